This design comes from an exercise in tuning for small area, a short achievable clock period and few clock cycles per item on the open sky130 flow, not from production work. The RTL was checked by simulation tests, not by an equivalence proof against the original design. Order is by start time. A run may have started before the one above it ended, and the first run may already hold edits. Some runs may be left out. An edit can pass the tests and still lose a function that they never use.

<file path="design/flow/design.v">
module gcd_ctrl
	(input start				,
	input reset_n				,
	input clk					,
	input registers_equal		,
	input register_a_smaller	,
	output swap_registers		,
	output subtract_registers	,
	output done_flag			);
	enum logic [1:0] {
		TEST = 2'h0,
		SWAP = 2'h1,
		SUBT = 2'h2,
		DONE = 2'h3
	} ps, ns;
	always_ff @(posedge clk, negedge reset_n) begin
		if (~reset_n)			ps <= DONE;
		else					ps <= ns;
	end
	always_comb
		case (ps)
			DONE:	if (start)						ns = TEST;
					else							ns = DONE;
			TEST:	if (registers_equal)			ns = DONE;
					else if (register_a_smaller)	ns = SWAP;
					else 							ns = SUBT;
			SWAP:									ns = SUBT;
			SUBT:									ns = TEST;
		endcase
	assign swap_registers		= (ns == SWAP);
	assign subtract_registers	= (ns == SUBT);
	assign done_flag			= (ns == DONE && ps == TEST);
endmodule
	module gcd(	input [31:0] a_in,           
			input [31:0] b_in,           
			input start,                 
			input reset_n,               
			input clk,                   
			output reg [31:0] result,   
			output reg done);           
	logic			registers_equal		;
	logic			register_a_smaller	;
	logic			swap_registers		;
	logic			subtract_registers	;
	logic			done_flag			;
	logic	[31:0]	register_b			;
	always_ff @(posedge clk, negedge reset_n) begin
		if (~reset_n)					register_b <= 0;
		else if (start)					register_b <= b_in;
		else if (swap_registers)		register_b <= result;
	end
	always_ff @(posedge clk, negedge reset_n) begin
		if (~reset_n)					result <= 0;
		else if (start)					result <= a_in;
		else if (swap_registers)		result <= register_b;
		else if (subtract_registers)	result <= result - register_b;
	end
	always_ff @(posedge clk, negedge reset_n) begin
		if (~reset_n)					done <= 0;
		else if (done_flag)				done <= 1;
		else							done <= 0;
	end
	assign registers_equal		= (result == register_b);
	assign register_a_smaller	= (result < register_b);
	gcd_ctrl gcd_ctrl_0(
		.start					,
		.reset_n				,
		.clk					,
		.registers_equal		,
		.register_a_smaller		,
		.swap_registers			,
		.subtract_registers		,
		.done_flag				);
endmodule
</file>
<file path="design/flow/run.sh">
#!/bin/bash
# synth_recipe.tcl (not shown) runs the flow's synth.tcl, then flattens the netlist and writes it again
# the make line also repeats each setting of config.mk as NAME=value (left out here)
make -C /OpenROAD-flow-scripts/flow DESIGN_CONFIG=/design/flow/config.mk WORK_HOME=/design/flow/orfs CLKGATE_MAP_FILE= SYNTH_SCRIPT=/design/flow/synth_recipe.tcl finish
</file>
<file path="design/flow/config.mk">
export PLATFORM = sky130hd
export DESIGN_NAME = gcd
export DESIGN_NICKNAME = gcd
export VERILOG_FILES = /design/flow/design.v
export SDC_FILE = /design/flow/constraint.sdc
export NUM_CORES = 4
export LEC_CHECK = 0
export CAP_MARGIN = 20
export CORE_MARGIN = 2
export CORE_UTILIZATION = 40
export SLEW_MARGIN = 20
</file>
<file path="design/flow/constraint.sdc">
create_clock -name core_clock -period 4.5 [get_ports {clk}]
set_input_delay 0.9000 -clock core_clock [delete_from_list [all_inputs] [get_ports {clk}]]
set_output_delay 0.9000 -clock core_clock [all_outputs]
set_load 0.01 [all_outputs]
</file>
==> results of run 1 <==
## cell usage in the layout (no fill, tap or decap), types with 4 or more instances in the layout
cell and count:
sky130_fd_sc_hd__nor3_1 10, sky130_fd_sc_hd__o31ai_2 8, sky130_fd_sc_hd__o221ai_1 7, sky130_fd_sc_hd__o21ai_0 34, sky130_fd_sc_hd__a211oi_2 11, sky130_fd_sc_hd__xnor2_1 14, sky130_fd_sc_hd__nand2b_1 7, sky130_fd_sc_hd__ha_1 32
sky130_fd_sc_hd__xor2_1 12, sky130_fd_sc_hd__nor3b_1 4, sky130_fd_sc_hd__a211oi_1 9, sky130_fd_sc_hd__inv_1 43, sky130_fd_sc_hd__o31ai_1 8, sky130_fd_sc_hd__nand2_1 95, sky130_fd_sc_hd__o21ai_1 22, sky130_fd_sc_hd__a21o_1 10
sky130_fd_sc_hd__nand4_1 5, sky130_fd_sc_hd__a21oi_1 113, sky130_fd_sc_hd__a22oi_1 7, sky130_fd_sc_hd__clkdlybuf4s50_1 97, sky130_fd_sc_hd__dfrtp_1 65, sky130_fd_sc_hd__a31oi_1 7, sky130_fd_sc_hd__nor2b_1 5, sky130_fd_sc_hd__buf_4 8
sky130_fd_sc_hd__nor2_1 39, sky130_fd_sc_hd__nand3_1 10, sky130_fd_sc_hd__clkbuf_16 9, sky130_fd_sc_hd__o21a_1 7, sky130_fd_sc_hd__o211ai_1 5
## per-layer routing
layer	wire (um)	vias to the layer above	GRT usage, %
met4	168	0	6.92
met3	639	11	3.69
met2	7040	110	35.8
met5	0	-	0
li1	-	2560	-
met1	7090	2388	29.3
## worst reg2reg max path, delay by kind of cell, from the launching register on
| family | cells | cell delay [ns] |
|---|---|---|
| compound gates | 4 | 0.81 |
| flops | 1 | 0.39 |
| buf+inv | 2 | 0.40 |
| fa+ha+maj | 2 | 0.65 |
| simple gates | 5 | 1.13 |
## through the flow
step	std cells	worst slack, ns	cell area (um^2)	hold slack (ns)
global placement	909	1.07	6380	0.534
floorplan	669	1.68	5280	0.513
finish	925	1.02	6650	0.541
detailed placement	909	1.01	6380	0.534
CTS	925	0.978	6650	0.542
global route	925	0.581	6650	0.570
## final timing paths
kind                                             from                          to  cells after the start  slack [ns]
setup / recovery                result[0]$_DFFE_PN0P_      result[30]$_DFFE_PN0P_                     13        1.02
hold / removal             register_b[21]$_DFFE_PN0P_      result[21]$_DFFE_PN0P_                      2        0.54
setup reg to reg                result[0]$_DFFE_PN0P_      result[30]$_DFFE_PN0P_                     13        1.02
hold reg to reg            register_b[21]$_DFFE_PN0P_      result[21]$_DFFE_PN0P_                      2        0.54
max in group asynchronous                     reset_n  gcd_ctrl_0.ps[1]$_DFF_PN1_                      2        2.89
min in group asynchronous                     reset_n       result[3]$_DFFE_PN0P_                      1        0.62
## area by class of cell
type	instances	area (um^2)
Clock buffer	14	264
Clock inverter	2	10.0
Fill cell	1224	6120
Inverter	43	161
Multi-Input combinational cell	521	3290
Sequential cell	67	1680
Tap cell	172	215
Timing Repair Buffer	106	1040
## flip-flops by register name, summed over array words and instances (netlist names)
name           flops
register_b        32
result            32
gcd_ctrl_0.ps      2
done               1
## cell families (layout without fill, tap and decap cells)
group	Yosys count	after routing	share of synthesized area, %
adder cells (fa/ha/maj)	33	33	7.96
AO/OA/AOI/OAI	271	271	33.0
AND/OR/NAND/NOR	190	190	16.4
flip-flops	67	67	31.8
XOR/XNOR	26	26	4.31
buffers and inverters	81	165	6.42
multiplexers	1	1	0.189
==> out/results.env, run 1 <==
FIRST_PASS_ITERS=5
RUN_STATUS='no timing/DRC/antenna violations'
TOP_POST_SYNTHESIS_CELLS_BY_COUNT='113 x sky130_fd_sc_hd__a21oi_1, 95 x sky130_fd_sc_hd__nand2_1, 65 x sky130_fd_sc_hd__dfrtp_1, 43 x sky130_fd_sc_hd__inv_1, 39 x sky130_fd_sc_hd__nor2_1'
POST-DP-HPWL_UM=10600
WORST-ENDPOINT-ARRIVAL_NS=3.71
CHIPHEIGHT_UM=119
CTS_HOLD_REPAIR.BUFFERS=0
LAYOUT.CORE_UTILIZATION_PCT=52.1
INITIAL_CORE_UTIL_PCT=41.4
DRT_FIRST_ITER_VIOLATIONS=247
SYNTHTOLAYOUTAREAGROWTH_PCT=26.0
FINAL.PERIOD_UTILIZATION_PCT=77.4
SYNTH_AREA_UM2=5280
ROUTABILITYCONGESTION=0.923
YS_ASYNC_SR_FRACTION_PCT=100
PATH_COMMON_CELL='sky130_fd_sc_hd__nand2_1'
HTREE_LEVELS=3
CTSROOTBUFFERMASTER='sky130_fd_sc_hd__clkbuf_16'
NUM-NETS-FINAL=848
CLOCKBUFFERDEPTH=2
YOSYS_MOST_USED_DFF='sky130_fd_sc_hd__dfrtp_1'
YOSYS.CELL_COUNT.TOP_TYPE='sky130_fd_sc_hd__a21oi_1'
CP.BUFFERS_INVERTERS=2
SETUP_VIOLATIONS=0
RSZ_0062_RAISED_AFTER_GLOBAL_ROUTING='false'
FIN_WORST_SKEW_NS=0.00829
DIE_W_UM=119
DRTANTENNAVIOLNETS=0
IOPINCOUNT=100
POST-ROUTE-DRC-COUNT=0
HOLDCRITPATHCLASS='flop to flop'
FIRST_GLOBAL_VIAS=5023
ANTENNADIODECOUNT=0
CRIT_FAMILY='simple AND/OR/NAND/NOR gates'
MAXCAPVIOLCOUNT=0
CTS-RESIZED-GATES=0
SYN_NETS=769
FLOORPLAN.DIE_AREA_UM2=14100
YS_SEQ_ELEMENTS=67
SYNTH.TOP_CELL.AREA_SHARE_PCT=30.8
CRIT_FANOUT=52
WORSTSETUPENDPOINTTYPE='flop'
CLOCK_INSERTION_DELAY_WORST_SKEW_NS=0.35
HOLD_VIOL=0
GLOBALROUTETOTALUTIL_PCT=21.8
GRT_FIRST_PASS_WIRELENGTH_UM=25200
CRITPATHKIND='flop to flop'
SYNTH-SEQ-AREA-SHARE_PCT=31.8
SYNTHCELLS=669
DRT-WIRELENGTH-PER-CELL_UM=16.1
PERIOD_MINUS_SLACK_NS=3.48
FLOORPLAN.ROWS=41
WORSTPATHREQUIRED_NS=4.73
YOSYS_WARNINGS=2
CTS_NUM_SINKS=67
GRT_START_MAX_NET_PINS=60
GR-TOTAL-OVERFLOW=0
AVGSYNTHCELLAREA_UM2=7.90
VIAS_PER_CELL=5.48
DRT-TOTAL-WL_UM=14900
POST-CTS-SETUP-BUFFER-COUNT=0
IO_BUFFERS=99
LAYOUT-DRIVE-GT1-SHARE_PCT=7.17
SETUP_TOTAL_NEGATIVE_SLACK_NS=0
WORST-SLEW-PIN-TRANSITION_NS=0.981
CORE_AREA_UM2=12800
RELATIVE_MAX_TRANSITION_MARGIN_PCT=34.6
ANTENNA_FOUND_INITIAL=0
CRITICAL-PATH-MAX-STAGE-DELAY_NS=0.42
SYNTH.LARGEST_AREA_CELL='sky130_fd_sc_hd__dfrtp_1'
WORSTPATHCELLLIST='inv_1, ha_1, fa_1, nor2b_1, o21bai_1, a211oi_2, nor3_2, nor2_2, o21ai_4, buf_4, nand2_1, nand2_1, o221a_1'
SLEW_VIOL_FINAL=0
CTS_INSERTED_BUFFERS=9
CRITICAL-PATH-SLOWEST-CELL='sky130_fd_sc_hd__fa_1'
SYNTH.LIB_CELLS_USED.DISTINCT=57
YOSYS-TOP-CELLS-AREA='sky130_fd_sc_hd__dfrtp_1 31%, sky130_fd_sc_hd__a21oi_1 11%, sky130_fd_sc_hd__ha_1 7.6%'
MAX_FREQ_MHz=287
CLK_PIN_SLEW_WORST_PATHS_NS=0.06
DR_TOTAL_VIAS=5069
TRITONCTS='built'
NUMBER_OF_ENABLE_FLIP_FLOP_CELLS_AFTER_SYNTHESIS=0
STARTPOINT_TYPE='flop'
Testbench counts, summed over its fixed seeds: cycles 1,879,978, items 8,000.
Power of run 1 is not shown: the default activity estimate is doubtful for this run.
==> run 2, diff against run 1 <==
==> design/flow/design.v (replaced) <==
module gcd #(parameter int CAP = 4)
	(	input [31:0] a_in,           
		input [31:0] b_in,           
		input start,                 
		input reset_n,               
		input clk,                   
		output logic [31:0] result,  
		output logic done);          
	logic	[31:0]	reg_a, reg_b;
	logic			busy;
	logic			zero_a, zero_b;      
	logic			b_even;              
	logic			finish;              
	logic	[4:0]	k;                   
	logic	[31:0]	op_a, op_b, x, gen, prop, carry, diff, mask, shifted, next_a;
	logic			sign, equal, more_twos, k_zero, shl, step;
	logic	[CAP:1]	sel;
	logic	[4:0]	k_in;
	assign op_a		= zero_a ? 32'd0 : reg_a;
	assign op_b		= zero_b ? 32'd0 : reg_b;
	assign x		= op_a ^ op_b;
	assign gen		= op_a & ~op_b;
	assign prop		= ~x;
	logic	[31:0]	pg0, pg1, pg2, pg3, pg4, pg5;    
	logic	[31:0]	pp0, pp1, pp2, pp3, pp4, pp5;    
	assign pg0 = gen;
	assign pp0 = prop;
	prefix_level #(0) u_l0 (pg0, pp0, pg1, pp1);
	prefix_level #(1) u_l1 (pg1, pp1, pg2, pp2);
	prefix_level #(2) u_l2 (pg2, pp2, pg3, pp3);
	prefix_level #(3) u_l3 (pg3, pp3, pg4, pp4);
	prefix_level #(4) u_l4 (pg4, pp4, pg5, pp5);
	assign carry	= {pg5[30:0] | pp5[30:0], 1'b1};
	assign diff		= prop ^ carry;
	assign sign		= ~(pg5[31] | pp5[31]);      
	logic	[CAP:1]	none;                
	assign none[1] = 1'b1;
	for (genvar j = 1; j <= CAP; j++) begin : g_sel
		if (j < CAP) begin : g_mid
			assign sel[j]		= none[j] & x[j];
			assign none[j+1]	= none[j] & ~x[j];
		end else begin : g_last
			assign sel[j]		= none[j];
		end
	end
	assign more_twos = (x[CAP:0] == '0);
	for (genvar i = 0; i < 32; i++) begin : g_shift
		logic [CAP:1] terms, fit;
		for (genvar j = 1; j <= CAP; j++) begin : g_term
			if (i + j <= 31) begin : g_in
				assign terms[j]	= sel[j] & diff[i + j];
				assign fit[j]	= sel[j];
			end else begin : g_out
				assign terms[j]	= 1'b0;
				assign fit[j]	= 1'b0;
			end
		end
		assign shifted[i] = |terms;
		if (i == 0) begin : g_lsb
			assign mask[i] = more_twos & ~pp5[CAP - 1];
		end else if (i + CAP <= 31) begin : g_low
			assign mask[i] = more_twos ? ~pp5[i + CAP - 1] : 1'b1;
		end else begin : g_top
			assign mask[i] = |fit;
		end
	end
	assign next_a	= shifted ^ (mask & {32{sign}});
	assign equal	= ~zero_a & ~zero_b & (x == '0);
	assign k_zero	= (k == 5'd0);
	assign done		= busy & k_zero & (finish | equal);
	assign shl		= busy & ~k_zero & (finish | equal);
	assign step		= busy & ~finish & ~equal;
	always_comb begin
		k_in = 5'd0;
		for (int i = 31; i >= 0; i--)
			if (a_in[i] | b_in[i]) k_in = 5'(i);
	end
	always_ff @(posedge clk, negedge reset_n) begin
		if (~reset_n)		busy <= 1'b0;
		else				busy <= start | (busy & ~done);
	end
	always_ff @(posedge clk) begin
		if (start) begin
			reg_a	<= a_in;
			zero_b	<= ~a_in[0];
			zero_a	<= a_in[0] & ~b_in[0];
			b_even	<= ~b_in[0];
		end else begin
			reg_a	<= next_a;
			zero_b	<= more_twos;
			zero_a	<= b_even & zero_b & ~more_twos;
			b_even	<= b_even & zero_b;
		end
	end
	always_ff @(posedge clk) begin
		if (start) begin
			reg_b	<= b_in;
			finish	<= 1'b0;
			k		<= k_in;
		end else if (shl) begin
			reg_b	<= reg_b << 1;
			finish	<= 1'b1;
			k		<= k - 5'd1;
		end else if (step & sign) begin
			reg_b	<= reg_a;
		end
	end
	assign result	= reg_b;
endmodule
module prefix_level #(parameter int L = 0)
	(	input [31:0] g_in, p_in,
		output logic [31:0] g_out, p_out);
	for (genvar i = 0; i < 32; i++) begin : g_bit
		localparam int J = ((i >> L) << L) - 1;
		localparam bit NODE = ((i >> L) % 2 == 1);
		if (NODE) begin : g_node
			assign g_out[i] = g_in[i] | p_in[i] & g_in[J];
			assign p_out[i] = p_in[i] & p_in[J];
		end else begin : g_pass
			assign g_out[i] = g_in[i];
			assign p_out[i] = p_in[i];
		end
	end
endmodule
--- a/design/flow/config.mk
+++ b/design/flow/config.mk
@@ -5,7 +5,9 @@
 export SDC_FILE = /design/flow/constraint.sdc
 export NUM_CORES = 4
 export LEC_CHECK = 0
+export ABC_AREA = 1
 export CAP_MARGIN = 20
 export CORE_MARGIN = 2
 export CORE_UTILIZATION = 40
+export SETUP_SLACK_MARGIN = 0.6
 export SLEW_MARGIN = 20
==> run 2 against run 1 <==
Compared with the run above:
- global-route usage grew 1.7 points
- final area grew 27%
- maximum frequency shrank 7.4%
- register-to-register slack lost 0.16 ns
- clock-buffer cell count shrank 3
- sequential cell count grew 7
- critical path depth grew 3
- synthesized cell count grew 59%
- first-iteration DRC count grew 110%
- hold slack lost 0.028 ns
- utilization shrank 0.70 points
- critical endpoint is now done
==> out/results.env, run 2 <==
RUN_STATUS='no timing/DRC/antenna violations'
CTSROOTBUFFERMASTER='sky130_fd_sc_hd__clkbuf_16'
CHIPHEIGHT_UM=133
HTREE_LEVELS=3
FIN_WORST_SKEW_NS=0.00461
FLOORPLAN.DIE_AREA_UM2=17700
GR-TOTAL-OVERFLOW=0
LAYOUT.CELLS.MOST_COMMON_LIST='279 x sky130_fd_sc_hd__nand2_1, 146 x sky130_fd_sc_hd__nor2_1, 120 x sky130_fd_sc_hd__inv_1, 97 x sky130_fd_sc_hd__clkdlybuf4s50_1, 91 x sky130_fd_sc_hd__o21ai_0'
RSZ_0062_RAISED_AFTER_GLOBAL_ROUTING='true'
VIAS_PER_CELL=5.17
WORST-ENDPOINT-ARRIVAL_NS=2.86
CLK_PIN_SLEW_WORST_PATHS_NS=0.06
SYNTH.LIB_CELLS_USED.DISTINCT=55
CTS_HOLD_REPAIR.BUFFERS=0
FLOORPLAN.ROWS=47
SETUP_TOTAL_NEGATIVE_SLACK_NS=0
DRT_FIRST_ITER_VIOLATIONS=522
ANTENNADIODECOUNT=0
SLEW_VIOL_FINAL=0
REGS_BY_FF_COUNT='reg_a (32), reg_b (32), k (5)'
SYNTH-SEQ-AREA-SHARE_PCT=27.9
SYNTH_AREA_UM2=6660
PERIOD_MINUS_SLACK_NS=3.76
YS_SEQ_ELEMENTS=74
CRIT_FANOUT=7
CRIT_FAMILY='simple AND/OR/NAND/NOR gates'
POST-DP-HPWL_UM=15300
CP.BUFFERS_INVERTERS=4
CRITPATHKIND='flop to output pin'
CLOCK_INSERTION_DELAY_WORST_SKEW_NS=0.35
CTS_INSERTED_BUFFERS=9
TOP_POST_SYNTHESIS_CELLS_BY_COUNT='282 x sky130_fd_sc_hd__nand2_1, 152 x sky130_fd_sc_hd__nor2_1, 121 x sky130_fd_sc_hd__inv_1, 92 x sky130_fd_sc_hd__o21ai_0, 49 x sky130_fd_sc_hd__nand3_1'
GRT_START_MAX_NET_PINS=104
POST-ROUTE-DRC-COUNT=0
SYNTHCELLS=1062
IOPINCOUNT=100
SYN_NETS=1163
LAYOUT.CORE_UTILIZATION_PCT=51.4
FIRST_GLOBAL_VIAS=6610
SYNTH.TOP_CELL.AREA_SHARE_PCT=16.7
GRT_FIRST_PASS_WIRELENGTH_UM=33400
YOSYS.CELL_COUNT.TOP_TYPE='sky130_fd_sc_hd__nand2_1'
WORST-SLEW-PIN-TRANSITION_NS=0.947
FINAL.PERIOD_UTILIZATION_PCT=83.5
CORE_AREA_UM2=16400
MOSTFREQUENTLAYOUTCELL='sky130_fd_sc_hd__nand2_1'
CTS_NUM_SINKS=74
ROUTABILITYCONGESTION=0.939
WORSTSETUPENDPOINTTYPE='output pin'
MAX_FREQ_MHz=266
YOSYS_MOST_USED_DFF='sky130_fd_sc_hd__edfxtp_1'
CRITICAL-PATH-SLOWEST-CELL='sky130_fd_sc_hd__or3_1'
DR_TOTAL_VIAS=7114
YOSYS-TOP-CELLS-AREA='sky130_fd_sc_hd__edfxtp_1 17%, sky130_fd_sc_hd__nand2_1 16%, sky130_fd_sc_hd__dfxtp_1 11%'
DRT-TOTAL-WL_UM=20700
IO_BUFFERS=99
AVGSYNTHCELLAREA_UM2=6.27
FIRST_PASS_ITERS=5
MAXCAPVIOLCOUNT=0
CRITICAL-PATH-MAX-STAGE-DELAY_NS=0.36
TRITONCTS='built'
RELATIVE_MAX_TRANSITION_MARGIN_PCT=36.8
HOLDCRITPATHCLASS='flop to flop'
N_FILL_CELL=1677
DIE_W_UM=133
SETUP_VIOLATIONS=0
NUM-NETS-FINAL=1252
SYNTH.LARGEST_AREA_CELL='sky130_fd_sc_hd__edfxtp_1'
GLOBALROUTETOTALUTIL_PCT=23.5
NUMBER_OF_ENABLE_FLIP_FLOP_CELLS_AFTER_SYNTHESIS=37
YS_ASYNC_SR_FRACTION_PCT=1.35
WORSTPATHCELLLIST='inv_2, buf_4, nand2_1, ha_1, nand2_2, nor2_4, nand2_1, inv_2, nand2_4, nor2_2, nand2_1, or3_1, nand2_2, nand2_1, nor2_1, clkbuf_2'
DRTANTENNAVIOLNETS=0
PLACEDINSTANCEAREA_UM2=7910
ANTENNA_FOUND_INITIAL=0
SYNTHTOLAYOUTAREAGROWTH_PCT=26.6
STARTPOINT_TYPE='flop'
FINAL_CELL_AREA_UM2=8430
DRT-WIRELENGTH-PER-CELL_UM=15.0
LAYOUT-DRIVE-GT1-SHARE_PCT=8.22
PATH_COMMON_CELL='sky130_fd_sc_hd__nand2_1'
FINALHOLDWORSTSLACK_NS=0.514
CLOCKBUFFERDEPTH=2
YOSYS_WARNINGS=1
INITIAL_CORE_UTIL_PCT=40.6
WORSTPATHREQUIRED_NS=3.60
HOLD_VIOL=0
==> run 2: cell types whose count changed in the layout (fill, tap and decap cells not counted), sizes merged, moves of 36 or more <==
cell / change
a21oi: -72
dfrtp: -64
dfxtp: +36
edfxtp: +37
inv: +83
nand2: +193
nand3: +39
nor2: +116
o21ai: +60
==> run 2: worst reg2reg max path, stage by stage (launching register included) <==
cell and delay [ns]:
sky130_fd_sc_hd__dfxtp_1 0.33, sky130_fd_sc_hd__inv_2 0.11, sky130_fd_sc_hd__buf_4 0.18, sky130_fd_sc_hd__nand2_1 0.07, sky130_fd_sc_hd__ha_1 0.35, sky130_fd_sc_hd__buf_8 0.19, sky130_fd_sc_hd__a21oi_2 0.19, sky130_fd_sc_hd__o21ai_2 0.08
sky130_fd_sc_hd__nand2_1 0.06, sky130_fd_sc_hd__nand2_1 0.12, sky130_fd_sc_hd__o21ai_2 0.20, sky130_fd_sc_hd__nand2_1 0.08, sky130_fd_sc_hd__nand2_1 0.10, sky130_fd_sc_hd__nand2_1 0.06, sky130_fd_sc_hd__nand2_1 0.09, sky130_fd_sc_hd__nand2_1 0.07
sky130_fd_sc_hd__nand2_2 0.09, sky130_fd_sc_hd__nand2_1 0.09, sky130_fd_sc_hd__a21oi_2 0.17, sky130_fd_sc_hd__xor2_2 0.25, sky130_fd_sc_hd__o22ai_1 0.12, sky130_fd_sc_hd__nor2_2 0.19, sky130_fd_sc_hd__a21oi_1 0.08, sky130_fd_sc_hd__o21ai_1 0.17
sky130_fd_sc_hd__o21a_1 0.14
==> run 2: through the flow <==
step	worst slack, ns	cells
5_1_grt	0.556	1376
6_report	0.742	1376
3_3_place_gp	0.462	1356
3_5_place_dp	0.429	1356
4_1_cts	0.602	1374
2_1_floorplan	0.607	1062
==> run 2: layer usage <==
metal / vias to the layer above / part of all wire [%] / global-route usage [%]
met1: 3241 / 48 / 31.8
li1: 3698 / - / -
met5: - / 0 / 0
met4: 0 / 1.4 / 7.17
met3: 15 / 3.8 / 2.49
met2: 160 / 47 / 39.5
==> run 2: layout make-up <==
cell class	instances	area (um^2)	area share, %
multi-input cells	818	4300	51.0
clock buffers	11	253	3.00
well taps	220	275	3.26
inverters	128	480	5.70
repair buffers	120	1190	14.1
flip-flops and latches	74	1860	22.0
clock inverters	5	76.3	0.905
==> run 2: logic make-up after synthesis <==
kind of cell             share of synthesized area [%]
AND/OR/NAND/NOR                                   33.3
AO/OA/AOI/OAI                                     20.3
buffers and inverters                             9.84
flip-flops                                        27.9
adder cells (fa/ha/maj)                           6.39
XOR/XNOR                                          2.37
==> run 2: final timing paths <==
| check | startpoint | endpoint | slack [ns] | cells after the start |
|---|---|---|---|---|
| max | zero_b$_DFF_P_ | done | 0.74 | 16 |
| min | finish$_SDFFE_PP0P_ | finish$_SDFFE_PP0P_ | 0.51 | 4 |
| max in group asynchronous | reset_n | busy$_DFF_PN0_ | 3.72 | 1 |
| min reg2reg | finish$_SDFFE_PP0P_ | finish$_SDFFE_PP0P_ | 0.51 | 4 |
| max reg2reg | zero_b$_DFF_P_ | reg_a[9]$_DFF_P_ | 0.86 | 24 |
| min in group asynchronous | reset_n | busy$_DFF_PN0_ | 0.69 | 1 |
==> run 2: repair_timing <==
action / 4_1_cts / 5_1_grt
pin swaps: 1 / 2
endpoints found under the setup margin: 1 / 18
gates resized for setup: 18 / 20
endpoints found under the hold margin: 0 / 0
gates cloned: 1 / 0
buffers inserted: 1 / 2
Testbench counts for the RTL of run 2, summed over its fixed seeds: cycles 158,140, items 8,000.
Power of run 2 is not shown: the default activity estimate is doubtful for this run.
==> run 3, diff against run 2 <==
==> design/flow/flow/run.sh (new file) <==
#!/bin/bash
# The standard layout, with the port buffers made of the smallest buffer
# (buf_1) instead of the default pick. Each step's full log is under
# orfs/logs/; make's own output goes to make.log here.
set -euo pipefail
export BUFFER_PORTS_ARGS="-buffer_cell sky130_fd_sc_hd__buf_1"
bash standard.sh finish > make.log 2>&1
==> design/flow/standard.sh (new file) <==
#!/bin/bash
# synth_recipe.tcl (not shown) runs the flow's synth.tcl, then flattens the netlist and writes it again
# the make line also repeats each setting of config.mk as NAME=value (left out here)
make -C /OpenROAD-flow-scripts/flow DESIGN_CONFIG=/design/flow/config.mk WORK_HOME=/design/flow/orfs CLKGATE_MAP_FILE= SYNTH_SCRIPT=/design/flow/synth_recipe.tcl "${@:-finish}"
removed: design/flow/run.sh
==> run 3 against run 2 <==
Compared with the run above:
- synthesized area unchanged
- final area decreased by 6.4%
- first-iteration DRC count decreased by 7.3%
- critical path depth decreased by 1
- via count increased by 0.32%
- utilization decreased by 3.3 points
- maximum frequency decreased by 0.16%
- synthesized cell count unchanged
- die area unchanged
- sequential share of layout area increased by 1.5 points
- worst setup slack got worse by 0.0061 ns
==> out/results.env, run 3 <==
CORE_AREA_UM2=16400
VIAS_PER_CELL=5.18
RUN_STATUS='no timing/DRC/antenna violations'
HTREE_LEVELS=3
GR-TOTAL-OVERFLOW=0
CP.BUFFERS_INVERTERS=5
YOSYS_MOST_USED_DFF='sky130_fd_sc_hd__edfxtp_1'
YS_ASYNC_SR_FRACTION_PCT=1.35
PATH_COMMON_CELL='sky130_fd_sc_hd__nand2_1'
SLEW_VIOL_FINAL=0
SYNTHCELLS=1062
RELATIVE_MAX_TRANSITION_MARGIN_PCT=36.2
LAYOUT.CELLS.MOST_COMMON_LIST='277 x sky130_fd_sc_hd__nand2_1, 145 x sky130_fd_sc_hd__nor2_1, 120 x sky130_fd_sc_hd__inv_1, 97 x sky130_fd_sc_hd__buf_1, 91 x sky130_fd_sc_hd__o21ai_0'
LAYOUT-DRIVE-GT1-SHARE_PCT=8.81
MAXCAPVIOLCOUNT=0
YOSYS_WARNINGS=1
STARTPOINT_TYPE='flop'
AVGSYNTHCELLAREA_UM2=6.27
FINAL_CELL_AREA_UM2=7900
CTS_NUM_SINKS=74
RSZ_0062_RAISED_AFTER_GLOBAL_ROUTING='true'
NUM-NETS-FINAL=1254
GRT_FIRST_PASS_WIRELENGTH_UM=33700
GRT_START_MAX_NET_PINS=104
DIE_W_UM=133
WORST-ENDPOINT-ARRIVAL_NS=2.86
GLOBALROUTETOTALUTIL_PCT=23.7
FINAL.PERIOD_UTILIZATION_PCT=83.6
DRT-WIRELENGTH-PER-CELL_UM=15.0
ANTENNADIODECOUNT=0
MAX_FREQ_MHz=266
CHIPHEIGHT_UM=133
IO_BUFFERS=99
SYNTH_AREA_UM2=6660
SEQCELLAREA_UM2=1860
NUMBER_OF_ENABLE_FLIP_FLOP_CELLS_AFTER_SYNTHESIS=37
SETUP_TOTAL_NEGATIVE_SLACK_NS=0
SETUP_VIOLATIONS=0
SYNTH-SEQ-AREA-SHARE_PCT=27.9
PLACEDINSTANCEAREA_UM2=7280
INITIAL_CORE_UTIL_PCT=40.6
WORSTPATHREQUIRED_NS=3.60
HOLDCRITPATHCLASS='primary input to async pin'
SYNTH.LIB_CELLS_USED.DISTINCT=55
CRIT_FANOUT=15
SYNTH.TOP_CELL.AREA_SHARE_PCT=16.7
HOLD_VIOL=0
PERIOD_MINUS_SLACK_NS=3.76
CRITICAL-PATH-MAX-STAGE-DELAY_NS=0.35
CLOCKBUFFERDEPTH=2
AREA_OF_COMBINATIONAL_CELLS_WITH_MULTIPLE_INPUTS_UM2=4350
WORST-SLEW-PIN-TRANSITION_NS=0.957
WL_MET1_UM=9830
YOSYS-TOP-CELLS-AREA='sky130_fd_sc_hd__edfxtp_1 17%, sky130_fd_sc_hd__nand2_1 16%, sky130_fd_sc_hd__dfxtp_1 11%'
IOPINCOUNT=100
SYN_NETS=1163
DR_WL_MET3_UM=861
TOP_LAYER_USED='met4'
CLK_PIN_SLEW_WORST_PATHS_NS=0.06
SYNTH.LARGEST_AREA_CELL='sky130_fd_sc_hd__edfxtp_1'
LAYOUT.CORE_UTILIZATION_PCT=48.1
FIRST_GLOBAL_VIAS=6818
TOP_POST_SYNTHESIS_CELLS_BY_COUNT='282 x sky130_fd_sc_hd__nand2_1, 152 x sky130_fd_sc_hd__nor2_1, 121 x sky130_fd_sc_hd__inv_1, 92 x sky130_fd_sc_hd__o21ai_0, 49 x sky130_fd_sc_hd__nand3_1'
CTSROOTBUFFERMASTER='sky130_fd_sc_hd__clkbuf_16'
YS_SEQ_ELEMENTS=74
CRITICAL-PATH-SLOWEST-CELL='sky130_fd_sc_hd__dfxtp_2'
ANTENNA_FOUND_INITIAL=0
CTS_INSERTED_BUFFERS=9
CRIT_FAMILY='simple AND/OR/NAND/NOR gates'
WORSTPATHCELLLIST='clkinvlp_4, buf_12, buf_12, nand2_1, ha_1, inv_1, nor3_4, nand2_4, nor2_4, nand2_1, or3_1, nand2_2, nand2_1, nor2_2, buf_2'
ROUTABILITYCONGESTION=0.921
SYNTHTOLAYOUTAREAGROWTH_PCT=18.5
FLOORPLAN.DIE_AREA_UM2=17700
DRT-TOTAL-WL_UM=20700
FLOORPLAN.ROWS=47
TRITONCTS='built'
WORSTSETUPENDPOINTTYPE='output pin'
POST-DP-HPWL_UM=15300
FIRST_PASS_ITERS=5
POST-ROUTE-DRC-COUNT=0
REGS_BY_FF_COUNT='reg_a (32), reg_b (32), k (5)'
MOSTFREQUENTLAYOUTCELL='sky130_fd_sc_hd__nand2_1'
DRTANTENNAVIOLNETS=0
MET2_WIRELENGTH_UM=9720
DRT_FIRST_ITER_VIOLATIONS=484
DR_TOTAL_VIAS=7137
CLOCK_INSERTION_DELAY_WORST_SKEW_NS=0.35
FIN_WORST_SKEW_NS=0.00657
CRITPATHKIND='flop to output pin'
N_FILL_CELL=1765
YOSYS.CELL_COUNT.TOP_TYPE='sky130_fd_sc_hd__nand2_1'
run 3: cell counts after synthesis:
Identical to the previous run, type by type.
run 3: cell families after synthesis:
family	Yosys count	synth area share (%)
flip-flops	74	27.9
adder cells (fa/ha/maj)	34	6.39
XOR/XNOR	18	2.37
buffers and inverters	170	9.84
AND/OR/NAND/NOR	536	33.3
AO/OA/AOI/OAI	230	20.3
run 3: final timing paths:
path	from	end	slack, ns	cells after the start
hold / removal	reset_n	busy$_DFF_PN0_	0.30	1
min in group core_clock	b_even$_DFF_P_	b_even$_DFF_P_	0.51	2
setup reg to reg	zero_b$_DFF_P_	reg_a[9]$_DFF_P_	0.92	24
setup / recovery	zero_b$_DFF_P_	done	0.74	15
hold reg to reg	b_even$_DFF_P_	b_even$_DFF_P_	0.51	2
max in group asynchronous	reset_n	busy$_DFF_PN0_	4.10	1
run 3: worst register-to-register path: stages (launching register included):
cell and delay, ns:
sky130_fd_sc_hd__dfxtp_2 0.38, sky130_fd_sc_hd__clkinvlp_4 0.11, sky130_fd_sc_hd__buf_12 0.15, sky130_fd_sc_hd__buf_12 0.15, sky130_fd_sc_hd__nand2_1 0.07, sky130_fd_sc_hd__ha_1 0.25
sky130_fd_sc_hd__inv_1 0.10, sky130_fd_sc_hd__o21ai_0 0.11, sky130_fd_sc_hd__a31oi_1 0.27, sky130_fd_sc_hd__nand2_2 0.14, sky130_fd_sc_hd__o21ai_2 0.19, sky130_fd_sc_hd__nand2_1 0.07
sky130_fd_sc_hd__nand2_1 0.10, sky130_fd_sc_hd__nand2_1 0.06, sky130_fd_sc_hd__nand2_1 0.09, sky130_fd_sc_hd__nand2_1 0.07, sky130_fd_sc_hd__nand2_2 0.09, sky130_fd_sc_hd__nand2_1 0.08
sky130_fd_sc_hd__a21oi_2 0.17, sky130_fd_sc_hd__xor2_2 0.21, sky130_fd_sc_hd__o22ai_1 0.11, sky130_fd_sc_hd__nor2_2 0.19, sky130_fd_sc_hd__buf_4 0.13, sky130_fd_sc_hd__o21ai_1 0.08
sky130_fd_sc_hd__o21a_1 0.11
run 3: what timing repair did:
action / 4_1_cts / 5_1_grt
pin swaps: 2 / 7
hold buffers: 0 / 0
buffers inserted: 1 / 6
gates cloned: 0 / 0
resized for setup: 26 / 13
endpoints found under the setup margin: 33 / 4
run 3: stage by stage:
stage | hold slack [ns] | setup slack, ns | cells
final | 0.300 | 0.736 | 1378
after global routing | 0.296 | 0.543 | 1378
after CTS | 0.293 | 0.615 | 1372
after detailed placement | 0.480 | 0.522 | 1355
after global placement | 0.496 | 0.555 | 1355
after floorplan | 0.453 | 0.607 | 1062
run 3: layout make-up:
type                            count  share of cell area [%]
Sequential cell                    74                    23.5
Clock inverter                      4                   0.919
Clock buffer                       12                    3.38
Timing Repair Buffer              122                    7.43
Multi-Input combinational cell    818                    55.1
Inverter                          128                    6.13
Tap cell                          220                    3.49
run 3: metal layers:
metal / global-route usage, % / vias up
met2: 39.8 / 172
met3: 2.84 / 19
met1: 32.0 / 3242
li1: - / 3704
met5: 0 / -
met4: 7.11 / 0
Power of run 3 is not shown: the default activity estimate is doubtful for this run.
==> run 4, diff against run 3 <==
--- a/design/flow/design.v
+++ b/design/flow/design.v
@@ -9,15 +9,16 @@
 	logic	[31:0]	reg_a, reg_b;
 	logic			busy;
 	logic			zero_a, zero_b;      
+	logic			plus_one;            
 	logic			b_even;              
 	logic			finish;              
 	logic	[4:0]	k;                   
-	logic	[31:0]	op_a, op_b, x, gen, prop, carry, diff, mask, shifted, next_a;
-	logic			sign, equal, more_twos, k_zero, shl, step;
+	logic	[31:0]	op_a, op_b, x, gen, prop, carry, diff, shifted, next_a;
+	logic			c_out, sign, equal, more_twos, k_zero, shl, step;
 	logic	[CAP:1]	sel;
 	logic	[4:0]	k_in;
 	assign op_a		= zero_a ? 32'd0 : reg_a;
-	assign op_b		= zero_b ? 32'd0 : reg_b;
+	assign op_b		= zero_b ? {32{plus_one}} : reg_b;
 	assign x		= op_a ^ op_b;
 	assign gen		= op_a & ~op_b;
 	assign prop		= ~x;
@@ -31,8 +32,9 @@
 	prefix_level #(3) u_l3 (pg3, pp3, pg4, pp4);
 	prefix_level #(4) u_l4 (pg4, pp4, pg5, pp5);
 	assign carry	= {pg5[30:0] | pp5[30:0], 1'b1};
+	assign c_out	= pg5[31] | pp5[31];
 	assign diff		= prop ^ carry;
-	assign sign		= ~(pg5[31] | pp5[31]);      
+	assign sign		= ~(c_out | zero_b);
 	logic	[CAP:1]	none;                
 	assign none[1] = 1'b1;
 	for (genvar j = 1; j <= CAP; j++) begin : g_sel
@@ -43,28 +45,19 @@
 			assign sel[j]		= none[j];
 		end
 	end
-	assign more_twos = (x[CAP:0] == '0);
+	assign more_twos = none[CAP] & ~x[CAP];
 	for (genvar i = 0; i < 32; i++) begin : g_shift
-		logic [CAP:1] terms, fit;
+		logic [CAP:1] terms;
 		for (genvar j = 1; j <= CAP; j++) begin : g_term
 			if (i + j <= 31) begin : g_in
 				assign terms[j]	= sel[j] & diff[i + j];
-				assign fit[j]	= sel[j];
 			end else begin : g_out
-				assign terms[j]	= 1'b0;
-				assign fit[j]	= 1'b0;
+				assign terms[j]	= sel[j] & sign;
 			end
 		end
 		assign shifted[i] = |terms;
-		if (i == 0) begin : g_lsb
-			assign mask[i] = more_twos & ~pp5[CAP - 1];
-		end else if (i + CAP <= 31) begin : g_low
-			assign mask[i] = more_twos ? ~pp5[i + CAP - 1] : 1'b1;
-		end else begin : g_top
-			assign mask[i] = |fit;
-		end
 	end
-	assign next_a	= shifted ^ (mask & {32{sign}});
+	assign next_a	= {shifted[31:1] ^ {31{sign}}, more_twos ? shifted[0] ^ sign : 1'b1};
 	assign equal	= ~zero_a & ~zero_b & (x == '0);
 	assign k_zero	= (k == 5'd0);
 	assign done		= busy & k_zero & (finish | equal);
@@ -81,15 +74,17 @@
 	end
 	always_ff @(posedge clk) begin
 		if (start) begin
-			reg_a	<= a_in;
-			zero_b	<= ~a_in[0];
-			zero_a	<= a_in[0] & ~b_in[0];
-			b_even	<= ~b_in[0];
+			reg_a		<= a_in;
+			zero_b		<= ~a_in[0];
+			zero_a		<= a_in[0] & ~b_in[0];
+			b_even		<= ~b_in[0];
+			plus_one	<= 1'b0;
 		end else begin
-			reg_a	<= next_a;
-			zero_b	<= more_twos;
-			zero_a	<= b_even & zero_b & ~more_twos;
-			b_even	<= b_even & zero_b;
+			reg_a		<= next_a;
+			zero_b		<= more_twos;
+			zero_a		<= b_even & zero_b & ~more_twos;
+			b_even		<= b_even & zero_b;
+			plus_one	<= sign & more_twos;
 		end
 	end
 	always_ff @(posedge clk) begin
==> design/flow/flow/run.sh (replaced) <==
#!/bin/bash
# The standard layout with two changes:
#  - synthesis maps the logic with an area-oriented ABC script (abc.script
#    here, in place of ORFS's abc_area.script; ABC_AREA is 1 in config.mk),
#    leaving the sizing for timing to the placement and repair steps;
#  - the port buffers are the smallest buffer (buf_1).
# Each step's full log is under orfs/logs/; make's output goes to make.log.
set -euo pipefail
here=$(pwd)
rm -rf "$here/scripts"
cp -r "$FLOW_HOME/scripts" "$here/scripts"
chmod -R u+w "$here/scripts"
cp "$here/flow/abc.script" "$here/scripts/abc_area.script"
export SCRIPTS_DIR="$here/scripts"
export BUFFER_PORTS_ARGS="-buffer_cell sky130_fd_sc_hd__buf_1"
bash standard.sh finish > make.log 2>&1
==> design/flow/flow/abc.script (new file) <==
strash
&get -n
&st
&dch
&nf -a
&put
topo
stime -c
--- a/design/flow/config.mk
+++ b/design/flow/config.mk
@@ -8,6 +8,6 @@
 export ABC_AREA = 1
 export CAP_MARGIN = 20
 export CORE_MARGIN = 2
-export CORE_UTILIZATION = 40
-export SETUP_SLACK_MARGIN = 0.6
+export CORE_UTILIZATION = 60
+export SETUP_SLACK_MARGIN = 0.3
 export SLEW_MARGIN = 20
==> run 4 against run 3 <==
Compared with the run above:
- sequential share of layout area is 4.3 points higher
- register-to-register slack worse by 0.40 ns
- clock skew is 0.0035 ns higher
- utilization is 25 points higher
- final area is 14% lower
==> out/results.env, run 4 <==
DRT-TOTAL-WL_UM=17200
ROUTABILITYCONGESTION=0.942
CRIT_FANOUT=15
SYNTH.LARGEST_AREA_CELL='sky130_fd_sc_hd__edfxtp_1'
SYN_NETS=815
YOSYS_MOST_USED_DFF='sky130_fd_sc_hd__edfxtp_1'
SEQCELLAREA_UM2=1880
FIN_WORST_SKEW_NS=0.0101
DRT_FIRST_ITER_VIOLATIONS=329
GRT_FIRST_PASS_WIRELENGTH_UM=27200
CORE_AREA_UM2=9280
CLOCKBUFFERDEPTH=2
HOLD_VIOL=0
WORST-SLEW-PIN-TRANSITION_NS=1.07
CTS_INSERTED_BUFFERS=9
AVGSYNTHCELLAREA_UM2=8.08
GRT_START_MAX_NET_PINS=74
AREA_OF_COMBINATIONAL_CELLS_WITH_MULTIPLE_INPUTS_UM2=3980
SYNTH_AREA_UM2=5770
RUN_STATUS='no timing/DRC/antenna violations'
GLOBALROUTETOTALUTIL_PCT=33.3
SYNTHTOLAYOUTAREAGROWTH_PCT=17.3
SYNTH.TOP_CELL.AREA_SHARE_PCT=19.3
RSZ_0062_RAISED_AFTER_GLOBAL_ROUTING='true'
SETUP_TOTAL_NEGATIVE_SLACK_NS=0
ANTENNADIODECOUNT=0
SETUP_VIOLATIONS=0
SYNTH.LIB_CELLS_USED.DISTINCT=43
FIRST_GLOBAL_VIAS=5665
HOLDCRITPATHCLASS='primary input to async pin'
WORST-ENDPOINT-ARRIVAL_NS=3.14
WORSTSETUPENDPOINTTYPE='output pin'
PERIOD_MINUS_SLACK_NS=4.04
DIE_W_UM=102
YOSYS-TOP-CELLS-AREA='sky130_fd_sc_hd__edfxtp_1 19%, sky130_fd_sc_hd__dfxtp_1 13%, sky130_fd_sc_hd__ha_1 7.4%'
POST-DP-HPWL_UM=12400
SYNTHCELLS=714
TOP_POST_SYNTHESIS_CELLS_BY_COUNT='94 x sky130_fd_sc_hd__nand2_1, 82 x sky130_fd_sc_hd__o21ai_0, 73 x sky130_fd_sc_hd__nor2_1, 69 x sky130_fd_sc_hd__a21oi_1, 42 x sky130_fd_sc_hd__o22ai_1'
N_FILL_CELL=796
NUM-NETS-FINAL=939
CHIPHEIGHT_UM=102
SYNTH-SEQ-AREA-SHARE_PCT=32.5
DR_TOTAL_VIAS=5970
DRTANTENNAVIOLNETS=0
CTS_NUM_SINKS=75
MAXCAPVIOLCOUNT=0
NUMBER_OF_ENABLE_FLIP_FLOP_CELLS_AFTER_SYNTHESIS=37
FLOORPLAN.DIE_AREA_UM2=10400
ANTENNA_FOUND_INITIAL=0
RELATIVE_MAX_TRANSITION_MARGIN_PCT=29.0
YOSYS.CELL_COUNT.TOP_TYPE='sky130_fd_sc_hd__nand2_1'
TRITONCTS='built'
DRT-WIRELENGTH-PER-CELL_UM=17.7
FLOORPLAN.ROWS=35
LAYOUT.CELLS.MOST_COMMON_LIST='98 x sky130_fd_sc_hd__buf_1, 94 x sky130_fd_sc_hd__nand2_1, 81 x sky130_fd_sc_hd__o21ai_0, 71 x sky130_fd_sc_hd__nor2_1, 66 x sky130_fd_sc_hd__a21oi_1'
MOSTFREQUENTLAYOUTCELL='sky130_fd_sc_hd__buf_1'
CTSROOTBUFFERMASTER='sky130_fd_sc_hd__clkbuf_8'
MAX_FREQ_MHz=247
VIAS_PER_CELL=6.14
CLOCK_INSERTION_DELAY_WORST_SKEW_NS=0.37
WORSTPATHREQUIRED_NS=3.60
STARTPOINT_TYPE='flop'
GR-TOTAL-OVERFLOW=0
CRITPATHKIND='flop to output pin'
SLEW_VIOL_FINAL=0
FINAL.PERIOD_UTILIZATION_PCT=89.9
YS_ASYNC_SR_FRACTION_PCT=1.33
REGS_BY_FF_COUNT='reg_a (32), reg_b (32), k (5)'
IOPINCOUNT=100
YS_SEQ_ELEMENTS=75
LAYOUT-DRIVE-GT1-SHARE_PCT=6.41
FIRST_PASS_ITERS=5
IO_BUFFERS=99
CLK_PIN_SLEW_WORST_PATHS_NS=0.09
YOSYS_WARNINGS=1
INITIAL_CORE_UTIL_PCT=62.1
HTREE_LEVELS=3
POST-ROUTE-DRC-COUNT=0
[run 4: cell types whose count changed after synthesis, moves of 17 or more]
cell                       before  now
sky130_fd_sc_hd__a21oi_1       38   69
sky130_fd_sc_hd__clkbuf_1      30    0
sky130_fd_sc_hd__inv_1        121    0
sky130_fd_sc_hd__mux2i_1        0   31
sky130_fd_sc_hd__nand2_1      282   94
sky130_fd_sc_hd__nand3_1       49   14
sky130_fd_sc_hd__nor2_1       152   73
sky130_fd_sc_hd__nor2b_1        0   37
sky130_fd_sc_hd__o21ai_1       23    0
sky130_fd_sc_hd__o22ai_1       25   42
sky130_fd_sc_hd__xnor2_1        5   23
sky130_fd_sc_hd__xor2_1        13   36
[run 4: cell type report]
class                      count  area share, %
clock buffer                   9           1.83
clock inverter                 7          0.999
inverter                      15          0.944
tap                          129           2.39
sequential                    75           27.9
timing repair buffer         111           7.12
multi-input combinational    626           58.9
[run 4: kinds of logic (layout without fill, tap and decap cells)]
group           count (synthesis)  in the layout  synth area share (%)
simple gates                  258            260                  20.4
compound gates                241            241                  24.2
flops                          75             75                  32.5
xor+xnor                       59             59                  8.96
fa+ha+maj                      34             34                  7.38
mux                            32             32                  5.58
buf+inv                        15            142                 0.976
[run 4: path summary, 6_finish.rpt]
path / from / endpoint / slack, ns / cells past startpoint
max in group asynchronous: reset_n / busy$_DFF_PN0_ / 4.13 / 1
worst max register to register: plus_one$_SDFF_PP0_ / reg_a[27]$_DFF_P_ / 0.52 / 19
worst min register to register: finish$_SDFFE_PP0P_ / finish$_SDFFE_PP0P_ / 0.52 / 2
worst max-delay path: plus_one$_SDFF_PP0_ / done / 0.46 / 11
worst min-delay path: reset_n / busy$_DFF_PN0_ / 0.27 / 1
min in group core_clock: finish$_SDFFE_PP0P_ / finish$_SDFFE_PP0P_ / 0.52 / 2
[run 4: what timing repair did]
item,CTS,global route
cloned,1,1
buffers inserted,0,3
resized for setup,4,21
pin swaps,1,10
hold buffers,0,0
endpoints found under the setup margin,1,12
[run 4: metal layers]
metal / GRT usage, % / wire, um
met5: 0 / 0
met4: 14.3 / 620
met3: 4.38 / 1150
met2: 55.8 / 8020
met1: 43.5 / 7420
[run 4: per-stage QoR]
step	util, %	setup slack, ns	instances	hold WS [ns]	cell area [um^2]
final	72.8	0.455	972	0.274	6760
after global routing	72.8	0.280	972	0.271	6760
after CTS	71.6	0.313	968	0.268	6650
after detailed placement	69.3	0.266	951	0.512	6430
after global placement	69.3	0.362	951	0.479	6430
after floorplan	-	0.340	714	0.464	5830
[run 4: worst max-delay path: stages (launching register included)]
cell	delay, ns
sky130_fd_sc_hd__dfxtp_1	0.43
sky130_fd_sc_hd__and2_4	0.24
sky130_fd_sc_hd__a21oi_2	0.06
sky130_fd_sc_hd__ha_4	0.37
sky130_fd_sc_hd__nand2_1	0.13
sky130_fd_sc_hd__nor4_2	0.27
sky130_fd_sc_hd__nand2_1	0.17
sky130_fd_sc_hd__or4_4	0.52
sky130_fd_sc_hd__nor3_4	0.17
sky130_fd_sc_hd__o21ai_1	0.14
sky130_fd_sc_hd__nor2_1	0.10
sky130_fd_sc_hd__buf_1	0.16
Testbench counts for the RTL of run 4, summed over its fixed seeds: cycles 158,140, items 8,000.
Power of run 4 is not shown: the default activity estimate is doubtful for this run.
==> run 5, diff against run 4 <==
--- a/design/flow/design.v
+++ b/design/flow/design.v
@@ -10,7 +10,6 @@
 	logic			busy;
 	logic			zero_a, zero_b;      
 	logic			plus_one;            
-	logic			b_even;              
 	logic			finish;              
 	logic	[4:0]	k;                   
 	logic	[31:0]	op_a, op_b, x, gen, prop, carry, diff, shifted, next_a;
@@ -77,13 +76,11 @@
 			reg_a		<= a_in;
 			zero_b		<= ~a_in[0];
 			zero_a		<= a_in[0] & ~b_in[0];
-			b_even		<= ~b_in[0];
 			plus_one	<= 1'b0;
 		end else begin
 			reg_a		<= next_a;
 			zero_b		<= more_twos;
-			zero_a		<= b_even & zero_b & ~more_twos;
-			b_even		<= b_even & zero_b;
+			zero_a		<= ~reg_b[0] & zero_b & ~more_twos;    
 			plus_one	<= sign & more_twos;
 		end
 	end
==> run 5 against run 4 <==
Compared with the run above:
- synthesized area fell by 1.3%
- critical path depth increased by 1
- clock-buffer cell count is the same
- maximum frequency is essentially flat
- final cell count is 0.21% higher
- global-route usage about the same
- worst setup slack got worse by 0.0011 ns
- sequential share of layout area fell by 0.38 points
- hold slack improved by 0.032 ns
- non-clock buffer count up 10
- critical endpoint unchanged
==> out/results.env, run 5 <==
WORSTSETUPENDPOINTTYPE='output pin'
DRTANTENNAVIOLNETS=0
STARTPOINT_TYPE='flop'
FIRST_PASS_ITERS=5
IOPINCOUNT=100
FIN_WORST_SKEW_NS=0.0138
FLOORPLAN.ROWS=35
GRT_FIRST_PASS_WIRELENGTH_UM=26800
CHIPHEIGHT_UM=101
YS_SEQ_ELEMENTS=74
DR_TOTAL_VIAS=5956
DRT-TOTAL-WL_UM=16900
DIE_W_UM=101
SLEW_VIOL_FINAL=0
TRITONCTS='built'
CLOCK_INSERTION_DELAY_WORST_SKEW_NS=0.36
MAX_FREQ_MHz=247
WORST-SLEW-PIN-TRANSITION_NS=0.732
DRT_FIRST_ITER_VIOLATIONS=560
CTS_NUM_SINKS=74
GRT_START_MAX_NET_PINS=81
FLOORPLAN.DIE_AREA_UM2=10300
HOLDCRITPATHCLASS='primary input to async pin'
POST-DP-HPWL_UM=12400
CTS_INSERTED_BUFFERS=9
SYNTH.LIB_CELLS_USED.DISTINCT=37
CLOCKBUFFERDEPTH=2
YS_ASYNC_SR_FRACTION_PCT=1.35
NUMBER_OF_ENABLE_FLIP_FLOP_CELLS_AFTER_SYNTHESIS=37
HTREE_LEVELS=3
LAYOUT.CELLS.MOST_COMMON_LIST='97 x sky130_fd_sc_hd__buf_1, 89 x sky130_fd_sc_hd__nand2_1, 80 x sky130_fd_sc_hd__nor2_1, 74 x sky130_fd_sc_hd__o21ai_0'
SYNTH.TOP_CELL.AREA_SHARE_PCT=19.5
SYNTH_AREA_UM2=5690
POST-ROUTE-DRC-COUNT=0
RELATIVE_MAX_TRANSITION_MARGIN_PCT=51.2
NUM-NETS-FINAL=941
CTSROOTBUFFERMASTER='sky130_fd_sc_hd__clkbuf_8'
LAYOUT-DRIVE-GT1-SHARE_PCT=6.98
REGS_BY_FF_COUNT='reg_a (32), reg_b (32), k (5)'
N_FILL_CELL=716
SETUP_VIOLATIONS=0
SYNTHTOLAYOUTAREAGROWTH_PCT=19.0
SYNTH.LARGEST_AREA_CELL='sky130_fd_sc_hd__edfxtp_1'
SYN_NETS=809
HOLD_VIOL=0
VIAS_PER_CELL=6.11
FINAL_CELL_AREA_UM2=6770
FINAL.PERIOD_UTILIZATION_PCT=89.9
YOSYS.CELL_COUNT.TOP_TYPE='sky130_fd_sc_hd__nand2_1'
YOSYS-TOP-CELLS-AREA='sky130_fd_sc_hd__edfxtp_1 20%, sky130_fd_sc_hd__dfxtp_1 13%, sky130_fd_sc_hd__ha_1 7.5%'
CRIT_FANOUT=16
SYNTHCELLS=708
RUN_STATUS='no timing/DRC/antenna violations'
INITIAL_CORE_UTIL_PCT=61.6
SETUP_TOTAL_NEGATIVE_SLACK_NS=0
PLACEDINSTANCEAREA_UM2=6470
CLK_PIN_SLEW_WORST_PATHS_NS=0.08
GLOBALROUTETOTALUTIL_PCT=33.3
YOSYS_WARNINGS=1
ROUTABILITYCONGESTION=0.988
CORE_AREA_UM2=9240
CRITPATHKIND='flop to output pin'
FIRST_GLOBAL_VIAS=5450
SYNTH-SEQ-AREA-SHARE_PCT=32.6
MOSTFREQUENTLAYOUTCELL='sky130_fd_sc_hd__buf_1'
PERIOD_MINUS_SLACK_NS=4.05
IO_BUFFERS=99
WORSTPATHREQUIRED_NS=3.60
MAXCAPVIOLCOUNT=0
DRT-WIRELENGTH-PER-CELL_UM=17.3
RSZ_0062_RAISED_AFTER_GLOBAL_ROUTING='false'
AVGSYNTHCELLAREA_UM2=8.04
ANTENNADIODECOUNT=0
TOP_POST_SYNTHESIS_CELLS_BY_COUNT='89 x sky130_fd_sc_hd__nand2_1, 81 x sky130_fd_sc_hd__nor2_1, 76 x sky130_fd_sc_hd__o21ai_0, 62 x sky130_fd_sc_hd__a21oi_1, 59 x sky130_fd_sc_hd__o22ai_1'
WORST-ENDPOINT-ARRIVAL_NS=3.15
GR-TOTAL-OVERFLOW=0
ANTENNA_FOUND_INITIAL=0
YOSYS_MOST_USED_DFF='sky130_fd_sc_hd__edfxtp_1'
[run 5: cell types whose count changed after synthesis, sizes merged, moves of 2 or more]
cell / previous run / this run
a221oi: 3 / 0
xor2: 36 / 43
nor2b: 37 / 35
o22ai: 42 / 59
nand3: 14 / 16
a21oi: 69 / 62
a211oi: 5 / 7
nand2: 94 / 89
nor2: 73 / 81
xnor2: 23 / 17
a21o: 4 / 2
o21ai: 82 / 76
o221ai: 2 / 0
[run 5: logic make-up after synthesis]
| logic type | Yosys count | share of synthesized area [%] |
|---|---|---|
| mux | 31 | 5.45 |
| fa+ha+maj | 34 | 7.47 |
| flops | 74 | 32.6 |
| xor+xnor | 60 | 9.23 |
| buf+inv | 14 | 0.923 |
| compound gates | 234 | 23.5 |
| simple gates | 261 | 20.8 |
[run 5: per-stage QoR]
step                      util, %  std cells  worst slack, ns  hold slack, ns
after CTS                    72.2        970            0.324           0.302
after floorplan                 -        708            0.307           0.458
final                        73.3        974            0.454           0.306
after global routing         73.3        974            0.275           0.304
after detailed placement     70.1        954            0.359           0.481
after global placement       70.1        954            0.476           0.475
[run 5: critical path, stage by stage, from the launching register on]
cell	delay, ns
sky130_fd_sc_hd__dfxtp_4	0.39
sky130_fd_sc_hd__and2_4	0.23
sky130_fd_sc_hd__buf_8	0.17
sky130_fd_sc_hd__a21oi_1	0.05
sky130_fd_sc_hd__ha_1	0.34
sky130_fd_sc_hd__nand4_1	0.19
sky130_fd_sc_hd__nor3_2	0.22
sky130_fd_sc_hd__nand2_1	0.12
sky130_fd_sc_hd__or4_4	0.52
sky130_fd_sc_hd__nor3_4	0.20
sky130_fd_sc_hd__o21ai_1	0.13
sky130_fd_sc_hd__nor2_1	0.10
sky130_fd_sc_hd__clkbuf_2	0.13
[run 5: final timing paths]
kind / start / end / slack (ns) / depth (start not counted)
min reg2reg: finish$_SDFFE_PP0P_ / finish$_SDFFE_PP0P_ / 0.51 / 2
max: zero_b$_DFF_P_ / done / 0.45 / 12
min in group core_clock: finish$_SDFFE_PP0P_ / finish$_SDFFE_PP0P_ / 0.51 / 2
max in group asynchronous: reset_n / busy$_DFF_PN0_ / 4.09 / 1
min: reset_n / busy$_DFF_PN0_ / 0.31 / 1
max reg2reg: zero_b$_DFF_P_ / reg_a[21]$_DFF_P_ / 0.56 / 19
[run 5: area by class of cell]
class / instances / area (um^2) / share of cell area (%)
multi-input cells: 620 / 3890 / 57.4
flip-flops and latches: 74 / 1860 / 27.5
inverters: 14 / 57.6 / 0.850
repair buffers: 121 / 611 / 9.01
clock inverters: 7 / 68.8 / 1.02
clock buffers: 9 / 124 / 1.83
well taps: 129 / 161 / 2.38
[run 5: per-layer routing]
metal  global-route usage (%)  wire length [um]  up-vias  part of all wire [%]
met5                        0                 0        -                     0
met4                     9.98               364        0                   2.2
met3                     5.04              1650       40                   9.8
met2                     52.3              7520      322                    45
met1                     47.6              7350     2708                    44
li1                         -                 -     2886                     -
[run 5: repair_timing]
item	4_1_cts	5_1_grt
endpoints found under the setup margin	1	14
pin swaps	0	6
setup buffers	0	4
resized for setup	2	18
hold buffers	0	0
Testbench counts for the RTL of run 5, summed over its fixed seeds: cycles 158,140, items 8,000.
Power of run 5 is left out: the tool's default activity adds up to more than one toggle a clock period on the data nets, which glitch-free logic cannot reach.
==> run 6, diff against run 5 <==
--- a/design/flow/design.v
+++ b/design/flow/design.v
@@ -10,6 +10,7 @@
 	logic			busy;
 	logic			zero_a, zero_b;      
 	logic			plus_one;            
+	logic			b_even;              
 	logic			finish;              
 	logic	[4:0]	k;                   
 	logic	[31:0]	op_a, op_b, x, gen, prop, carry, diff, shifted, next_a;
@@ -76,11 +77,13 @@
 			reg_a		<= a_in;
 			zero_b		<= ~a_in[0];
 			zero_a		<= a_in[0] & ~b_in[0];
+			b_even		<= ~b_in[0];
 			plus_one	<= 1'b0;
 		end else begin
 			reg_a		<= next_a;
 			zero_b		<= more_twos;
-			zero_a		<= ~reg_b[0] & zero_b & ~more_twos;    
+			zero_a		<= b_even & zero_b & ~more_twos;
+			b_even		<= b_even & zero_b;
 			plus_one	<= sign & more_twos;
 		end
 	end
--- a/design/flow/config.mk
+++ b/design/flow/config.mk
@@ -8,6 +8,6 @@
 export ABC_AREA = 1
 export CAP_MARGIN = 20
 export CORE_MARGIN = 2
-export CORE_UTILIZATION = 60
-export SETUP_SLACK_MARGIN = 0.3
+export CORE_UTILIZATION = 65
+export SETUP_SLACK_MARGIN = 0.35
 export SLEW_MARGIN = 20
==> run 6 against run 5 <==
Compared with the run above:
- still clean on timing, DRC and antenna
- worst setup slack improved by 0.011 ns
- non-clock buffer count fell by 1
- via count rose by 4.0%
- critical path type unchanged
==> out/results.env, run 6 <==
RUN_STATUS='no timing/DRC/antenna violations'
CHIPHEIGHT_UM=98.2
SYNTH.LARGEST_AREA_CELL='sky130_fd_sc_hd__edfxtp_1'
NUM-NETS-FINAL=949
PERIOD_MINUS_SLACK_NS=4.03
CTS_INSERTED_BUFFERS=9
DIE_W_UM=98.2
WORSTSETUPENDPOINTTYPE='output pin'
MAX_FREQ_MHz=248
GRT_START_MAX_NET_PINS=74
LAYOUT.CELLS.MOST_COMMON_LIST='97 x sky130_fd_sc_hd__buf_1, 94 x sky130_fd_sc_hd__nand2_1, 80 x sky130_fd_sc_hd__o21ai_0, 70 x sky130_fd_sc_hd__nor2_1, 65 x sky130_fd_sc_hd__a21oi_1'
CLK_PIN_SLEW_WORST_PATHS_NS=0.08
STARTPOINT_TYPE='flop'
SLEW_VIOL_FINAL=0
CLOCKBUFFERDEPTH=2
NUMBER_OF_ENABLE_FLIP_FLOP_CELLS_AFTER_SYNTHESIS=37
GR-TOTAL-OVERFLOW=0
SYN_NETS=815
CRITICAL-PATH-MAX-STAGE-DELAY_NS=0.62
FLOORPLAN.DIE_AREA_UM2=9640
DRT-WIRELENGTH-PER-CELL_UM=18.7
CRITPATHKIND='flop to output pin'
ANTENNA_FOUND_INITIAL=0
VIAS_PER_CELL=6.45
CORE_AREA_UM2=8680
POST-DP-HPWL_UM=12300
WORSTPATHCELLLIST='and2_4, buf_4, a21oi_1, ha_1, nand4_1, or4_4, nor3_4, o21ai_2, nor2_1, clkbuf_2'
WORST-ENDPOINT-ARRIVAL_NS=3.13
FIRST_PASS_ITERS=6
WORSTPATHREQUIRED_NS=3.60
GRT_FIRST_PASS_WIRELENGTH_UM=28000
SETUP_VIOLATIONS=0
GLOBALROUTETOTALUTIL_PCT=35.5
FINALHOLDWORSTSLACK_NS=0.290
MAXCAPVIOLCOUNT=0
HOLDCRITPATHCLASS='primary input to async pin'
DRT_FIRST_ITER_VIOLATIONS=494
YOSYS_WARNINGS=1
TOP_POST_SYNTHESIS_CELLS_BY_COUNT='94 x sky130_fd_sc_hd__nand2_1, 82 x sky130_fd_sc_hd__o21ai_0, 73 x sky130_fd_sc_hd__nor2_1, 69 x sky130_fd_sc_hd__a21oi_1, 42 x sky130_fd_sc_hd__o22ai_1'
LAYOUT.CORE_UTILIZATION_PCT=79.4
MOSTFREQUENTLAYOUTCELL='sky130_fd_sc_hd__buf_1'
ROUTABILITYCONGESTION=0.934
SETUP_TOTAL_NEGATIVE_SLACK_NS=0
FINAL_CELL_AREA_UM2=6890
DR_TOTAL_VIAS=6196
FIN_WORST_SKEW_NS=0.0169
SYNTHTOLAYOUTAREAGROWTH_PCT=19.5
CP.BUFFERS_INVERTERS=2
CTS_NUM_SINKS=75
CLOCK_INSERTION_DELAY_WORST_SKEW_NS=0.37
IO_BUFFERS=99
RELATIVE_MAX_TRANSITION_MARGIN_PCT=35.1
TRITONCTS='built'
N_FILL_CELL=626
IOPINCOUNT=100
DRTANTENNAVIOLNETS=0
YS_SEQ_ELEMENTS=75
SYNTHCELLS=714
SYNTH.TOP_CELL.AREA_SHARE_PCT=19.3
YOSYS.CELL_COUNT.TOP_TYPE='sky130_fd_sc_hd__nand2_1'
FIRST_GLOBAL_VIAS=5876
FINAL.PERIOD_UTILIZATION_PCT=89.7
CRIT_FANOUT=9
POST-ROUTE-DRC-COUNT=0
LAYOUT-DRIVE-GT1-SHARE_PCT=7.97
YOSYS_MOST_USED_DFF='sky130_fd_sc_hd__edfxtp_1'
PLACEDINSTANCEAREA_UM2=6400
YOSYS-TOP-CELLS-AREA='sky130_fd_sc_hd__edfxtp_1 19%, sky130_fd_sc_hd__dfxtp_1 13%, sky130_fd_sc_hd__ha_1 7.4%'
YS_ASYNC_SR_FRACTION_PCT=1.33
ANTENNADIODECOUNT=0
HTREE_LEVELS=3
CRIT_FAMILY='simple AND/OR/NAND/NOR gates'
SYNTH-SEQ-AREA-SHARE_PCT=32.5
SYNTH_AREA_UM2=5770
AVGSYNTHCELLAREA_UM2=8.08
SYNTH.LIB_CELLS_USED.DISTINCT=43
DRT-TOTAL-WL_UM=18000
INITIAL_CORE_UTIL_PCT=66.5
WORST-SLEW-PIN-TRANSITION_NS=0.973
FLOORPLAN.ROWS=34
CRITICAL-PATH-SLOWEST-CELL='sky130_fd_sc_hd__or4_4'
RSZ_0062_RAISED_AFTER_GLOBAL_ROUTING='true'
HOLD_VIOL=0
REGS_BY_FF_COUNT='reg_a (32), reg_b (32), k (5)'
CTSROOTBUFFERMASTER='sky130_fd_sc_hd__clkbuf_8'
run 6: stage by stage:
step | setup slack, ns | cells
2_1_floorplan | 0.369 | 714
3_3_place_gp | 0.405 | 929
3_5_place_dp | 0.318 | 929
4_1_cts | 0.379 | 948
5_1_grt | 0.322 | 961
6_report | 0.465 | 961
run 6: final cells by class:
type	count	area [um^2]	share of cell area, %
Multi-Input combinational cell	626	3980	57.7
Clock buffer	10	128	1.85
Tap cell	108	135	1.96
Clock inverter	6	138	2.00
Timing Repair Buffer	120	554	8.04
Sequential cell	75	1880	27.3
Inverter	15	68.8	0.999
Timing Repair inverter	1	8.76	0.127
run 6: what timing repair did:
item | CTS | global route
resized for setup | 5 | 20
pin swaps | 1 | 13
setup endpoints to repair | 4 | 43
hold buffers | 0 | 0
cloned | 2 | 1
endpoints found under the hold margin | 0 | 0
setup buffers | 1 | 12
run 6: per-layer routing:
layer	part of all wire [%]	routed length [um]	up-vias	global-route usage, %
met1	40	7200	2842	46.9
met5	0	0	-	0
met2	47	8500	393	59.0
li1	-	-	2906	-
met3	9.9	1770	55	6.30
met4	2.6	472	0	11.8
run 6: final timing paths:
| check | startpoint | end | slack (ns) | cells past startpoint |
|---|---|---|---|---|
| worst max-delay path | zero_b$_DFF_P_ | done | 0.47 | 10 |
| worst min-delay path | reset_n | busy$_DFF_PN0_ | 0.29 | 1 |
| worst max register to register | zero_b$_DFF_P_ | reg_a[20]$_DFF_P_ | 0.52 | 21 |
| worst min register to register | finish$_SDFFE_PP0P_ | finish$_SDFFE_PP0P_ | 0.55 | 2 |
| max in group asynchronous | reset_n | busy$_DFF_PN0_ | 4.11 | 1 |
| min in group core_clock | finish$_SDFFE_PP0P_ | finish$_SDFFE_PP0P_ | 0.55 | 2 |
run 6: logic make-up after synthesis:
logic type / Yosys count / synth area share, %
buffers and inverters: 15 / 0.976
multiplexers: 32 / 5.58
adder cells (fa/ha/maj): 34 / 7.38
XOR/XNOR: 59 / 8.96
flip-flops: 75 / 32.5
AO/OA/AOI/OAI: 241 / 24.2
AND/OR/NAND/NOR: 258 / 20.4
Testbench counts for the RTL of run 6, summed over its fixed seeds: cycles 158,140, items 8,000.
Power of run 6 is not shown: the default activity estimate is doubtful for this run.
==> run 7, diff against run 6 <==
--- a/design/flow/design.v
+++ b/design/flow/design.v
@@ -10,7 +10,6 @@
 	logic			busy;
 	logic			zero_a, zero_b;      
 	logic			plus_one;            
-	logic			b_even;              
 	logic			finish;              
 	logic	[4:0]	k;                   
 	logic	[31:0]	op_a, op_b, x, gen, prop, carry, diff, shifted, next_a;
@@ -77,13 +76,11 @@
 			reg_a		<= a_in;
 			zero_b		<= ~a_in[0];
 			zero_a		<= a_in[0] & ~b_in[0];
-			b_even		<= ~b_in[0];
 			plus_one	<= 1'b0;
 		end else begin
 			reg_a		<= next_a;
 			zero_b		<= more_twos;
-			zero_a		<= b_even & zero_b & ~more_twos;
-			b_even		<= b_even & zero_b;
+			zero_a		<= ~reg_b[0] & zero_b & ~more_twos;    
 			plus_one	<= sign & more_twos;
 		end
 	end
==> design/flow/flow/run.sh (replaced) <==
#!/bin/bash
# The standard layout with three changes:
#  - synthesis maps the logic with an area-oriented ABC script (abc.script
#    here, in place of ORFS's abc_area.script; ABC_AREA is 1 in config.mk),
#    leaving the sizing for timing to the placement and repair steps;
#  - the port buffers are the smallest buffer (buf_1);
#  - clock tree synthesis inserts no dummy loads.
# Each step's full log is under orfs/logs/; make's output goes to make.log.
set -euo pipefail
here=$(pwd)
rm -rf "$here/scripts"
cp -r "$FLOW_HOME/scripts" "$here/scripts"
chmod -R u+w "$here/scripts"
cp "$here/flow/abc.script" "$here/scripts/abc_area.script"
export SCRIPTS_DIR="$here/scripts"
export BUFFER_PORTS_ARGS="-buffer_cell sky130_fd_sc_hd__buf_1"
export CTS_ARGS="-sink_clustering_enable -repair_clock_nets -dont_use_dummy_load"
bash standard.sh finish > make.log 2>&1
--- a/design/flow/config.mk
+++ b/design/flow/config.mk
@@ -8,6 +8,6 @@
 export ABC_AREA = 1
 export CAP_MARGIN = 20
 export CORE_MARGIN = 2
-export CORE_UTILIZATION = 65
-export SETUP_SLACK_MARGIN = 0.35
+export CORE_UTILIZATION = 60
+export SETUP_SLACK_MARGIN = 0.3
 export SLEW_MARGIN = 20
==> run 7 against run 6 <==
Compared with the run above:
- still clean on timing, DRC and antenna
- worst setup slack got worse by 0.071 ns
- synthesized cell count fell by 0.84%
- maximum frequency is 1.7% lower
- clock-buffer cell count decreased by 1
- clock skew increased by 0.0095 ns
- routed wire length down 6.3%
- final area is 2.8% lower
- final cell count increased by 0.62%
- synthesized area down 1.3%
- register-to-register slack improved by 0.06 ns
- utilization down 6.9 points
- largest cell class unchanged
- highest routed layer unchanged
==> out/results.env, run 7 <==
RUN_STATUS='no timing/DRC/antenna violations'
YOSYS-TOP-CELLS-AREA='sky130_fd_sc_hd__edfxtp_1 20%, sky130_fd_sc_hd__dfxtp_1 13%, sky130_fd_sc_hd__ha_1 7.5%'
CLOCKBUFFERDEPTH=2
HOLD_VIOL=0
DR_TOTAL_VIAS=5887
HOLDCRITPATHCLASS='primary input to async pin'
FLOORPLAN.ROWS=35
WORSTSETUPENDPOINTTYPE='output pin'
DRTANTENNAVIOLNETS=0
ANTENNADIODECOUNT=0
ANTENNA_FOUND_INITIAL=0
CORE_AREA_UM2=9240
TRITONCTS='built'
NUMBER_OF_ENABLE_FLIP_FLOP_CELLS_AFTER_SYNTHESIS=37
ROUTABILITYCONGESTION=0.988
DRT-WIRELENGTH-PER-CELL_UM=17.4
WORST-SLEW-PIN-TRANSITION_NS=0.753
GRT_START_MAX_NET_PINS=81
CTSROOTBUFFERMASTER='sky130_fd_sc_hd__clkbuf_8'
SYNTHTOLAYOUTAREAGROWTH_PCT=17.7
FIN_WORST_SKEW_NS=0.0263
SYNTHCELLS=708
CTS_INSERTED_BUFFERS=9
CRITICAL-PATH-SLOWEST-CELL='sky130_fd_sc_hd__or4_4'
RSZ_0062_RAISED_AFTER_GLOBAL_ROUTING='false'
CHIPHEIGHT_UM=101
SYN_NETS=809
LAYOUT.CORE_UTILIZATION_PCT=72.5
CLK_PIN_SLEW_WORST_PATHS_NS=0.07
MAXCAPVIOLCOUNT=0
AVGSYNTHCELLAREA_UM2=8.04
SYNTH.TOP_CELL.AREA_SHARE_PCT=19.5
SYNTHSIMPLEGATEAREAFRAC_PCT=20.8
WORST-ENDPOINT-ARRIVAL_NS=3.21
CLOCK_INSERTION_DELAY_WORST_SKEW_NS=0.35
SETUP_TOTAL_NEGATIVE_SLACK_NS=0
CP-STARTPOINT='zero_b$_DFF_P_'
YS_ASYNC_SR_FRACTION_PCT=1.35
GLOBALROUTETOTALUTIL_PCT=33.0
POST-ROUTE-DRC-COUNT=0
SETUP_VIOLATIONS=0
DRT-TOTAL-WL_UM=16800
SLEW_VIOL_FINAL=0
YOSYS_MOST_USED_DFF='sky130_fd_sc_hd__edfxtp_1'
PERIOD_MINUS_SLACK_NS=4.11
VIAS_PER_CELL=6.09
FIRST_GLOBAL_VIAS=5379
RR_WORST_DEPTH=19
LAYOUT.CELLS.MOST_COMMON_LIST='97 x sky130_fd_sc_hd__buf_1, 89 x sky130_fd_sc_hd__nand2_1, 80 x sky130_fd_sc_hd__nor2_1, 74 x sky130_fd_sc_hd__o21ai_0'
POST-DP-HPWL_UM=12400
SYNTH-SEQ-AREA-SHARE_PCT=32.6
YS_SEQ_ELEMENTS=74
LAYOUT-DRIVE-GT1-SHARE_PCT=6.32
HTREE_LEVELS=3
CRIT_FANOUT=10
YOSYS_WARNINGS=1
RELATIVE_MAX_TRANSITION_MARGIN_PCT=49.8
GRT_FIRST_PASS_WIRELENGTH_UM=26500
INITIAL_CORE_UTIL_PCT=61.6
POST_SYNTHESIS_COMPOUND_GATE_AREA_FRACTION_PCT=23.5
POST_SYNTH_MUX_AREA_SHARE_PCT=5.45
MAIN_COMBINATIONAL_CELL_FAMILY_BY_AREA_AFTER_SYNTHESIS='compound AO/OA/AOI/OAI gates'
MAX_FREQ_MHz=244
CTS_NUM_SINKS=74
GR-TOTAL-OVERFLOW=0
TIMING.RR.START='zero_b$_DFF_P_'
STARTPOINT_TYPE='flop'
IOPINCOUNT=100
IO_BUFFERS=99
TOP_POST_SYNTHESIS_CELLS_BY_COUNT='89 x sky130_fd_sc_hd__nand2_1, 81 x sky130_fd_sc_hd__nor2_1, 76 x sky130_fd_sc_hd__o21ai_0, 62 x sky130_fd_sc_hd__a21oi_1, 59 x sky130_fd_sc_hd__o22ai_1'
FLOORPLAN.DIE_AREA_UM2=10300
NUM-NETS-FINAL=941
SYNTH_ADDER_AREA_SHARE_PCT=7.47
DIE_W_UM=101
CRITICAL-PATH-MAX-STAGE-DELAY_NS=0.58
REGS_BY_FF_COUNT='reg_a (32), reg_b (32), k (5)'
N_FILL_CELL=726
SYNTH.LIB_CELLS_USED.DISTINCT=37
SYNTH-XOR-AREA-SHARE_PCT=9.23
DRT_FIRST_ITER_VIOLATIONS=534
CRITPATHKIND='flop to output pin'
SYNTH_AREA_UM2=5690
FIRST_PASS_ITERS=6
YOSYS.CELL_COUNT.TOP_TYPE='sky130_fd_sc_hd__nand2_1'
WORSTPATHCELLLIST='and2_4, buf_6, a21oi_1, ha_1, nand2_1, nor2_2, nand3_2, or4_4, nor3_4, o21ai_1, nor2_1, clkbuf_2'
SYNTH.LARGEST_AREA_CELL='sky130_fd_sc_hd__edfxtp_1'
MOSTFREQUENTLAYOUTCELL='sky130_fd_sc_hd__buf_1'
CTS_HOLD_REPAIR.BUFFERS=0
WORSTPATHREQUIRED_NS=3.60
FINAL.PERIOD_UTILIZATION_PCT=91.2
run 7: changes by cell type after synthesis, moves of 2 or more:
cell / delta
sky130_fd_sc_hd__a21o_1: -2
sky130_fd_sc_hd__a211oi_1: +2
sky130_fd_sc_hd__o22ai_1: +17
sky130_fd_sc_hd__nand3_1: +2
sky130_fd_sc_hd__nor2_1: +8
sky130_fd_sc_hd__o221ai_1: -2
sky130_fd_sc_hd__nand2_1: -5
sky130_fd_sc_hd__xor2_1: +7
sky130_fd_sc_hd__a21oi_1: -7
sky130_fd_sc_hd__nor2b_1: -2
sky130_fd_sc_hd__a221oi_1: -3
sky130_fd_sc_hd__o21ai_0: -6
sky130_fd_sc_hd__xnor2_1: -6
run 7: cells by family (layout without fill, tap and decap cells):
| logic type | after synthesis | in the layout |
|---|---|---|
| multiplexers | 31 | 31 |
| buffers and inverters | 14 | 144 |
| flip-flops | 74 | 74 |
| XOR/XNOR | 60 | 60 |
| AO/OA/AOI/OAI | 234 | 234 |
| AND/OR/NAND/NOR | 261 | 261 |
| adder cells (fa/ha/maj) | 34 | 34 |
run 7: worst max-delay path, delay by kind of cell, from the launching register on:
family	cells	cell delay [ns]
and+or+nand+nor	7	1.58
DFF	1	0.41
adders and majority gates	1	0.35
buffers and inverters	2	0.32
AOI/OAI and AO/OA	2	0.19
run 7: final cells by class:
| cell class | instances | area, um^2 | share of cell area (%) |
|---|---|---|---|
| clock buffers | 9 | 124 | 1.85 |
| multi-input cells | 620 | 3890 | 58.0 |
| flip-flops and latches | 74 | 1860 | 27.8 |
| repair buffers | 121 | 607 | 9.06 |
| well taps | 129 | 161 | 2.41 |
| inverters | 14 | 57.6 | 0.859 |
run 7: through the flow:
step / worst slack [ns] / cell area (um^2) / hold slack [ns] / cells
after detailed placement: 0.359 / 6470 / 0.481 / 954
after CTS: 0.343 / 6600 / 0.313 / 963
after floorplan: 0.307 / 5750 / 0.458 / 708
after global placement: 0.476 / 6470 / 0.475 / 954
final: 0.394 / 6700 / 0.317 / 967
after global routing: 0.251 / 6700 / 0.317 / 967
run 7: repair_timing:
action                                  CTS  global route
gates cloned                              0             0
resized for setup                         2            17
pin swaps                                 0             7
endpoints found under the setup margin    1            14
setup buffers                             0             4
run 7: routing by layer:
| layer | vias up | part of all wire, % | global-route usage (%) |
|---|---|---|---|
| met3 | 35 | 10 | 4.49 |
| met5 | - | 0 | 0 |
| met2 | 323 | 45 | 52.0 |
| met4 | 0 | 1.5 | 9.25 |
| met1 | 2652 | 43 | 47.6 |
| li1 | 2877 | - | - |
run 7: worst paths after layout:
path / end / slack [ns]
worst max-delay path: done / 0.39
worst min-delay path: busy$_DFF_PN0_ / 0.32
worst max register to register: reg_a[21]$_DFF_P_ / 0.58
worst min register to register: finish$_SDFFE_PP0P_ / 0.51
max in group asynchronous: busy$_DFF_PN0_ / 4.08
min in group core_clock: finish$_SDFFE_PP0P_ / 0.51
Testbench counts for the RTL of run 7, summed over its fixed seeds: cycles 158,140, items 8,000.
Power of run 7 is not shown: default switching activity piles up to over one toggle a cycle in this logic, so the estimate is an artifact.

==> what the ideal ports hide <==
In the flow no input, the clock included, has a driving cell. The finished layouts below were timed again as built, in two steps. Step 1: set_driving_cell puts a clkbuf_16 on clk and a buf_2 on each other input, an assumption about the parent block. Step 2, shift: input delay + t, output delay - t, t = (earliest + latest rising clock arrival at the registers) / 2. This alone moves slack from input paths to output paths. a / b / c = no drivers / after step 1 / after step 2; a / b = the first two.
run	shift t [ns]	slack for setup (ns)	worst hold slack (ns)	worst slew at a driven data input, ns	cell pins on the clock port's net
run 1	0.383	1.019 / 1.019 / 1.019	0.541 / 0.541 / 0.541	0.04	1
run 2	0.390	0.742 / 0.696 / 0.850	0.514 / 0.514 / 0.514	0.04	1
run 3	0.392	0.736 / 0.693 / 0.920	0.300 / 0.279 / 0.509	0.03	1
run 4	0.400	0.455 / 0.418 / 0.161	0.274 / 0.258 / 0.522	0.04	1
run 5	0.381	0.454 / 0.422 / 0.237	0.306 / 0.295 / 0.509	0.03	1
run 6	0.393	0.465 / 0.430 / 0.151	0.290 / 0.277 / 0.554	0.04	1
run 7	0.374	0.394 / 0.361 / 0.248	0.317 / 0.306 / 0.506	0.03	1
After both steps every run listed still meets setup and hold. The setup slack of run 6, which loses most, moves by -0.035 ns with the drivers and by -0.314 ns with both steps.
